From an optimization exercise on the open Yosys and OpenROAD flow, aimed at small area; shortcuts taken in it are not production practice. At most, simulation tests tie the RTL to the original design; equivalence was not proved. Order is by start time. A run may have started before the one above it ended, and the first run may already hold edits. Some runs may be left out. An edit can pass the tests and still lose a function that they never use. No functional check of the RTL was part of runs 1, 2 and 8. In runs 8 to 11 the design's own scripts or RTL, not TritonCTS, make the clock network. No driver is modelled on the clock port, so clock power and skew are understated where the tree is cut down; a real chip needs a root buffer or a tree. Power figures rest on the tool's default switching activity, not on a simulated workload.

## flow/config.mk

```make
export PLATFORM = sky130hd
export DESIGN_NAME = top
export DESIGN_NICKNAME = top
export VERILOG_FILES = /design/flow/design.v
export SDC_FILE = /design/flow/constraint.sdc
export NUM_CORES = 4
export LEC_CHECK = 0
export CAP_MARGIN = 20
export CORE_MARGIN = 2
export CORE_UTILIZATION = 40
export SLEW_MARGIN = 20
```

## flow/constraint.sdc

```tcl
create_clock -name core_clock -period 12.0 [get_ports {clk}]
set_input_delay 2.4000 -clock core_clock [delete_from_list [all_inputs] [get_ports {clk}]]
set_output_delay 2.4000 -clock core_clock [all_outputs]
set_load 0.01 [all_outputs]
```

## flow/design.v

```verilog
module full_adder(input a, b, cin, output sum, carry);
    assign sum   = a ^ b ^ cin;
    assign carry = (a & b) | (a & cin) | (b & cin);
endmodule
module full_carry_only(input a, b, cin, output carry);
    assign carry = (a & b) | (a & cin) | (b & cin);
endmodule
module half_carry_only(input a, b, output carry);
    assign carry = a & b;
endmodule
module truncated_adder_8bit (
    input  wire signed [7:0] a,
    input  wire signed [7:0] b,
    input  wire c0,
    output reg  signed [7:0] sum_trunc
);
    reg c1, c2, c3, c4, c5, c6, c7, c8;   
    always @(*) begin
        c1 = (a[0] & b[0]) | (a[0] & c0) | (b[0] & c0);
        sum_trunc[0] = a[1] ^ b[1] ^ c1;
        c2 = (a[1] & b[1]) | (a[1] & c1) | (b[1] & c1);
        sum_trunc[1] = a[2] ^ b[2] ^ c2;
        c3 = (a[2] & b[2]) | (a[2] & c2) | (b[2] & c2);
        sum_trunc[2] = a[3] ^ b[3] ^ c3;
        c4 = (a[3] & b[3]) | (a[3] & c3) | (b[3] & c3);
        sum_trunc[3] = a[4] ^ b[4] ^ c4;
        c5 = (a[4] & b[4]) | (a[4] & c4) | (b[4] & c4);
        sum_trunc[4] = a[5] ^ b[5] ^ c5;
        c6 = (a[5] & b[5]) | (a[5] & c5) | (b[5] & c5);
        sum_trunc[5] = a[6] ^ b[6] ^ c6;
        c7 = (a[6] & b[6]) | (a[6] & c6) | (b[6] & c6);
        sum_trunc[6] = a[7] ^ b[7] ^ c7;
        c8 = (a[7] & b[7]) | (a[7] & c7) | (b[7] & c7);
        sum_trunc[7] = a[7] ^ b[7] ^ c8;
    end
endmodule
module truncated_multiplier_8bit (
    input signed [7:0] A, B,
    output [7:0] c
);
    wire [7:0] p0, p1, p2, p3, p4, p5, p6, p7;
    wire [15:0] p0_ext, p1_ext, p2_ext, p3_ext, p4_ext, p5_ext, p6_ext, p7_ext;
    wire [15:0] extra_add;
    assign p0 = A & {8{B[0]}};
    assign p1 = A & {8{B[1]}};
    assign p2 = A & {8{B[2]}};
    assign p3 = A & {8{B[3]}};
    assign p4 = A & {8{B[4]}};
    assign p5 = A & {8{B[5]}};
    assign p6 = A & {8{B[6]}};
    assign p7 = A & {8{B[7]}};
    assign p0_ext = {{8{p0[7]}}, p0};            
    assign p1_ext = {{7{p1[7]}}, p1, 1'b0};      
    assign p2_ext = {{6{p2[7]}}, p2, 2'b0};      
    assign p3_ext = {{5{p3[7]}}, p3, 3'b0};      
    assign p4_ext = {{4{p4[7]}}, p4, 4'b0};      
    assign p5_ext = {{3{p5[7]}}, p5, 5'b0};      
    assign p6_ext = {{2{p6[7]}}, p6, 6'b0};      
    assign p7_ext = B[7] ? {~p7[7], ~p7, 7'b0} : {p7, 7'b0};  
    assign extra_add = B[7] ? 16'b000000010000000 : 16'b0;  
    wire c1a;
    half_carry_only ha1a(p0_ext[1], p1_ext[1], c1a);
    wire s2a, c2a, c2b;
    full_adder fa2a(p0_ext[2], p1_ext[2], c1a, s2a, c2a);
    half_carry_only fa2b(s2a, p2_ext[2], c2b);
    wire s3a, s3b, c3a, c3b, c3c;
    full_adder fa3a(p0_ext[3], p1_ext[3], c2a, s3a, c3a);
    full_adder fa3b(s3a, p2_ext[3], c2b, s3b, c3b);
    half_carry_only fa3c(s3b, p3_ext[3], c3c);
    wire s4a, s4b, s4c, c4a, c4b, c4c, c4d;
    full_adder fa4a(p0_ext[4], p1_ext[4], c3a, s4a, c4a);
    full_adder fa4b(s4a, p2_ext[4], c3b, s4b, c4b);
    full_adder fa4c(s4b, p3_ext[4], c3c, s4c, c4c);
    half_carry_only fa4d(s4c, p4_ext[4], c4d);
    wire s5a, s5b, s5c, s5d, c5a, c5b, c5c, c5d, c5e;
    full_adder fa5a(p0_ext[5], p1_ext[5], c4a, s5a, c5a);
    full_adder fa5b(s5a, p2_ext[5], c4b, s5b, c5b);
    full_adder fa5c(s5b, p3_ext[5], c4c, s5c, c5c);
    full_adder fa5d(s5c, p4_ext[5], c4d, s5d, c5d);
    half_carry_only fa5e(s5d, p5_ext[5], c5e);
    wire s6a, s6b, s6c, s6d, s6e, c6a, c6b, c6c, c6d, c6e, c6f;
    full_adder fa6a(p0_ext[6], p1_ext[6], c5a, s6a, c6a);
    full_adder fa6b(s6a, p2_ext[6], c5b, s6b, c6b);
    full_adder fa6c(s6b, p3_ext[6], c5c, s6c, c6c);
    full_adder fa6d(s6c, p4_ext[6], c5d, s6d, c6d);
    full_adder fa6e(s6d, p5_ext[6], c5e, s6e, c6e);
    half_carry_only fa6f(s6e, p6_ext[6], c6f);
    wire s7a, s7b, s7c, s7d, s7e, s7f, c7a, c7b, c7c, c7d, c7e, c7f, c7g;
    full_adder fa7a(p0_ext[7], p1_ext[7], c6a, s7a, c7a);
    full_adder fa7b(s7a, p2_ext[7], c6b, s7b, c7b);
    full_adder fa7c(s7b, p3_ext[7], c6c, s7c, c7c);
    full_adder fa7d(s7c, p4_ext[7], c6d, s7d, c7d);
    full_adder fa7e(s7d, p5_ext[7], c6e, s7e, c7e);
    full_adder fa7f(s7e, p6_ext[7], c6f, s7f, c7f);
    full_carry_only fa7g(s7f, p7_ext[7], extra_add[7], c7g);
    wire s8a, s8b, s8c, s8d, s8e, s8f, c8a, c8b, c8c, c8d, c8e, c8f, c8g;
    full_adder fa8a(p0_ext[8], p1_ext[8], c7a, s8a, c8a);
    full_adder fa8b(s8a, p2_ext[8], c7b, s8b, c8b);
    full_adder fa8c(s8b, p3_ext[8], c7c, s8c, c8c);
    full_adder fa8d(s8c, p4_ext[8], c7d, s8d, c8d);
    full_adder fa8e(s8d, p5_ext[8], c7e, s8e, c8e);
    full_adder fa8f(s8e, p6_ext[8], c7f, s8f, c8f);
    full_adder fa8g(s8f, p7_ext[8], c7g, c[0], c8g);
    wire s9a, s9b, s9c, s9d, s9e, s9f, c9a, c9b, c9c, c9d, c9e, c9f, c9g;
    full_adder fa9a(p0_ext[9], p1_ext[9], c8a, s9a, c9a);
    full_adder fa9b(s9a, p2_ext[9], c8b, s9b, c9b);
    full_adder fa9c(s9b, p3_ext[9], c8c, s9c, c9c);
    full_adder fa9d(s9c, p4_ext[9], c8d, s9d, c9d);
    full_adder fa9e(s9d, p5_ext[9], c8e, s9e, c9e);
    full_adder fa9f(s9e, p6_ext[9], c8f, s9f, c9f);
    full_adder fa9g(s9f, p7_ext[9], c8g, c[1], c9g);
    wire s10a, s10b, s10c, s10d, s10e, s10f, c10a, c10b, c10c, c10d, c10e, c10f, c10g;
    full_adder fa10a(p0_ext[10], p1_ext[10], c9a, s10a, c10a);
    full_adder fa10b(s10a, p2_ext[10], c9b, s10b, c10b);
    full_adder fa10c(s10b, p3_ext[10], c9c, s10c, c10c);
    full_adder fa10d(s10c, p4_ext[10], c9d, s10d, c10d);
    full_adder fa10e(s10d, p5_ext[10], c9e, s10e, c10e);
    full_adder fa10f(s10e, p6_ext[10], c9f, s10f, c10f);
    full_adder fa10g(s10f, p7_ext[10], c9g, c[2], c10g);
    wire s11a, s11b, s11c, s11d, s11e, s11f, c11a, c11b, c11c, c11d, c11e, c11f, c11g;
    full_adder fa11a(p0_ext[11], p1_ext[11], c10a, s11a, c11a);
    full_adder fa11b(s11a, p2_ext[11], c10b, s11b, c11b);
    full_adder fa11c(s11b, p3_ext[11], c10c, s11c, c11c);
    full_adder fa11d(s11c, p4_ext[11], c10d, s11d, c11d);
    full_adder fa11e(s11d, p5_ext[11], c10e, s11e, c11e);
    full_adder fa11f(s11e, p6_ext[11], c10f, s11f, c11f);
    full_adder fa11g(s11f, p7_ext[11], c10g, c[3], c11g);
    wire s12a, s12b, s12c, s12d, s12e, s12f, c12a, c12b, c12c, c12d, c12e, c12f, c12g;
    full_adder fa12a(p0_ext[12], p1_ext[12], c11a, s12a, c12a);
    full_adder fa12b(s12a, p2_ext[12], c11b, s12b, c12b);
    full_adder fa12c(s12b, p3_ext[12], c11c, s12c, c12c);
    full_adder fa12d(s12c, p4_ext[12], c11d, s12d, c12d);
    full_adder fa12e(s12d, p5_ext[12], c11e, s12e, c12e);
    full_adder fa12f(s12e, p6_ext[12], c11f, s12f, c12f);
    full_adder fa12g(s12f, p7_ext[12], c11g, c[4], c12g);
    wire s13a, s13b, s13c, s13d, s13e, s13f, c13a, c13b, c13c, c13d, c13e, c13f, c13g;
    full_adder fa13a(p0_ext[13], p1_ext[13], c12a, s13a, c13a);
    full_adder fa13b(s13a, p2_ext[13], c12b, s13b, c13b);
    full_adder fa13c(s13b, p3_ext[13], c12c, s13c, c13c);
    full_adder fa13d(s13c, p4_ext[13], c12d, s13d, c13d);
    full_adder fa13e(s13d, p5_ext[13], c12e, s13e, c13e);
    full_adder fa13f(s13e, p6_ext[13], c12f, s13f, c13f);
    full_adder fa13g(s13f, p7_ext[13], c12g, c[5], c13g);
    wire s14a, s14b, s14c, s14d, s14e, s14f, c14a, c14b, c14c, c14d, c14e, c14f, c14g;
    full_adder fa14a(p0_ext[14], p1_ext[14], c13a, s14a, c14a);
    full_adder fa14b(s14a, p2_ext[14], c13b, s14b, c14b);
    full_adder fa14c(s14b, p3_ext[14], c13c, s14c, c14c);
    full_adder fa14d(s14c, p4_ext[14], c13d, s14d, c14d);
    full_adder fa14e(s14d, p5_ext[14], c13e, s14e, c14e);
    full_adder fa14f(s14e, p6_ext[14], c13f, s14f, c14f);
    full_adder fa14g(s14f, p7_ext[14], c13g, c[6], c14g);
    wire s15a, s15b, s15c, s15d, s15e, s15f, c15a, c15b, c15c, c15d, c15e, c15f, c15g;
    full_adder fa15a(p0_ext[15], p1_ext[15], c14a, s15a, c15a);
    full_adder fa15b(s15a, p2_ext[15], c14b, s15b, c15b);
    full_adder fa15c(s15b, p3_ext[15], c14c, s15c, c15c);
    full_adder fa15d(s15c, p4_ext[15], c14d, s15d, c15d);
    full_adder fa15e(s15d, p5_ext[15], c14e, s15e, c15e);
    full_adder fa15f(s15e, p6_ext[15], c14f, s15f, c15f);
    full_adder fa15g(s15f, p7_ext[15], c14g, c[7], c15g);
endmodule
module controller (
    input  wire clk,
    input  wire rst,
    output reg en_a1, en_a2, en_a3, en_a4,
    output reg en_b1, en_b2, en_b3, en_b4,
    output reg en_f1, en_f2, en_f3, en_f4,
    output reg en_add1_1, en_add1_2, en_add1_3, en_add1_4,
    output reg en_add2_1, en_add2_2, en_add2_3, en_add2_4,
    output reg save_c
);
    parameter S0=4'b0000, S1=4'b0001, S2=4'b0011, S3=4'b0010,
              S4=4'b0110, S5=4'b0111, S6=4'b1111, S7=4'b1110,
              S8=4'b1100, S9=4'b1101, S10=4'b0101, S11=4'b0100;
    reg  [3:0] state;
    always @(posedge clk or posedge rst) begin
        if (rst) begin
            state <= S0;
        end else begin
            case (state)
                S0:  state <= S1;
                S1:  state <= S2;
                S2:  state <= S3;
                S3:  state <= S4;
                S4:  state <= S5;
                S5:  state <= S6;
                S6:  state <= S7;
                S7:  state <= S8;
                S8:  state <= S9;
                S9:  state <= S10;
                S10: state <= S11;
                S11: state <= S0;
                default: state <= S0;
            endcase
        end
    end
    always @(*) begin
        en_a1=0; en_a2=0; en_a3=0; en_a4=0;
        en_b1=0; en_b2=0; en_b3=0; en_b4=0;
        en_f1=0; en_f2=0; en_f3=0; en_f4=0;
        en_add1_1=0; en_add1_2=0; en_add1_3=0; en_add1_4=0;
        en_add2_1=0; en_add2_2=0; en_add2_3=0; en_add2_4=0;
        save_c=0;
        case (state)
            S0:  begin en_a1=1; en_add2_4=1; en_f3=1; end
            S1:  begin en_a2=1; en_f4=1; end
            S2:  begin en_a3=1; end
            S3:  begin en_a4=1; end
            S4:  begin en_b1=1; end
            S5:  begin en_a1=1; save_c=1; en_b2=1; end
            S6:  begin en_a2=1; save_c=1; en_b3=1; end
            S7:  begin en_a3=1; save_c=1; en_b4=1; end
            S8:  begin en_a4=1; save_c=1; en_add1_1=1; end
            S9:  begin en_add1_2=1; en_add2_1=1; end
            S10: begin en_add1_3=1; en_add2_2=1; en_f1=1; end
            S11: begin en_add1_4=1; en_add2_3=1; en_f2=1; end
        endcase
    end
endmodule
module datapath (
    input  wire        clk,
    input  wire        rst,
    input  wire        en_a1, en_a2, en_a3, en_a4,
    input  wire        en_b1, en_b2, en_b3, en_b4,
    input  wire        en_f1, en_f2, en_f3, en_f4,
    input  wire        en_add1_1, en_add1_2, en_add1_3, en_add1_4,
    input  wire        en_add2_1, en_add2_2, en_add2_3, en_add2_4,
    input  wire        save_c,
    input  signed [7:0] din,
    output reg signed  [7:0] f1, f2, f3, f4
);
    reg cin;
    reg signed [7:0]  a1, a2, a3, a4, b1, b2, b3, b4, a_mult, b_mult, a_add1, b_add1, a_add2, b_add2;
    wire signed [7:0] c_mult, c_add1, c_add2;
    truncated_multiplier_8bit uut (.A(a_mult), .B(b_mult), .c(c_mult));
    truncated_adder_8bit add1 (a_add1, b_add1, 1'b0, c_add1);
    truncated_adder_8bit add2 (a_add2, b_add2, cin, c_add2);
    always @(posedge clk or posedge rst) begin
        if (rst) begin
            a1 <= 8'd0; a2 <= 8'd0; a3 <= 8'd0; a4 <= 8'd0;
            b1 <= 8'd0; b2 <= 8'd0; b3 <= 8'd0; b4 <= 8'd0;
            a_mult <= 8'd0; b_mult <= 8'd0;
            a_add1 <= 8'd0; b_add1 <= 8'd0; a_add2 <= 8'd0; b_add2 <= 8'd0;
            cin <= 1'b0;
            f1 <= 8'd0; f2 <= 8'd0; f3 <= 8'd0; f4 <= 8'd0;
        end else begin
            if (en_a1) begin
                if (save_c) a1 <= c_mult;
                else        a1 <= din;
            end
            if (en_a2) begin
                if (save_c) a2 <= c_mult;
                else        a2 <= din;
            end
            if (en_a3) begin
                if (save_c) a3 <= c_mult;
                else        a3 <= din;
            end
            if (en_a4) begin
                if (save_c) a4 <= c_mult;
                else        a4 <= din;
            end
            if (en_b1) begin
                a_mult <= a1;
                b_mult <= din;
                b1 <= din;
            end
            if (en_b2) begin
                a_mult <= a2;
                b_mult <= din;
                b2     <= din;
            end
            if (en_b3) begin
                a_mult <= a3;
                b_mult <= din;
                b3     <= din;
            end
            if (en_b4) begin
                a_mult <= a4;
                b_mult <= din;
                b4     <= din;
            end
            if (en_add1_1) begin
                a_add1 <= a1;  
                b_add1 <= din;  
            end
            if (en_add1_2) begin
                a_add1 <= a2;  
                b_add1 <= din;  
            end
            if (en_add1_3) begin
                a_add1 <= a3;  
                b_add1 <= din;  
            end
            if (en_add1_4) begin
                a_add1 <= a4;  
                b_add1 <= din;  
            end
            if (en_add2_1) begin
                a_add2 <= c_add1;  
                b_add2 <= {~b1[7], ~b1[7:1]};
                cin <= ~b1[0];
            end
            if (en_add2_2) begin
                a_add2 <= c_add1;  
                b_add2 <= {~b2[7], ~b2[7:1]};
                cin <= ~b2[0];
            end
            if (en_add2_3) begin
                a_add2 <= c_add1;  
                b_add2 <= {~b3[7], ~b3[7:1]};
                cin <= ~b3[0];
            end
            if (en_add2_4) begin
                a_add2 <= c_add1;  
                b_add2 <= {~b4[7], ~b4[7:1]};
                cin <= ~b4[0];
            end
            if (en_f1) f1 <= c_add2;  
            if (en_f2) f2 <= c_add2;  
            if (en_f3) f3 <= c_add2;  
            if (en_f4) f4 <= c_add2;  
        end
    end
endmodule
module top (
    input  wire        clk,
    input  wire        rst,
    input  wire signed [7:0] din,
    output wire signed [7:0] f1, f2, f3, f4
);
    wire en_a1, en_a2, en_a3, en_a4;
    wire en_b1, en_b2, en_b3, en_b4;
    wire en_f1, en_f2, en_f3, en_f4;
    wire en_add1_1, en_add1_2, en_add1_3, en_add1_4;
    wire en_add2_1, en_add2_2, en_add2_3, en_add2_4;
    wire save_c;
    controller ctrl_inst (
        .clk(clk),
        .rst(rst),
        .en_a1(en_a1), .en_a2(en_a2), .en_a3(en_a3), .en_a4(en_a4),
        .en_b1(en_b1), .en_b2(en_b2), .en_b3(en_b3), .en_b4(en_b4),
        .en_f1(en_f1), .en_f2(en_f2), .en_f3(en_f3), .en_f4(en_f4),
        .en_add1_1(en_add1_1), .en_add1_2(en_add1_2), .en_add1_3(en_add1_3), .en_add1_4(en_add1_4),
        .en_add2_1(en_add2_1), .en_add2_2(en_add2_2), .en_add2_3(en_add2_3), .en_add2_4(en_add2_4),
        .save_c(save_c)
    );
    datapath dp_inst (
        .clk(clk),
        .rst(rst),
        .en_a1(en_a1), .en_a2(en_a2), .en_a3(en_a3), .en_a4(en_a4),
        .en_b1(en_b1), .en_b2(en_b2), .en_b3(en_b3), .en_b4(en_b4),
        .en_f1(en_f1), .en_f2(en_f2), .en_f3(en_f3), .en_f4(en_f4),
        .en_add1_1(en_add1_1), .en_add1_2(en_add1_2), .en_add1_3(en_add1_3), .en_add1_4(en_add1_4),
        .en_add2_1(en_add2_1), .en_add2_2(en_add2_2), .en_add2_3(en_add2_3), .en_add2_4(en_add2_4),
        .save_c(save_c),
        .din(din),
        .f1(f1), .f2(f2), .f3(f3), .f4(f4)
    );
endmodule
```

## flow/run.sh

```bash
#!/bin/bash
# synth_recipe.tcl (not shown) runs the flow's synth.tcl, then flattens the netlist and writes it again
# the make line also repeats each setting of config.mk as NAME=value (left out here)
make -C /OpenROAD-flow-scripts/flow DESIGN_CONFIG=/design/flow/config.mk WORK_HOME=/design/flow/orfs CLKGATE_MAP_FILE= SYNTH_SCRIPT=/design/flow/synth_recipe.tcl finish
```

==> results_dict.tcl, run 1 <==
set metrics [dict create \
    row_count 54 \
    path_common_cell "fa_1" \
    wl_mm 18.64 \
    status "finished clean" \
    power.leakage_nw 4.562 \
    drc_errors 0 \
    cts_hold_buf 0 \
    post_cts_buffers 0 \
    synthDistinctLibCells 41 \
    synth_top_area_share_pct 42.32 \
    clk_latency_ps 430 \
    num_vias 5638 \
    place_inst 1089 \
    rsz0062_at_grt "false" \
    io_buffers 41 \
    drtIter0Drc 293 \
    synth-edff-count 0 \
    reg2reg_from "dp_inst.b_mult[1]" \
    dp_hpwl_mm 12.89 \
    worstSetupStartpointType "flip-flop" \
    gp_congestion 0.7597 \
    design.portCount 42 \
    synthTopCellsByArea "dfrtp_1 (42%), fa_1 (21%), mux2_2 (8.6%), nand2_1 (7.8%), o21ai_0 (3.4%)" \
    fin_ws_ps 1407 \
    worstMarginPinSlew_ps 1048 \
    synth_nets 900 \
    synth_area_leader_cell "dfrtp_1" \
    overflow 0 \
    grt_pass1_wl_mm 31.95 \
    wl_per_cell_um 16.63 \
    whs_ps 451.3 \
    ant_nets 0 \
    synth_warnings 3 \
    crit_family "adder cells" \
    finalSetupTns_ps 0 \
    setup.worst_path.end "dp_inst.a3[7]" \
    crit_type "flip-flop to flip-flop" \
    rr_worst_depth 27 \
    syn_inst 797 \
    critPathCaptureType "flip-flop" \
    fillers 2037 \
    cts_resized 0 \
    die_h_um 151.9 \
    drt_pre_antenna_iters 5 \
    finalCritPeriodShare_pct 88.27 \
    fmax_mhz 94.40 \
    critPathRequiredTime_ps 12300 \
    clk_path_buf_depth 2 \
    syn_area_per_cell_sq_um 10.98 \
    initial_core_util_pct 40.47 \
    yosysSeqAreaShare_pct 42.32 \
    p_per_area_nw_per_um2 232.1 \
    hold_path.class "flip-flop to flip-flop" \
    root_buffer "clkbuf_16" \
    grt_pass1_vias 5880 \
    core_area_sq_um 21620 \
    grt_max_degree 90 \
    r2r-end "dp_inst.a3[7]" \
    vias_per_cell 5.029 \
    die_w_um 151.9 \
    cts_tree "yes" \
    cp.buffers_inverters 1 \
    cp.depth 27 \
    fin_cells 1121 \
    setup_viol 0 \
    r2r_slack_ps 1410 \
    drive_gt1_share_pct 13.56 \
    numCtsBuffers 17 \
    die_area_sq_um 23080 \
    antenna_found_initial 0 \
    ys.flop_type "dfrtp_1" \
    critPathMaxFanout 8 \
    track_usage_pct 17.54 \
    final_max_slew_viol_count 0 \
    crit_start "dp_inst.b_mult[1]" \
    pre_cts_slack_ps 1398 \
    cap_violations 0 \
    antenna_cells 0 \
    utilization_pct 46.34 \
    vdd_drop_max_uv 114.8 \
    hold_violations 0 \
    htreeDepth 4 \
    min_period_ps 10590 \
    cpPeakStageDelay_ps 500 \
    slowest_stage "fa_1" \
    yosys_register_bits 148 \
    relSlewSlack_pct 29.98 \
    synthArstFlopShare_pct 100.0 \
    clkSinkCount 148 \
    clkTransAtPathRegs_ps 60 \
    fin_skew_ps 9.875 \
    layout.nets 931 \
    synthesis.area_sq_um 8751 \
    area_growth_pct 14.48 \
    arrival_ps 10900 \
]
[cell type report]
type / count / area (sq um) / area share [%]
inverters: 36 / 140.1 / 1.399
flip-flops and latches: 148 / 3705 / 36.98
well taps: 280 / 350.3 / 3.497
clock buffers: 17 / 425.4 / 4.246
repair buffers: 48 / 462.9 / 4.621
clock inverters: 15 / 161.4 / 1.611
multi-input cells: 577 / 4773 / 47.65
[cell families after synthesis]
logic type               synth area share (%)
XOR/XNOR                                1.258
flip-flops                              42.32
multiplexers                            11.37
AO/OA/AOI/OAI                           5.405
buffers and inverters                   3.231
AND/OR/NAND/NOR                         15.11
adder cells (fa/ha/maj)                 21.30
[worst min path at each step]
| stage | from | to | cells past startpoint |
|---|---|---|---|
| after floorplan | dp_inst.b4[0] | dp_inst.cin | 1 |
| after global placement | dp_inst.b4[0] | dp_inst.cin | 1 |
| final | dp_inst.b4[0] | dp_inst.cin | 1 |
| after detailed placement | dp_inst.b4[0] | dp_inst.cin | 1 |
| after global routing | dp_inst.b4[0] | dp_inst.cin | 1 |
| after CTS | dp_inst.b4[0] | dp_inst.cin | 1 |
[layer usage]
layer / track usage [%] / vias up / part of all wire (%)
met2: 28.36 / 106 / 49
li1: - / 2650 / -
met5: 0 / - / 0
met3: 3.451 / 23 / 3.0
met1: 24.18 / 2859 / 46
met4: 5.207 / 0 / 1.8
[report_power, final]
group | internal, mW | leakage, nW | switching (mW) | total (mW)
clock | 0.295 | 0.289 | 0.235 | 0.530
combinational | 0.529 | 2.54 | 0.547 | 1.08
sequential | 0.635 | 1.73 | 0.0836 | 0.719
total | 1.46 | 4.56 | 0.866 | 2.33
[worst reg2reg max path, stage by stage, from the launching register on]
cell	delay (ps)
dfrtp_1	460
and2_1	200
and3_1	200
fa_1	390
fa_1	470
fa_1	440
fa_1	470
fa_1	440
fa_1	470
fa_1	450
fa_1	480
fa_1	450
fa_1	390
fa_1	400
fa_1	500
inv_1	60
fa_1	440
fa_1	390
fa_1	400
fa_1	480
fa_1	440
fa_1	390
fa_1	380
xnor2_1	160
xnor3_1	290
xnor2_1	340
nor3_1	110
or3_1	390
[cell usage in the layout (no fill, tap or decap), types with 2 or more instances in the layout]
cell and count:
clkbuf_16 17, xor2_1 4, xnor2_1 6, o21ai_0 60, or3_1 3, and3_1 6
and2_1 35, nand2_1 183, dfrtp_1 147, mux2i_1 24, nand2b_1 16, fa_1 92
nand3_1 15, inv_8 4, inv_6 6, o22ai_1 3, nor3_1 6, or4_1 2
a221o_1 2, clkdlybuf4s50_1 41, inv_1 35, a21oi_1 8, mux2_2 67, nor2_1 22
buf_4 7, a221oi_1 5, o21ai_1 2, clkinv_2 2
[through the flow]
step / power (mW) / area (sq um)
2_1_floorplan: 1.479 / 8751
3_3_place_gp: 1.802 / 9432
3_5_place_dp: 1.827 / 9432
4_1_cts: 2.369 / 10020
5_1_grt: 2.561 / 10020
6_report: 2.326 / 10020
[cell usage after synthesis, drive strengths merged (4+ instances only)]
library cell and n:
clkbuf 25, buf 11, nand2b 16, mux2i 24
xor2 4, inv 36, and2 36, nand3 15
and3 6, fa 92, nand2 183, nor3 7
xnor2 6, a221oi 5, mux2 67, nor2 23
o21ai 62, a21oi 8, dfrtp 148
==> inputs of run 2 (changes only) <==
==> flow/design.v (replaced) <==
module full_adder(input a, b, cin, output sum, carry);
    assign sum   = a ^ b ^ cin;
    assign carry = (a & b) | (a & cin) | (b & cin);
endmodule
module truncated_adder_8bit (
    input  wire [8:0] t,
    input  wire [7:0] d,
    output wire [7:0] r
);
    wire [9:2] c;
    wire c1 = t[0] & d[0];
    assign c[2] = (t[1] & d[1]) | (t[1] & c1) | (d[1] & c1);
    full_adder fa2 (t[2], d[2], c[2], r[0], c[3]);
    full_adder fa3 (t[3], d[3], c[3], r[1], c[4]);
    full_adder fa4 (t[4], d[4], c[4], r[2], c[5]);
    full_adder fa5 (t[5], d[5], c[5], r[3], c[6]);
    full_adder fa6 (t[6], d[6], c[6], r[4], c[7]);
    full_adder fa7 (t[7], d[7], c[7], r[5], c[8]);
    full_adder fa8 (t[8], d[7], c[8], r[6], c[9]);
    assign r[7] = t[8] ^ d[7] ^ c[9];
endmodule
module truncated_multiplier_8bit (
    input  wire [7:0] a,
    input  wire [7:0] b,
    output wire [8:0] t
);
    wire h1 = (a[0] & b[1]) & (a[1] & b[0]);
    full_adder fa_s2 ((a[0] & b[2]), (a[1] & b[1]), (a[2] & b[0]), s2, c3);
    wire h4 = h1 & s2;
    full_adder fa_s5 ((a[0] & b[3]), (a[1] & b[2]), (a[2] & b[1]), s5, c6);
    full_adder fa_s7 ((a[3] & b[0]), c3, h4, s7, c8);
    wire h9 = s5 & s7;
    full_adder fa_s10 ((a[0] & b[4]), (a[1] & b[3]), (a[2] & b[2]), s10, c11);
    full_adder fa_s12 ((a[3] & b[1]), (a[4] & b[0]), c6, s12, c13);
    full_adder fa_s14 (c8, h9, s10, s14, c15);
    wire h16 = s12 & s14;
    full_adder fa_s17 ((a[0] & b[5]), (a[1] & b[4]), (a[2] & b[3]), s17, c18);
    full_adder fa_s19 ((a[3] & b[2]), (a[4] & b[1]), (a[5] & b[0]), s19, c20);
    full_adder fa_s21 (c11, c13, c15, s21, c22);
    full_adder fa_s23 (h16, s17, s19, s23, c24);
    wire h25 = s21 & s23;
    full_adder fa_s26 ((a[0] & b[6]), (a[1] & b[5]), (a[2] & b[4]), s26, c27);
    full_adder fa_s28 ((a[3] & b[3]), (a[4] & b[2]), (a[5] & b[1]), s28, c29);
    full_adder fa_s30 ((a[6] & b[0]), c18, c20, s30, c31);
    full_adder fa_s32 (c22, c24, h25, s32, c33);
    full_adder fa_s34 (s26, s28, s30, s34, c35);
    wire h36 = s32 & s34;
    full_adder fa_s37 ((a[1] & b[6]), (a[2] & b[5]), (a[3] & b[4]), s37, c38);
    full_adder fa_s39 ((a[4] & b[3]), (a[5] & b[2]), (a[6] & b[1]), s39, c40);
    full_adder fa_s41 (~(a[0] & b[7]), ~(a[7] & b[0]), c27, s41, c42);
    full_adder fa_s43 (c29, c31, c33, s43, c44);
    full_adder fa_s45 (c35, h36, s37, s45, c46);
    full_adder fa_s47 (s39, s41, s43, s47, c48);
    wire h49 = s45 & s47;
    full_adder fa_s50 ((a[2] & b[6]), (a[3] & b[5]), (a[4] & b[4]), s50, c51);
    full_adder fa_s52 ((a[5] & b[3]), (a[6] & b[2]), ~(a[1] & b[7]), s52, c53);
    full_adder fa_s54 (~(a[7] & b[1]), 1'b1, c38, s54, c55);
    full_adder fa_s56 (c40, c42, c44, s56, c57);
    full_adder fa_s58 (c46, c48, h49, s58, c59);
    full_adder fa_s60 (s50, s52, s54, s60, c61);
    full_adder fa_s62 (s56, s58, s60, s62, c63);
    full_adder fa_s64 ((a[3] & b[6]), (a[4] & b[5]), (a[5] & b[4]), s64, c65);
    full_adder fa_s66 ((a[6] & b[3]), ~(a[2] & b[7]), ~(a[7] & b[2]), s66, c67);
    full_adder fa_s68 (~b[1], ~b[0], c51, s68, c69);
    full_adder fa_s70 (c53, c55, c57, s70, c71);
    full_adder fa_s72 (c59, c61, c63, s72, c73);
    full_adder fa_s74 (s64, s66, s68, s74, c75);
    full_adder fa_s76 (s70, s72, s74, s76, c77);
    full_adder fa_s78 ((a[4] & b[6]), (a[5] & b[5]), (a[6] & b[4]), s78, c79);
    full_adder fa_s80 (~(a[3] & b[7]), ~(a[7] & b[3]), ~b[2], s80, c81);
    full_adder fa_s82 (c65, c67, c69, s82, c83);
    full_adder fa_s84 (c71, c73, c75, s84, c85);
    full_adder fa_s86 (c77, s78, s80, s86, c87);
    full_adder fa_s88 (s82, s84, s86, s88, c89);
    full_adder fa_s90 ((a[5] & b[6]), (a[6] & b[5]), ~(a[4] & b[7]), s90, c91);
    full_adder fa_s92 (~(a[7] & b[4]), ~b[3], c79, s92, c93);
    full_adder fa_s94 (c81, c83, c85, s94, c95);
    full_adder fa_s96 (c87, c89, s90, s96, c97);
    full_adder fa_s98 (s92, s94, s96, s98, c99);
    full_adder fa_s100 ((a[6] & b[6]), ~(a[5] & b[7]), ~(a[7] & b[5]), s100, c101);
    full_adder fa_s102 (~b[4], c91, c93, s102, c103);
    full_adder fa_s104 (c95, c97, c99, s104, c105);
    full_adder fa_s106 (s100, s102, s104, s106, c107);
    full_adder fa_s108 (~(a[6] & b[7]), ~(a[7] & b[6]), ~b[5], s108, c109);
    full_adder fa_s110 (c101, c103, c105, s110, c111);
    full_adder fa_s112 (c107, s108, s110, s112, c113);
    full_adder fa_s114 ((a[7] & b[7]), ~b[6], c109, s114, c115);
    full_adder fa_s116 (c111, c113, s114, s116, c117);
    full_adder fa_s118 (b[7], c115, c117, s118, c119);
    assign t[0] = s62;
    assign t[1] = s76;
    assign t[2] = s88;
    assign t[3] = s98;
    assign t[4] = s106;
    assign t[5] = s112;
    assign t[6] = s116;
    assign t[7] = s118;
    assign t[8] = 1'b1 ^ c119;
endmodule
module top (
    input  wire        clk,
    input  wire        rst,
    input  wire signed [7:0] din,
    output reg  signed [7:0] f1, f2, f3, f4
);
    reg [3:0] ph;
    reg [8:0] s0, s1, s2, s3;
    wire [8:0] tn;
    wire [7:0] rn;
    truncated_multiplier_8bit mul (.a(s3[7:0]), .b(din), .t(tn));
    truncated_adder_8bit      add (.t(s3), .d(din), .r(rn));
    always @(posedge clk or posedge rst) begin
        if (rst) begin
            ph <= 4'd12;
        end else begin
            case (ph)
                4'd11:   ph <= 4'd0;
                4'd13:   ph <= 4'd2;
                default: ph <= ph + 4'd1;
            endcase
        end
    end
    always @(posedge clk) begin
        case (ph[3:2])
            2'b01:   s0 <= tn;
            2'b10:   s0 <= {1'b0, rn};
            default: s0 <= {1'b0, din};
        endcase
        s1 <= s0;
        s2 <= s1;
        s3 <= s2;
    end
    always @(posedge clk or posedge rst) begin
        if (rst) begin
            f1 <= 8'd0; f2 <= 8'd0; f3 <= 8'd0; f4 <= 8'd0;
        end else begin
            if (ph == 4'd10) f1 <= s1[7:0];
            if (ph == 4'd11) f2 <= s1[7:0];
            if (ph == 4'd0)  f3 <= s1[7:0];
            if (ph == 4'd1)  f4 <= s1[7:0];
        end
    end
endmodule
--- a/flow/config.mk
+++ b/flow/config.mk
@@ -11 +11,3 @@
 export SLEW_MARGIN = 20
+export SYNTH_HIERARCHICAL = 1
+export SYNTH_MINIMUM_KEEP_SIZE = 0
==> results_dict.tcl, run 2 <==
set metrics [dict create \
    yosysMostFrequentCell "fa_1" \
    synth_area_leader_cell "fa_1" \
    yosysSeqAreaShare_pct 38.90 \
    hold_path.class "flip-flop to flip-flop" \
    numCtsBuffers 9 \
    worstMarginPinSlew_ps 578.0 \
    root_buffer "clkbuf_8" \
    ys.flop_type "dfxtp_1" \
    gp_congestion 0.8131 \
    yosys_register_bits 72 \
    io_buffers 41 \
    dp_hpwl_mm 6.078 \
    fin_ws_ps 71.58 \
    status "finished clean" \
    track_usage_pct 16.07 \
    arrival_ps 12140 \
    wl_mm 7.938 \
    rsz0062_at_grt "true" \
    clk_path_buf_depth 2 \
    synth_common_cells "fa_1 (63), and2_1 (46), dfxtp_1 (36)" \
    clk_latency_ps 350 \
    design.portCount 42 \
    antenna_found_initial 0 \
    row_count 37 \
    syn_area_per_cell_sq_um 13.30 \
    area_growth_pct 18.16 \
    critPathCaptureType "flip-flop" \
    num_vias 2390 \
    setup_viol 0 \
    worstHoldPathCells 0 \
    synthTopCellsByArea "fa_1 (30%), dfrtp_1 (20%), dfxtp_1 (17%), and2_1 (6.9%), mux2_2 (6.5%)" \
    cts_hold_buf 0 \
    ant_nets 0 \
    synth_top_area_share_pct 30.21 \
    die_w_um 106.2 \
    crit_type "input pin to flip-flop" \
    synth-edff-count 0 \
    min_period_ps 11930 \
    pre_cts_slack_ps -710.8 \
    overflow 0 \
    vias_per_cell 4.751 \
    synthArstFlopShare_pct 50.00 \
    drtIter0Drc 88 \
    grt_pass1_vias 2708 \
    wl_per_cell_um 15.78 \
    synth_nets 395 \
    core_area_sq_um 10230 \
    cap_violations 0 \
    die_h_um 106.2 \
    synthesis.area_sq_um 4175 \
    drt_pre_antenna_iters 4 \
    grt_pass1_wl_mm 13.70 \
    drc_errors 0 \
    finalCritPeriodShare_pct 99.40 \
    clkSinkCount 72 \
    clkTransAtPathRegs_ps 80 \
    htreeDepth 3 \
    fmax_mhz 83.83 \
    drive_gt1_share_pct 23.43 \
    critPathMaxFanout 2 \
    cts_tree "yes" \
    synth_warnings 119 \
    post_cts_buffers 0 \
    r2r_slack_ps 1710 \
    rr_worst_depth 28 \
    critPathRequiredTime_ps 12220 \
    syn_inst 314 \
    initial_core_util_pct 40.81 \
    final_common_cell "fa_1" \
    layout_common_cells "fa_1 (54), and2_1 (40), clkdlybuf4s50_1 (38)" \
    slowest_stage "fa_1" \
    final_max_slew_viol_count 0 \
    r2r-end "s0[7]" \
    whs_endpoint "s3[1]" \
    hold_violations 0 \
    synthDistinctLibCells 28 \
    cpPeakStageDelay_ps 540 \
    reg2reg_from "s3[2]" \
    fin_skew_ps 17.21 \
    grt_max_degree 37 \
    relSlewSlack_pct 61.46 \
    worstSetupStartpointType "input pin" \
    die_area_sq_um 11270 \
    antenna_cells 0 \
    path_common_cell "fa_1" \
    layout.nets 443 \
    worstHoldStart "s2[1]" \
]
run 2: cell count changes in the layout (fill, tap and decap cells not counted), sizes merged, moves of 11 or more:
cell    before  now
and2        36   52
dfrtp      148   34
dfxtp        0   36
fa          92   63
inv         45   16
mux2        67   32
mux2i       24    1
nand2      183   22
nand2b      16    0
nand3       15    1
nor2        23   12
o21ai       62    0
run 2: how the worst max path moves through the flow:
stage	startpoint	to	slack, ps	depth (start not counted)
after floorplan	din[2]	s0[7]	-100	29
after global placement	din[2]	s0[7]	-640	29
after detailed placement	din[2]	s0[7]	-710	29
after CTS	din[1]	s0[7]	-50	29
after global routing	din[1]	s0[7]	-210	29
final	din[1]	s0[7]	70	29
run 2: cells by family (layout without fill, tap and decap cells):
logic type                 after synthesis  in the layout  share of synthesized area, %
AOI/OAI and AO/OA                       19             19                         2.787
xor gates and xnor gates                 3              3                        0.6294
adders and majority gates               71             71                         32.60
buffers and inverters                   26             79                         3.297
DFF                                     72             72                         38.90
muxes                                   33             33                         9.590
other                                    1              1                       0.08981
and+or+nand+nor                         89             89                         12.11
run 2: metal layers:
layer / vias up / track usage (%) / part of all wire [%]
met5: - / 0 / 0
met4: 0 / 4.229 / 1.0
met3: 9 / 3.801 / 4.4
met2: 46 / 27.38 / 53
met1: 1248 / 20.60 / 41
li1: 1087 / - / -
run 2: critical path, delay by kind of cell:
| family | cells | cell delay [ps] |
|---|---|---|
| AO/OA/AOI/OAI | 2 | 240 |
| buffers and inverters | 1 | 90 |
| adder cells (fa/ha/maj) | 20 | 8370 |
| AND/OR/NAND/NOR | 6 | 1010 |
run 2: per-stage QoR:
stage / hold slack, ps / TNS (ps) / cells / cell area, sq um / util (%)
3_5_place_dp: 313.5 / -1691 / 487 / 4762 / 46.55
3_3_place_gp: 310.0 / -1455 / 487 / 4762 / 46.55
4_1_cts: 320.8 / -47.97 / 503 / 4933 / 48.22
6_report: 318.0 / 0 / 503 / 4933 / 48.22
2_1_floorplan: 309.6 / -103.1 / 314 / 4203 / -
5_1_grt: 330.2 / -213.4 / 503 / 4933 / 48.22
run 2: timing repair:
| item | 4_1_cts | 5_1_grt |
|---|---|---|
| cloned | 0 | 0 |
| pin swaps | 27 | 5 |
| setup endpoints to repair | 3 | 2 |
| gates resized for setup | 17 | 0 |
run 2: area by class of cell:
| cell class | instances | area (sq um) |
|---|---|---|
| Inverter | 13 | 48.80 |
| Clock buffer | 10 | 127.6 |
| Sequential cell | 72 | 1624 |
| Fill cell | 929 | 5298 |
| Clock inverter | 6 | 42.54 |
| Tap cell | 136 | 170.2 |
| Multi-Input combinational cell | 216 | 2451 |
| Timing Repair Buffer | 50 | 469.2 |
run 2: modules after synthesis (local to each module, per instance):
module,cell area (sq um),copies in the design,flip-flops and latches
full_adder,20.02,63,0
top,2389,1,72
truncated_adder_8bit,32.53,1,0
truncated_multiplier_8bit,493.0,1,0
Power of run 2 is not shown: default switching activity piles up to over one toggle a cycle in this logic, so the estimate is an artifact.
==> inputs of run 3 (changes only) <==
==> flow/design.v (replaced) <==
module full_adder(input a, b, cin, output sum, carry);
    assign sum   = a ^ b ^ cin;
    assign carry = (a & b) | (a & cin) | (b & cin);
endmodule
module truncated_adder_8bit (
    input  wire [8:0] t,
    input  wire [7:0] d,
    output wire [7:0] r
);
    wire [9:2] c;
    wire c1 = t[0] | d[0];
    assign c[2] = (t[1] & d[1]) | (t[1] & c1) | (d[1] & c1);
    full_adder fa2 (t[2], d[2], c[2], r[0], c[3]);
    full_adder fa3 (t[3], d[3], c[3], r[1], c[4]);
    full_adder fa4 (t[4], d[4], c[4], r[2], c[5]);
    full_adder fa5 (t[5], d[5], c[5], r[3], c[6]);
    full_adder fa6 (t[6], d[6], c[6], r[4], c[7]);
    full_adder fa7 (t[7], d[7], c[7], r[5], c[8]);
    full_adder fa8 (t[8], d[7], c[8], r[6], c[9]);
    assign r[7] = t[8] ^ d[7] ^ c[9];
endmodule
module truncated_multiplier_8bit (
    input  wire [7:0] a,
    input  wire [7:0] b,
    output wire [8:0] tn
);
    wire p1 = ~(a[0] & b[0]);
    wire p2 = ~(a[0] & b[1]);
    wire p3 = ~(a[0] & b[2]);
    wire p4 = ~(a[0] & b[3]);
    wire p5 = ~(a[0] & b[4]);
    wire p6 = ~(a[0] & b[5]);
    wire p7 = ~(a[0] & b[6]);
    wire p8 = ~(a[1] & b[0]);
    wire p9 = ~(a[1] & b[1]);
    wire p10 = ~(a[1] & b[2]);
    wire p11 = ~(a[1] & b[3]);
    wire p12 = ~(a[1] & b[4]);
    wire p13 = ~(a[1] & b[5]);
    wire p14 = ~(a[1] & b[6]);
    wire p15 = ~(a[2] & b[0]);
    wire p16 = ~(a[2] & b[1]);
    wire p17 = ~(a[2] & b[2]);
    wire p18 = ~(a[2] & b[3]);
    wire p19 = ~(a[2] & b[4]);
    wire p20 = ~(a[2] & b[5]);
    wire p21 = ~(a[2] & b[6]);
    wire p22 = ~(a[3] & b[0]);
    wire p23 = ~(a[3] & b[1]);
    wire p24 = ~(a[3] & b[2]);
    wire p25 = ~(a[3] & b[3]);
    wire p26 = ~(a[3] & b[4]);
    wire p27 = ~(a[3] & b[5]);
    wire p28 = ~(a[3] & b[6]);
    wire p29 = ~(a[4] & b[0]);
    wire p30 = ~(a[4] & b[1]);
    wire p31 = ~(a[4] & b[2]);
    wire p32 = ~(a[4] & b[3]);
    wire p33 = ~(a[4] & b[4]);
    wire p34 = ~(a[4] & b[5]);
    wire p35 = ~(a[4] & b[6]);
    wire p36 = ~(a[5] & b[0]);
    wire p37 = ~(a[5] & b[1]);
    wire p38 = ~(a[5] & b[2]);
    wire p39 = ~(a[5] & b[3]);
    wire p40 = ~(a[5] & b[4]);
    wire p41 = ~(a[5] & b[5]);
    wire p42 = ~(a[5] & b[6]);
    wire p43 = ~(a[6] & b[0]);
    wire p44 = ~(a[6] & b[1]);
    wire p45 = ~(a[6] & b[2]);
    wire p46 = ~(a[6] & b[3]);
    wire p47 = ~(a[6] & b[4]);
    wire p48 = ~(a[6] & b[5]);
    wire p49 = ~(a[6] & b[6]);
    wire p50 = a[0] & b[7];
    wire p51 = a[7] & b[0];
    wire p52 = a[1] & b[7];
    wire p53 = a[7] & b[1];
    wire p54 = a[2] & b[7];
    wire p55 = a[7] & b[2];
    wire p56 = a[3] & b[7];
    wire p57 = a[7] & b[3];
    wire p58 = a[4] & b[7];
    wire p59 = a[7] & b[4];
    wire p60 = a[5] & b[7];
    wire p61 = a[7] & b[5];
    wire p62 = a[6] & b[7];
    wire p63 = a[7] & b[6];
    wire p64 = ~(a[7] & b[7]);
    wire p65 = ~b[7];
    wire h66 = p2 | p8;
    full_adder fa_s67 (p15, p3, p9, s67, c68);
    wire h69 = h66 | s67;
    full_adder fa_s70 (p10, p16, p22, s70, c71);
    full_adder fa_s72 (p4, c68, s70, s72, c73);
    wire h74 = h69 | s72;
    full_adder fa_s75 (p11, p17, p23, s75, c76);
    full_adder fa_s77 (p29, p5, c71, s77, c78);
    full_adder fa_s79 (s75, s77, c73, s79, c80);
    wire h81 = h74 | s79;
    full_adder fa_s82 (p12, p18, p24, s82, c83);
    full_adder fa_s84 (p30, p36, p6, s84, c85);
    full_adder fa_s86 (c76, s82, s84, s86, c87);
    full_adder fa_s88 (c78, s86, c80, s88, c89);
    wire h90 = h81 | s88;
    full_adder fa_s91 (p13, p19, p25, s91, c92);
    full_adder fa_s93 (p31, p37, p43, s93, c94);
    full_adder fa_s95 (p7, c83, c85, s95, c96);
    full_adder fa_s97 (s91, s93, c87, s97, c98);
    full_adder fa_s99 (s95, s97, c89, s99, c100);
    wire h101 = h90 | s99;
    full_adder fa_s102 (p14, p20, p26, s102, c103);
    full_adder fa_s104 (p32, p38, p44, s104, c105);
    full_adder fa_s106 (p50, p51, c92, s106, c107);
    full_adder fa_s108 (c94, s102, s104, s108, c109);
    full_adder fa_s110 (s106, c96, s108, s110, c111);
    full_adder fa_s112 (c98, s110, c100, s112, c113);
    wire h114 = h101 | s112;
    full_adder fa_s115 (p21, p27, p33, s115, c116);
    full_adder fa_s117 (p39, p45, p52, s117, c118);
    full_adder fa_s119 (p53, c103, c105, s119, c120);
    full_adder fa_s121 (s115, s117, c107, s121, c122);
    full_adder fa_s123 (c109, s119, s121, s123, c124);
    full_adder fa_s125 (c111, s123, c113, s125, c126);
    wire s127 = ~(h114 ^ s125);
    wire c128 = h114 | s125;
    full_adder fa_s129 (b[0], b[1], p28, s129, c130);
    full_adder fa_s131 (p34, p40, p46, s131, c132);
    full_adder fa_s133 (p54, p55, s129, s133, c134);
    full_adder fa_s135 (c116, c118, s131, s135, c136);
    full_adder fa_s137 (s133, c120, s135, s137, c138);
    full_adder fa_s139 (c122, s137, c124, s139, c140);
    full_adder fa_s141 (s139, c126, c128, s141, c142);
    full_adder fa_s143 (b[2], p35, p41, s143, c144);
    full_adder fa_s145 (p47, p56, p57, s145, c146);
    full_adder fa_s147 (c130, c132, s143, s147, c148);
    full_adder fa_s149 (s145, c134, c136, s149, c150);
    full_adder fa_s151 (s147, s149, c138, s151, c152);
    full_adder fa_s153 (s151, c140, c142, s153, c154);
    full_adder fa_s155 (b[3], p42, p48, s155, c156);
    full_adder fa_s157 (p58, p59, c144, s157, c158);
    full_adder fa_s159 (c146, s155, s157, s159, c160);
    full_adder fa_s161 (c148, c150, s159, s161, c162);
    full_adder fa_s163 (c152, s161, c154, s163, c164);
    full_adder fa_s165 (b[4], p49, p60, s165, c166);
    full_adder fa_s167 (p61, c156, s165, s167, c168);
    full_adder fa_s169 (c158, s167, c160, s169, c170);
    full_adder fa_s171 (s169, c162, c164, s171, c172);
    full_adder fa_s173 (b[5], p62, p63, s173, c174);
    full_adder fa_s175 (c166, s173, c168, s175, c176);
    full_adder fa_s177 (s175, c170, c172, s177, c178);
    full_adder fa_s179 (b[6], p64, c174, s179, c180);
    full_adder fa_s181 (s179, c176, c178, s181, c182);
    full_adder fa_s183 (p65, c180, c182, s183, c184);
    assign tn[0] = s127;
    assign tn[1] = s141;
    assign tn[2] = s153;
    assign tn[3] = s163;
    assign tn[4] = s171;
    assign tn[5] = s177;
    assign tn[6] = s181;
    assign tn[7] = s183;
    assign tn[8] = ~((c184) ^ 1'b0);
endmodule
module top (
    input  wire        clk,
    input  wire        rst,
    input  wire signed [7:0] din,
    output reg  signed [7:0] f1, f2, f3, f4
);
    reg [1:0] g, j;
    reg [8:0] s0, s1, s2, s3;
    wire [8:0] tn;
    wire [7:0] rn;
    truncated_multiplier_8bit mul (.a(s3[7:0]), .b(din), .tn(tn));
    truncated_adder_8bit      add (.t(s3), .d(din), .r(rn));
    always @(posedge clk or posedge rst) begin
        if (rst) begin
            g <= 2'd2;
            j <= 2'd0;
        end else begin
            j <= j + 2'd1;
            if (j == 2'd3) g <= {~g[1] & g[0], ~(g[1] & g[0])};
        end
    end
    always @(posedge clk) begin
        if (!g[0])     s0 <= {1'b0, din};
        else if (!g[1]) s0 <= ~tn;
        else           s0 <= {1'b0, rn};
        s1 <= s0;
        s2 <= s1;
        s3 <= s2;
    end
    always @(posedge clk or posedge rst) begin
        if (rst) begin
            f1 <= 8'd0; f2 <= 8'd0; f3 <= 8'd0; f4 <= 8'd0;
        end else begin
            if (g == 2'd3 && j == 2'd2) f1 <= s1[7:0];
            if (g == 2'd3 && j == 2'd3) f2 <= s1[7:0];
            if (g == 2'd0 && j == 2'd0) f3 <= s1[7:0];
            if (g == 2'd0 && j == 2'd1) f4 <= s1[7:0];
        end
    end
endmodule
==> results_dict.tcl, run 3 <==
set metrics [dict create \
    root_buffer "clkbuf_8" \
    grt_max_degree 37 \
    multi_input_area_sq_um 2246 \
    synthArstFlopShare_pct 50.00 \
    worstMarginPinSlew_ps 850.0 \
    wl_mm 7.225 \
    synthDistinctLibCells 31 \
    final_common_cell "fa_1" \
    die_w_um 104.2 \
    wl_per_cell_um 15.05 \
    grt_pass1_vias 2575 \
    r2r_slack_ps 4690 \
    synth_common_cells "fa_1 (62), nand2_1 (55), dfxtp_1 (36)" \
    critPathCaptureType "flip-flop" \
    numCtsBuffers 9 \
    drc_errors 0 \
    antenna_found_initial 0 \
    relSlewSlack_pct 43.33 \
    cp_cell_sequence "clkdlybuf4s50_1, nand2_1, fa_1, fa_1, fa_1, fa_1, fa_1, fa_1, or4b_1, nor3_2, ha_1, inv_1, fa_1, fa_1, fa_1, fa_1, fa_1, fa_1, fa_1, or2_2, a31oi_1" \
    antenna_cells 0 \
    drtIter0Drc 69 \
    rr_worst_depth 20 \
    synth_nets 382 \
    drive_gt1_share_pct 17.87 \
    fmax_mhz 103.3 \
    overflow 0 \
    worstHoldPathCells 0 \
    cpPeakStageDelay_ps 810 \
    ys.flop_type "dfxtp_1" \
    die_h_um 104.2 \
    ant_nets 0 \
    synth_area_leader_cell "fa_1" \
    cts_tree "yes" \
    clkTransAtPathRegs_ps 70 \
    htreeDepth 3 \
    synth_top_area_share_pct 30.93 \
    cts_resized 0 \
    rsz0062_at_grt "false" \
    dp_hpwl_mm 5.291 \
    slowest_stage "clkdlybuf4s50_1" \
    design.portCount 42 \
    drt_pre_antenna_iters 4 \
    status "finished clean" \
    r2r-end "s0[7]" \
    critPathMaxFanout 11 \
    final_max_slew_viol_count 0 \
    synth_warnings 117 \
    cp.buffers_inverters 2 \
    crit_type "input pin to flip-flop" \
    clk_latency_ps 340 \
    place_inst 464 \
    hold_path.class "flip-flop to flip-flop" \
    fillers 862 \
    fin_cells 480 \
    core_area_sq_um 9774 \
    setup_viol 0 \
    area_growth_pct 16.78 \
    gp_congestion 0.7883 \
    cap_violations 0 \
    io_buffers 41 \
    hold_violations 0 \
    arrival_ps 9950 \
    finalSetupTns_ps 0 \
    finalCritPeriodShare_pct 80.68 \
    whs_endpoint "s3[3]" \
    path_common_cell "fa_1" \
    yosys_register_bits 72 \
    cts_hold_buf 0 \
    synth-edff-count 0 \
    synthTopCellsByArea "fa_1 (31%), dfrtp_1 (22%), dfxtp_1 (18%), mux2_2 (9.0%), nand2_1 (5.1%)" \
    num_vias 2307 \
    vias_per_cell 4.806 \
    layout.nets 419 \
    worstHoldStart "s2[3]" \
    die_area_sq_um 10850 \
    syn_area_per_cell_sq_um 13.16 \
    track_usage_pct 14.89 \
    reg2reg_from "s3[2]" \
    syn_inst 305 \
    critPathRequiredTime_ps 12260 \
    post_cts_buffers 0 \
    yosysSeqAreaShare_pct 40.44 \
    crit_family "adder cells" \
    min_period_ps 9682 \
    seqCellArea_sq_um 1623 \
    initial_core_util_pct 41.05 \
    layout_common_cells "fa_1 (62), nand2_1 (55), clkdlybuf4s50_1 (41)" \
    yosysMostFrequentCell "fa_1" \
    grt_pass1_wl_mm 12.80 \
    clk_path_buf_depth 2 \
    synthesis.area_sq_um 4013 \
    clkSinkCount 72 \
    row_count 36 \
    fin_skew_ps 8.263 \
    worstSetupStartpointType "input pin" \
]
==> run 3: cell count changes in the layout (fill, tap and decap cells not counted), sizes merged, moves of 7 or more <==
| cell | change |
|---|---|
| a22oi | -8 |
| nand2 | +33 |
| inv | -7 |
| or2 | +7 |
| buf | -11 |
| and2 | -38 |
| a21oi | -10 |
==> run 3: per-layer routing <==
metal  vias up  share of wire, %  global-route usage, %
li1       1040                 -                      -
met1      1216                45                  19.82
met2        47                51                  24.48
met3         4               4.4                  4.198
met4         0              0.36                  3.185
met5         -                 0                      0
==> run 3: worst register-to-register path, cell delays in order (launching register included) <==
cell     delay (ps)
dfxtp_1         570
nand2_1         140
fa_1            430
fa_1            460
fa_1            410
fa_1            390
fa_1            380
fa_1            420
or4b_1          480
nor3_2          170
ha_1            170
inv_1            50
fa_1            370
fa_1            380
fa_1            390
fa_1            390
fa_1            390
fa_1            390
fa_1            430
or2_2           270
a31oi_1         160
==> run 3: logic make-up after synthesis <==
logic type / Yosys count / synth area share (%)
fa+ha+maj: 67 / 32.49
simple gates: 95 / 12.13
mux: 32 / 8.980
xor+xnor: 2 / 0.4366
compound gates: 12 / 1.933
buf+inv: 25 / 3.586
flops: 72 / 40.44
==> run 3: worst max-delay path by stage <==
| stage | slack [ps] | cells past startpoint | end | from |
|---|---|---|---|---|
| after global routing | 1960 | 21 | s0[7] | din[2] |
| after floorplan | 2950 | 21 | s0[7] | din[2] |
| after detailed placement | 1940 | 21 | s0[7] | din[2] |
| final | 2320 | 21 | s0[7] | din[2] |
| after global placement | 2060 | 21 | s0[7] | din[2] |
| after CTS | 2270 | 21 | s0[7] | din[2] |
==> run 3: modules after synthesis (local to each module, per instance) <==
module                     times used  cell area (sq um)
truncated_multiplier_8bit           1              394.1
truncated_adder_8bit                1              33.78
full_adder                         62              20.02
top                                 1               2343
==> run 3: layout make-up <==
type,instances,share of cell area [%]
Multi-Input combinational cell,208,47.93
Sequential cell,72,34.63
Tap cell,133,3.551
Clock inverter,3,0.8545
Timing Repair Buffer,42,8.919
Inverter,9,0.7210
Clock buffer,13,3.391
==> run 3: through the flow <==
stage	hold slack (ps)	utilization (%)	instance area, sq um	setup WS (ps)
after detailed placement	312.1	45.90	4487	1939
after floorplan	309.6	-	4013	2948
after CTS	327.1	47.94	4686	2275
after global routing	328.9	47.94	4686	1962
after global placement	310.8	45.90	4487	2058
final	326.1	47.94	4686	2318
Power of run 3 is not shown: the default activity estimate is doubtful for this run.
==> inputs of run 4 (changes only) <==
==> flow/flow/run.sh (new file) <==
#!/bin/bash
# The standard layout, with buf_1 port buffers and a clock tree without
# dummy loads. Each tool's output goes to a log file in this folder.
set -euo pipefail
bash standard.sh \
  "BUFFER_PORTS_ARGS=-buffer_cell sky130_fd_sc_hd__buf_1" \
  "CTS_ARGS=-sink_clustering_enable -repair_clock_nets -dont_use_dummy_load" \
  finish > flow_standard.log 2>&1
==> flow/standard.sh (new file) <==
#!/bin/bash
# synth_recipe.tcl (not shown) runs the flow's synth.tcl, then flattens the netlist and writes it again
# the make line also repeats each setting of config.mk as NAME=value (left out here)
make -C /OpenROAD-flow-scripts/flow DESIGN_CONFIG=/design/flow/config.mk WORK_HOME=/design/flow/orfs CLKGATE_MAP_FILE= SYNTH_SCRIPT=/design/flow/synth_recipe.tcl "${@:-finish}"
removed: flow/run.sh
==> results_dict.tcl, run 4 <==
set metrics [dict create \
    overflow 0 \
    slowest_stage "or4b_1" \
    cpPeakStageDelay_ps 490 \
    critPathCaptureType "flip-flop" \
    finalSetupTns_ps 0 \
    clk_latency_ps 330 \
    cap_violations 0 \
    grt_max_degree 37 \
    numCtsBuffers 9 \
    yosysMostFrequentCell "fa_1" \
    area_growth_pct 8.887 \
    clk_path_buf_depth 2 \
    synth-edff-count 0 \
    antenna_cells 0 \
    drive_gt1_share_pct 17.25 \
    clkSinkCount 72 \
    seqCellArea_sq_um 1623 \
    design.portCount 42 \
    grt_pass1_vias 2603 \
    syn_area_per_cell_sq_um 13.16 \
    synthArstFlopShare_pct 50.00 \
    worstHoldPathCells 0 \
    rsz0062_at_grt "false" \
    cts_tree "yes" \
    ys.flop_type "dfxtp_1" \
    multi_input_area_sq_um 2246 \
    drc_errors 0 \
    cp_cell_sequence "buf_1, nand2_1, fa_1, fa_1, fa_1, fa_1, fa_1, fa_1, or4b_1, nor3_2, ha_1, inv_1, fa_1, fa_1, fa_1, fa_1, fa_1, fa_1, fa_1, or2_2, a31oi_1" \
    track_usage_pct 14.80 \
    status "finished clean" \
    htreeDepth 3 \
    crit_family "adder cells" \
    syn_inst 305 \
    gp_congestion 0.7965 \
    die_w_um 104.2 \
    fin_skew_ps 16.77 \
    synth_top_area_share_pct 30.93 \
    layout.nets 421 \
    worstSetupStartpointType "input pin" \
    io_buffers 41 \
    layout_common_cells "fa_1 (62), nand2_1 (55), buf_1 (41)" \
    worstMarginPinSlew_ps 822.1 \
    yosys_register_bits 72 \
    synthDistinctLibCells 31 \
    row_count 36 \
    synth_nets 382 \
    dp_hpwl_mm 5.465 \
    critPathRequiredTime_ps 12260 \
    synth_warnings 117 \
    fillers 923 \
    die_area_sq_um 10850 \
    cp.buffers_inverters 2 \
    cp.depth 21 \
    grt_pass1_wl_mm 12.69 \
    cts_hold_buf 0 \
    relSlewSlack_pct 45.20 \
    cts_resized 0 \
    wl_per_cell_um 15.13 \
    die_h_um 104.2 \
    hold_violations 0 \
    vias_per_cell 4.806 \
    arrival_ps 9620 \
    initial_core_util_pct 41.05 \
    rr_worst_depth 20 \
    hold_path.class "flip-flop to flip-flop" \
    finalCritPeriodShare_pct 78.04 \
    setup_viol 0 \
    clkTransAtPathRegs_ps 60 \
    final_common_cell "fa_1" \
    drt_pre_antenna_iters 4 \
    min_period_ps 9364 \
    root_buffer "clkbuf_8" \
    path_common_cell "fa_1" \
    synth_area_leader_cell "fa_1" \
    num_vias 2283 \
    drtIter0Drc 56 \
    critPathMaxFanout 11 \
    core_area_sq_um 9774 \
    ant_nets 0 \
    post_cts_buffers 0 \
    crit_type "input pin to flip-flop" \
    synth_common_cells "fa_1 (62), nand2_1 (55), dfxtp_1 (36)" \
    wl_mm 7.186 \
    synthesis.area_sq_um 4013 \
    antenna_found_initial 0 \
    yosysSeqAreaShare_pct 40.44 \
    final_max_slew_viol_count 0 \
    synthTopCellsByArea "fa_1 (31%), dfrtp_1 (22%), dfxtp_1 (18%), mux2_2 (9.0%), nand2_1 (5.1%)" \
    fmax_mhz 106.8 \
]
==> run 4: metrics by stage <==
step / util, % / worst slack (ps) / area [sq um] / std cells / hold slack (ps)
after floorplan: - / 2948 / 4013 / 305 / 309.6
after detailed placement: 43.43 / 2246 / 4245 / 466 / 312.1
after global placement: 43.43 / 2378 / 4245 / 466 / 311.4
final: 44.70 / 2636 / 4369 / 475 / 325.3
after CTS: 44.70 / 2607 / 4369 / 475 / 328.4
after global routing: 44.70 / 2339 / 4369 / 475 / 332.4
==> run 4: modules after synthesis, one instance, submodules excluded <==
module,times used,flops+latches,cells inside
truncated_multiplier_8bit,1,0,80
top,1,72,158
full_adder,62,0,1
truncated_adder_8bit,1,0,5
==> run 4: layer usage <==
metal / global-route usage [%] / wire length, um / up-vias
li1: - / - / 1039
met1: 18.37 / 3133 / 1194
met2: 25.94 / 3725 / 43
met3: 4.261 / 291 / 7
met4: 2.799 / 36 / 0
met5: 0 / 0 / -
==> run 4: logic make-up after synthesis <==
logic type / synth area share, %
AOI/OAI and AO/OA: 1.933
DFF: 40.44
buffers and inverters: 3.586
adders and majority gates: 32.49
xor gates and xnor gates: 0.4366
and+or+nand+nor: 12.13
muxes: 8.980
==> run 4: final cells by class <==
| cell class | instances | share of cell area, % |
|---|---|---|
| clock buffers | 9 | 2.835 |
| inverters | 9 | 0.7732 |
| multi-input cells | 208 | 51.40 |
| flip-flops and latches | 72 | 37.14 |
| well taps | 133 | 3.809 |
| repair buffers | 44 | 4.038 |
==> run 4: final timing paths <==
kind                       startpoint  endpoint  slack, ps
max                            din[2]     s0[7]       2640
min                             s2[3]     s3[3]        330
max reg2reg                     s3[2]     s0[7]       4590
min reg2reg                     s2[3]     s3[3]        330
max in group asynchronous         rst      g[1]       9540
min in group asynchronous         rst     f2[0]       2130
Power of run 4 is not shown: the default activity estimate is doubtful for this run.
==> inputs of run 5 (changes only) <==
--- a/flow/flow/run.sh
+++ b/flow/flow/run.sh
@@ -6,3 +6,3 @@
   "BUFFER_PORTS_ARGS=-buffer_cell sky130_fd_sc_hd__buf_1" \
-  "CTS_ARGS=-sink_clustering_enable -repair_clock_nets -dont_use_dummy_load" \
+  "CTS_ARGS=-sink_clustering_enable -repair_clock_nets -dont_use_dummy_load -sink_clustering_size 40 -sink_clustering_max_diameter 300 -buf_list {sky130_fd_sc_hd__clkbuf_4 sky130_fd_sc_hd__clkbuf_8} -root_buf sky130_fd_sc_hd__clkbuf_8" \
   finish > flow_standard.log 2>&1
==> results_dict.tcl, run 5 <==
set metrics [dict create \
    synthArstFlopShare_pct 50.00 \
    finalSetupTns_ps 0 \
    path_common_cell "fa_1" \
    grt_pass1_wl_mm 12.69 \
    hold_path.class "flip-flop to flip-flop" \
    drc_errors 0 \
    relSlewSlack_pct 45.20 \
    root_buffer "clkbuf_8" \
    min_period_ps 9364 \
    gp_congestion 0.7965 \
    fillers 923 \
    cpPeakStageDelay_ps 490 \
    grt_pass1_vias 2603 \
    vias_per_cell 4.806 \
    synthesis.area_sq_um 4013 \
    syn_inst 305 \
    setup_viol 0 \
    cts_resized 0 \
    wl_per_cell_um 15.13 \
    rsz0062_at_grt "false" \
    synth-edff-count 0 \
    clkSinkCount 72 \
    initial_core_util_pct 41.05 \
    yosys_register_bits 72 \
    synth_common_cells "fa_1 (62), nand2_1 (55), dfxtp_1 (36)" \
    clkTransAtPathRegs_ps 60 \
    worstMarginPinSlew_ps 822.1 \
    fin_skew_ps 16.77 \
    htreeDepth 3 \
    numCtsBuffers 9 \
    synth_top_area_share_pct 30.93 \
    yosysSeqAreaShare_pct 40.44 \
    overflow 0 \
    fin_ws_ps 2636 \
    slowest_stage "or4b_1" \
    drt_pre_antenna_iters 4 \
    critPathMaxFanout 11 \
    cts_hold_buf 0 \
    area_growth_pct 8.887 \
    drive_gt1_share_pct 17.25 \
    ys.flop_type "dfxtp_1" \
    crit_type "input pin to flip-flop" \
    synthTopCellsByArea "fa_1 (31%), dfrtp_1 (22%), dfxtp_1 (18%), mux2_2 (9.0%), nand2_1 (5.1%)" \
    cp_cell_sequence "buf_1, nand2_1, fa_1, fa_1, fa_1, fa_1, fa_1, fa_1, or4b_1, nor3_2, ha_1, inv_1, fa_1, fa_1, fa_1, fa_1, fa_1, fa_1, fa_1, or2_2, a31oi_1" \
    final_cell_area_sq_um 4369 \
    hold_violations 0 \
    post_cts_buffers 0 \
    crit_family "adder cells" \
    syn_area_per_cell_sq_um 13.16 \
    track_usage_pct 14.80 \
    status "finished clean" \
    ant_nets 0 \
    design.portCount 42 \
    clk_latency_ps 330 \
    placed_cell_area_sq_um 4245 \
    synth_area_leader_cell "fa_1" \
    row_count 36 \
    synth_nets 382 \
    die_h_um 104.2 \
    cap_violations 0 \
    die_w_um 104.2 \
    worstSetupStartpointType "input pin" \
    yosysMostFrequentCell "fa_1" \
    cp.buffers_inverters 2 \
    antenna_cells 0 \
    clk_path_buf_depth 2 \
    final_max_slew_viol_count 0 \
    drtIter0Drc 56 \
    core_area_sq_um 9774 \
    grt_max_degree 37 \
    num_vias 2283 \
    io_buffers 41 \
    synth_warnings 117 \
    wl_mm 7.186 \
    dp_hpwl_mm 5.465 \
    finalCritPeriodShare_pct 78.04 \
    critPathRequiredTime_ps 12260 \
    cts_tree "yes" \
    final_common_cell "fa_1" \
    layout.nets 421 \
    arrival_ps 9620 \
    fmax_mhz 106.8 \
    layout_common_cells "fa_1 (62), nand2_1 (55), buf_1 (41)" \
    antenna_found_initial 0 \
    critPathCaptureType "flip-flop" \
    synthDistinctLibCells 31 \
    pre_cts_slack_ps 2246 \
    die_area_sq_um 10850 \
]
==> run 5: cell counts in the layout (fill, tap and decap cells not counted) <==
No cell type changed its count.
==> run 5: modules after synthesis, one instance, submodules excluded <==
module / flops+latches / cell area [sq um] / times used / cells
full_adder: 0 / 20.02 / 62 / 1
top: 72 / 2343 / 1 / 158
truncated_multiplier_8bit: 0 / 394.1 / 1 / 80
truncated_adder_8bit: 0 / 33.78 / 1 / 5
==> run 5: metrics by stage <==
step                      std cells  util (%)  hold slack, ps
final                           475     44.70           325.3
after detailed placement        466     43.43           312.1
after floorplan                 305         -           309.6
after CTS                       475     44.70           328.4
after global placement          466     43.43           311.4
after global routing            475     44.70           332.4
==> run 5: worst paths after layout <==
kind / from / endpoint / slack, ps / depth (start not counted)
setup / recovery: din[2] / s0[7] / 2640 / 21
setup reg to reg: s3[2] / s0[7] / 4590 / 20
min in group asynchronous: rst / f2[0] / 2130 / 3
hold / removal: s2[3] / s3[3] / 330 / 0
hold reg to reg: s2[3] / s3[3] / 330 / 0
max in group asynchronous: rst / g[1] / 9540 / 3
==> run 5: kinds of logic after synthesis <==
kind of cell,count (synthesis),share of synthesized area [%]
and+or+nand+nor,95,12.13
muxes,32,8.980
xor gates and xnor gates,2,0.4366
AOI/OAI and AO/OA,12,1.933
DFF,72,40.44
adders and majority gates,67,32.49
buffers and inverters,25,3.586
==> run 5: per-layer routing <==
layer  global-route usage, %  routed length [um]  up-vias
met2                   25.94                3725       43
li1                        -                   -     1039
met4                   2.799                  36        0
met3                   4.261                 291        7
met1                   18.37                3133     1194
met5                       0                   0        -
==> run 5: area by class of cell <==
class / count / area [sq um] / share of cell area, %
Clock buffer: 9 / 123.9 / 2.835
Inverter: 9 / 33.78 / 0.7732
Multi-Input combinational cell: 208 / 2246 / 51.40
Sequential cell: 72 / 1623 / 37.14
Tap cell: 133 / 166.4 / 3.809
Timing Repair Buffer: 44 / 176.4 / 4.038
==> run 5: worst register-to-register path, stage by stage (launching register included) <==
cell and delay (ps):
dfxtp_1 580, nand2_1 150, fa_1 450, fa_1 470
fa_1 430, fa_1 390, fa_1 390, fa_1 430
or4b_1 490, nor3_2 190, ha_1 170, inv_1 50
fa_1 370, fa_1 380, fa_1 390, fa_1 390
fa_1 390, fa_1 400, fa_1 420, or2_2 280
a31oi_1 150
Power of run 5 is not shown: the default activity estimate is doubtful for this run.
==> inputs of run 6 (changes only) <==
--- a/flow/design.v
+++ b/flow/design.v
@@ -182,4 +182,4 @@
         end else begin
-            j <= j + 2'd1;
-            if (j == 2'd3) g <= {~g[1] & g[0], ~(g[1] & g[0])};
+            j <= {j[0], ~j[1]};
+            if (j == 2'd2) g <= {~g[1] & g[0], ~(g[1] & g[0])};
         end
@@ -187,5 +187,4 @@
     always @(posedge clk) begin
-        if (!g[0])     s0 <= {1'b0, din};
-        else if (!g[1]) s0 <= ~tn;
-        else           s0 <= {1'b0, rn};
+        s0[7:0] <= !g[0] ? din : (g[1] ? rn : ~tn[7:0]);
+        s0[8]   <= ~tn[8];
         s1 <= s0;
@@ -198,4 +197,4 @@
         end else begin
-            if (g == 2'd3 && j == 2'd2) f1 <= s1[7:0];
-            if (g == 2'd3 && j == 2'd3) f2 <= s1[7:0];
+            if (g == 2'd3 && j == 2'd3) f1 <= s1[7:0];
+            if (g == 2'd3 && j == 2'd2) f2 <= s1[7:0];
             if (g == 2'd0 && j == 2'd0) f3 <= s1[7:0];
==> flow/flow/run.sh (replaced) <==
#!/bin/bash
# The standard layout, with buf_1 port buffers, every combinational cell at
# its smallest drive after floorplan (repair sizes up what needs it), and a
# clock tree without dummy loads. Tool output goes to log files here.
set -euo pipefail
here=$(pwd)
bash standard.sh \
  "BUFFER_PORTS_ARGS=-buffer_cell sky130_fd_sc_hd__buf_1" \
  "POST_FLOORPLAN_TCL=$here/flow/downsize.tcl" \
  "CTS_ARGS=-sink_clustering_enable -repair_clock_nets -dont_use_dummy_load -buf_list {sky130_fd_sc_hd__clkbuf_16} -root_buf sky130_fd_sc_hd__clkbuf_16 -sink_clustering_size 80 -sink_clustering_max_diameter 500" \
  finish > flow_standard.log 2>&1
==> flow/flow/downsize.tcl (new file) <==
# Give every combinational cell the smallest drive strength of its kind.
# Later repair steps size up whatever timing, slew or load needs.
set db [ord::get_db]
set block [ord::get_db_block]
set n 0
foreach inst [$block getInsts] {
  set m [[$inst getMaster] getName]
  if { ![regexp {^(sky130_fd_sc_hd__([a-z0-9]+))_(\d+)$} $m -> base kind drv] } { continue }
  if { [regexp {^(df|edf|sdf|sedf|dl|clk|tap|fill|decap|conb|diode|probe|lpflow)} $kind] } { continue }
  foreach d {0 1 2} {
    set cand "${base}_$d"
    if { $cand eq $m } { break }
    set cm [$db findMaster $cand]
    if { $cm ne "NULL" && $cm ne "" } {
      replace_cell [get_cells [$inst getName]] $cand
      incr n
      break
    }
  }
}
puts "downsize: replaced $n cells"
==> results_dict.tcl, run 6 <==
set metrics [dict create \
    status "finished clean" \
    dp_hpwl_mm 5.334 \
    synthArstFlopShare_pct 50.00 \
    fillers 919 \
    yosys_register_bits 72 \
    reg2reg_from "s3[2]" \
    row_count 36 \
    gp_congestion 0.8023 \
    grt_max_degree 37 \
    critPathCaptureType "flip-flop" \
    finalSetupTns_ps 0 \
    grt_pass1_wl_mm 12.19 \
    arrival_ps 9690 \
    yosysSeqAreaShare_pct 41.02 \
    worstMarginPinSlew_ps 1013 \
    drc_errors 0 \
    cts_hold_buf 0 \
    synth_warnings 117 \
    critPathRequiredTime_ps 12240 \
    antenna_cells 0 \
    fin_skew_ps 15.25 \
    synthDistinctLibCells 27 \
    cts_resized 0 \
    worstHoldStart "s2[3]" \
    clkSinkCount 72 \
    grt_pass1_vias 2564 \
    worstSetupStartpointType "input pin" \
    finalCritPeriodShare_pct 78.75 \
    fmax_mhz 105.8 \
    rsz0062_at_grt "false" \
    initial_core_util_pct 40.85 \
    syn_area_per_cell_sq_um 13.23 \
    critPathMaxFanout 11 \
    crit_type "input pin to flip-flop" \
    layout_common_cells "fa_1 (62), nand2_1 (56), buf_1 (41)" \
    numCtsBuffers 9 \
    synthTopCellsByArea "fa_1 (31%), dfrtp_1 (22%), dfxtp_1 (18%), mux2_2 (9.4%), nand2_1 (5.3%)" \
    cp_cell_sequence "buf_1, nand2_1, fa_1, fa_1, fa_1, fa_1, fa_1, fa_1, or4b_1, nor3_1, ha_1, inv_1, fa_1, fa_1, fa_1, fa_1, fa_1, fa_1, fa_1, or2_0, a31oi_1" \
    vias_per_cell 4.817 \
    synth_top_area_share_pct 31.37 \
    layout.nets 411 \
    clk_latency_ps 320 \
    slowest_stage "fa_1" \
    track_usage_pct 15.03 \
    multi_input_area_sq_um 2171 \
    num_vias 2259 \
    path_common_cell "fa_1" \
    relSlewSlack_pct 32.29 \
    core_area_sq_um 9684 \
    wl_per_cell_um 15.06 \
    final_max_slew_viol_count 0 \
    crit_start "din[2]" \
    synth_area_leader_cell "fa_1" \
    drt_pre_antenna_iters 4 \
    ys.flop_type "dfxtp_1" \
    die_area_sq_um 10700 \
    root_buffer "clkbuf_16" \
    min_period_ps 9450 \
    cpPeakStageDelay_ps 480 \
    die_h_um 103.5 \
    synthesis.area_sq_um 3956 \
    hold_path.class "flip-flop to flip-flop" \
    die_w_um 103.5 \
    hold_violations 0 \
    synth-edff-count 0 \
    antenna_found_initial 0 \
    clkTransAtPathRegs_ps 60 \
    syn_inst 299 \
    yosysMostFrequentCell "fa_1" \
    htreeDepth 3 \
    wl_mm 7.061 \
    clk_path_buf_depth 2 \
    cap_violations 0 \
    post_cts_buffers 0 \
    final_common_cell "fa_1" \
    synth_common_cells "fa_1 (62), nand2_1 (56), dfxtp_1 (36)" \
    drive_gt1_share_pct 4.167 \
    overflow 0 \
    setup_viol 0 \
    drtIter0Drc 99 \
    seqCellArea_sq_um 1623 \
    cts_tree "yes" \
    ant_nets 0 \
    synth_nets 372 \
    crit_family "adder cells" \
    design.portCount 42 \
    io_buffers 41 \
    cp.buffers_inverters 2 \
    area_growth_pct 10.82 \
]
-- run 6: changes by cell type in the layout (fill, tap and decap cells not counted), sizes merged, moves of 2 or more --
cell and change:
ha -4, nor3b -3, nand2b -2, nand3 -2
-- run 6: cell families (layout without fill, tap and decap cells) --
logic type / count (synthesis) / count (layout) / synth area share (%)
AND/OR/NAND/NOR: 95 / 95 / 12.49
buffers and inverters: 23 / 60 / 3.194
adder cells (fa/ha/maj): 63 / 63 / 31.69
AO/OA/AOI/OAI: 11 / 11 / 1.771
XOR/XNOR: 2 / 2 / 0.4428
flip-flops: 72 / 72 / 41.02
multiplexers: 33 / 33 / 9.393
-- run 6: per-layer routing --
layer | track usage [%] | share of wire, % | vias up
met2 | 25.06 | 51 | 43
li1 | - | - | 1025
met4 | 2.530 | 0.65 | 0
met3 | 4.234 | 4.3 | 6
met1 | 20.03 | 44 | 1185
met5 | 0 | 0 | -
-- run 6: cell type report --
class	count	share of cell area, %
multi-input cells	204	49.51
flip-flops and latches	72	37.01
repair buffers	43	3.853
well taps	133	3.796
inverters	8	0.6849
clock buffers	9	5.137
-- run 6: worst reg2reg max path, delay by kind of cell, from the launching register on --
family	cells	cell delay, ps
flip-flops	1	590
AO/OA/AOI/OAI	1	160
buffers and inverters	1	50
AND/OR/NAND/NOR	4	1050
adder cells (fa/ha/maj)	14	5490
-- run 6: path summary, 6_finish.rpt --
path,endpoint,slack [ps],depth (start not counted)
max in group asynchronous,g[1],9510,3
worst max-delay path,s0[7],2550,21
worst max register to register,s0[7],4580,20
min in group asynchronous,f1[4],2150,3
worst min register to register,s3[3],320,0
worst min-delay path,s3[3],320,0
-- run 6: Yosys stat by module (local to each module, per instance) --
module | cell area [sq um] | cells inside | flip-flops and latches | copies in the design
truncated_multiplier_8bit | 394.1 | 80 | 0 | 1
truncated_adder_8bit | 33.78 | 5 | 0 | 1
top | 2287 | 152 | 72 | 1
full_adder | 20.02 | 1 | 0 | 62
-- run 6: per-stage QoR --
step | hold WS [ps] | utilization [%] | area, sq um | instances | setup slack, ps
after global placement | 310.6 | 42.95 | 4159 | 460 | 2423
after detailed placement | 312.1 | 42.95 | 4159 | 460 | 2171
final | 315.9 | 45.27 | 4384 | 469 | 2550
after global routing | 324.2 | 45.27 | 4384 | 469 | 2194
after floorplan | 309.6 | - | 3956 | 299 | 2948
after CTS | 314.1 | 45.27 | 4384 | 469 | 2499
Power of run 6 is not shown: the default activity estimate is doubtful for this run.
==> inputs of run 7 (changes only) <==
--- a/flow/flow/run.sh
+++ b/flow/flow/run.sh
@@ -9,3 +9,3 @@
   "POST_FLOORPLAN_TCL=$here/flow/downsize.tcl" \
-  "CTS_ARGS=-sink_clustering_enable -repair_clock_nets -dont_use_dummy_load -buf_list {sky130_fd_sc_hd__clkbuf_16} -root_buf sky130_fd_sc_hd__clkbuf_16 -sink_clustering_size 80 -sink_clustering_max_diameter 500" \
+  "CTS_ARGS=-sink_clustering_enable -repair_clock_nets -dont_use_dummy_load -buf_list {sky130_fd_sc_hd__clkbuf_4} -root_buf sky130_fd_sc_hd__clkbuf_4 -tree_buf sky130_fd_sc_hd__clkbuf_4" \
   finish > flow_standard.log 2>&1
==> results_dict.tcl, run 7 <==
set metrics [dict create \
    antenna_found_initial 0 \
    hold_path.class "flip-flop to flip-flop" \
    yosysSeqAreaShare_pct 41.02 \
    core_area_sq_um 9684 \
    grt_pass1_wl_mm 12.23 \
    clk_path_buf_depth 2 \
    hold_violations 0 \
    routed-wl-met3_um 263 \
    finalSetupTns_ps 0 \
    status "finished clean" \
    ys.flop_type "dfxtp_1" \
    wl_mm 7.034 \
    dp_hpwl_mm 5.334 \
    final_max_slew_viol_count 0 \
    top_layer "met4" \
    fmax_mhz 106.5 \
    die_area_sq_um 10700 \
    clkSinkCount 72 \
    synth_common_cells "fa_1 (62), nand2_1 (56), dfxtp_1 (36)" \
    seqCellArea_sq_um 1623 \
    drive_gt1_share_pct 4.167 \
    drc_errors 0 \
    slowest_stage "buf_1" \
    clkTransAtPathRegs_ps 120 \
    vias_per_cell 4.810 \
    num_vias 2256 \
    numCtsBuffers 9 \
    overflow 0 \
    yosysMostFrequentCell "fa_1" \
    min_period_ps 9387 \
    yosys_register_bits 72 \
    die_w_um 103.5 \
    path_common_cell "fa_1" \
    fin_skew_ps 38.75 \
    htreeDepth 3 \
    utilization_pct 43.64 \
    cts_tree "yes" \
    wl_per_cell_um 15.00 \
    cpPeakStageDelay_ps 480 \
    grt_max_degree 37 \
    layout_common_cells "fa_1 (62), nand2_1 (56), buf_1 (41)" \
    synthArstFlopShare_pct 50.00 \
    layout.nets 411 \
    rsz0062_at_grt "false" \
    track_usage_pct 15.10 \
    drtIter0Drc 127 \
    post_cts_buffers 0 \
    cts_hold_buf 0 \
    critPathMaxFanout 11 \
    cts_resized 0 \
    fillers 938 \
    multi_input_area_sq_um 2171 \
    die_h_um 103.5 \
    worstMarginPinSlew_ps 996.4 \
    synth-edff-count 0 \
    synth_top_area_share_pct 31.37 \
    design.portCount 42 \
    synthTopCellsByArea "fa_1 (31%), dfrtp_1 (22%), dfxtp_1 (18%), mux2_2 (9.4%), nand2_1 (5.3%)" \
    syn_inst 299 \
    row_count 36 \
    met1_length_mm 3.112 \
    synth_warnings 117 \
    synth_nets 372 \
    synthesis.area_sq_um 3956 \
    gp_congestion 0.8023 \
    syn_area_per_cell_sq_um 13.23 \
    critPathCaptureType "flip-flop" \
    clk_latency_ps 390 \
    drt_pre_antenna_iters 4 \
    critPathRequiredTime_ps 12300 \
    relSlewSlack_pct 33.40 \
    final_common_cell "fa_1" \
    arrival_ps 9690 \
    initial_core_util_pct 40.85 \
    synth_area_leader_cell "fa_1" \
    worstSetupStartpointType "input pin" \
    crit_type "input pin to flip-flop" \
    synthDistinctLibCells 27 \
    grt_pass1_vias 2550 \
    ant_nets 0 \
    area_growth_pct 6.831 \
    finalCritPeriodShare_pct 78.23 \
    cap_violations 0 \
    root_buffer "clkbuf_4" \
    dr_wl_met2_mm 3.594 \
    io_buffers 41 \
    cp_cell_sequence "buf_1, nand2_1, fa_1, fa_1, fa_1, fa_1, fa_1, fa_1, or4b_1, nor3_1, ha_1, inv_1, fa_1, fa_1, fa_1, fa_1, fa_1, fa_1, fa_1, or2_0, a31oi_1" \
    antenna_cells 0 \
    setup_viol 0 \
]
==> run 7: cell counts after synthesis <==
Identical to the previous run, type by type.
==> run 7: metrics by stage <==
step	instance area, sq um	worst slack, ps	instances	hold WS (ps)
after global routing	4227	2291	469	316.0
final	4227	2613	469	309.4
after detailed placement	4159	2171	460	312.1
after CTS	4227	2591	469	312.8
after global placement	4159	2423	460	310.6
after floorplan	3956	2948	299	309.6
==> run 7: final cells by class <==
class | count | area share [%]
inverters | 8 | 0.7105
flip-flops and latches | 72 | 38.40
repair buffers | 43 | 3.996
clock buffers | 9 | 1.599
well taps | 133 | 3.937
multi-input cells | 204 | 51.36
==> run 7: worst paths after layout <==
check,start,end,slack (ps),cells after the start
hold / removal,s2[3],s3[3],310,0
min in group asynchronous,rst,f1[0],2070,3
setup reg to reg,s3[2],s0[7],4550,20
max in group asynchronous,rst,f1[7],9560,3
setup / recovery,din[2],s0[7],2610,21
hold reg to reg,s2[3],s3[3],310,0
==> run 7: Yosys stat by module, one instance, submodules excluded <==
module                     times used  flip-flops and latches
full_adder                         62                       0
top                                 1                      72
truncated_adder_8bit                1                       0
truncated_multiplier_8bit           1                       0
==> run 7: cells by family (layout without fill, tap and decap cells) <==
| kind of cell | Yosys count | count (layout) | share of synthesized area [%] |
|---|---|---|---|
| adders and majority gates | 63 | 63 | 31.69 |
| xor gates and xnor gates | 2 | 2 | 0.4428 |
| and+or+nand+nor | 95 | 95 | 12.49 |
| AOI/OAI and AO/OA | 11 | 11 | 1.771 |
| buffers and inverters | 23 | 60 | 3.194 |
| muxes | 33 | 33 | 9.393 |
| DFF | 72 | 72 | 41.02 |
==> run 7: critical path: cells and delay by family <==
kind | cells | cell delay (ps)
simple gates | 4 | 1080
fa+ha+maj | 14 | 5520
compound gates | 1 | 160
buf+inv | 2 | 530
==> run 7: per-layer routing <==
metal / vias to the layer above / track usage (%)
li1: 1024 / -
met1: 1183 / 20.34
met2: 43 / 24.96
met3: 6 / 4.234
met4: 0 / 2.530
met5: - / 0
Power of run 7 is not shown: the default activity estimate is doubtful for this run.
==> inputs of run 8 (changes only) <==
--- a/flow/design.v
+++ b/flow/design.v
@@ -186,5 +186,9 @@
     end
+    wire       selA  = ~g[0];
+    wire       selR  = g[0] & g[1];
+    wire       nselT = ~g[0] | g[1];
+    wire [7:0] s0_d;
+    ring_mux rm [7:0] (.sa(selA), .sr(selR), .nst(nselT), .d(din), .r(rn), .tn(tn[7:0]), .y(s0_d));
     always @(posedge clk) begin
-        s0[7:0] <= !g[0] ? din : (g[1] ? rn : ~tn[7:0]);
-        s0[8]   <= ~tn[8];
+        s0 <= {~tn[8], s0_d};
         s1 <= s0;
@@ -193,2 +197,11 @@
     end
+    wire e1 = (g == 2'd3) & (j == 2'd3);
+    wire e2 = (g == 2'd3) & (j == 2'd2);
+    wire e3 = (g == 2'd0) & (j == 2'd0);
+    wire e4 = (g == 2'd0) & (j == 2'd1);
+    wire [7:0] f1_d, f2_d, f3_d, f4_d;
+    hold_mux h1 [7:0] (.en(e1), .enn(~e1), .d(s1[7:0]), .q(f1), .y(f1_d));
+    hold_mux h2 [7:0] (.en(e2), .enn(~e2), .d(s1[7:0]), .q(f2), .y(f2_d));
+    hold_mux h3 [7:0] (.en(e3), .enn(~e3), .d(s1[7:0]), .q(f3), .y(f3_d));
+    hold_mux h4 [7:0] (.en(e4), .enn(~e4), .d(s1[7:0]), .q(f4), .y(f4_d));
     always @(posedge clk or posedge rst) begin
@@ -197,6 +210,3 @@
         end else begin
-            if (g == 2'd3 && j == 2'd3) f1 <= s1[7:0];
-            if (g == 2'd3 && j == 2'd2) f2 <= s1[7:0];
-            if (g == 2'd0 && j == 2'd0) f3 <= s1[7:0];
-            if (g == 2'd0 && j == 2'd1) f4 <= s1[7:0];
+            f1 <= f1_d; f2 <= f2_d; f3 <= f3_d; f4 <= f4_d;
         end
@@ -204 +214,7 @@
 endmodule
+module ring_mux (input wire sa, sr, nst, d, r, tn, output wire y);
+    assign y = (sa & d) | (sr & r) | ~(nst | tn);
+endmodule
+module hold_mux (input wire en, enn, d, q, output wire y);
+    assign y = (en & d) | (enn & q);
+endmodule
==> flow/flow/run.sh (replaced) <==
#!/bin/bash
# The standard layout, with buf_1 port buffers, every combinational cell at
# its smallest drive after floorplan (repair sizes up what needs it), and a
# flat clock tree of 2 x 2 buffers clkbuf_8. Tool output goes to log files here.
set -euo pipefail
here=$(pwd)
export CLK_GX=2 CLK_GY=2 CLK_BUF=sky130_fd_sc_hd__clkbuf_8
bash standard.sh \
  "BUFFER_PORTS_ARGS=-buffer_cell sky130_fd_sc_hd__buf_1" \
  "POST_FLOORPLAN_TCL=$here/flow/downsize.tcl" \
  "CTS_ARGS=-sink_clustering_enable -repair_clock_nets -dont_use_dummy_load" \
  "POST_CTS_TCL=$here/flow/clocktree.tcl" \
  finish > flow_standard.log 2>&1
==> flow/flow/clocktree.tcl (new file) <==
# After CTS: replace the clock tree CTS built by a flat one. The sinks are
# split into a CLK_GX x CLK_GY grid of groups (by x, then by y within each
# column); each group gets one buffer of type CLK_BUF at its centroid, driven
# from the clock port.
set gx [expr { [info exists ::env(CLK_GX)] ? $::env(CLK_GX) : 1 }]
set gy [expr { [info exists ::env(CLK_GY)] ? $::env(CLK_GY) : 1 }]
set bufcell [expr { [info exists ::env(CLK_BUF)] ? $::env(CLK_BUF) : "sky130_fd_sc_hd__clkbuf_16" }]
set db [ord::get_db]
set block [ord::get_db_block]
set clk [$block findNet clk]

# the clock tree: every buffer reached from the clock port through clock buffers
set tree {}
set front [list $clk]
set sinks {}
while { [llength $front] } {
  set net [lindex $front 0]
  set front [lrange $front 1 end]
  foreach it [$net getITerms] {
    if { ![$it isInputSignal] } { continue }
    set inst [$it getInst]
    set m [[$inst getMaster] getName]
    if { [string match "sky130_fd_sc_hd__clkbuf_*" $m] || [string match "sky130_fd_sc_hd__clkinv*" $m] } {
      lappend tree $inst
      lappend front [[$inst findITerm X] getNet]
    } else {
      lappend sinks $it
    }
  }
}
puts "clocktree: [llength $tree] tree cells, [llength $sinks] sinks"
foreach inst $tree {
  set onet [[$inst findITerm X] getNet]
  foreach it [$onet getITerms] { $it disconnect }
  odb::dbInst_destroy $inst
  odb::dbNet_destroy $onet
}
foreach it $sinks { $it disconnect }

# split the sinks by x
set keyed {}
foreach it $sinks {
  set b [[$it getInst] getBBox]
  lappend keyed [list [expr { ([$b xMin] + [$b xMax]) / 2 }] [expr { ([$b yMin] + [$b yMax]) / 2 }] $it]
}
set keyed [lsort -integer -index 0 $keyed]
set n [llength $keyed]
set master [$db findMaster $bufcell]
set g 0
for { set cx 0 } { $cx < $gx } { incr cx } {
  set col [lrange $keyed [expr { $cx * $n / $gx }] [expr { ($cx + 1) * $n / $gx - 1 }]]
  set col [lsort -integer -index 1 $col]
  set m [llength $col]
  for { set cy 0 } { $cy < $gy } { incr cy } {
    set part [lrange $col [expr { $cy * $m / $gy }] [expr { ($cy + 1) * $m / $gy - 1 }]]
    set net [odb::dbNet_create $block "clknet_flat_$g"]
    $net setSigType CLOCK
    set buf [odb::dbInst_create $block $master "clkbuf_flat_$g"]
    [$buf findITerm A] connect $clk
    [$buf findITerm X] connect $net
    set sx 0; set sy 0
    foreach k $part {
      lassign $k x y it
      $it connect $net
      incr sx $x; incr sy $y
    }
    set cnt [llength $part]
    $buf setLocation [expr { $sx / $cnt }] [expr { $sy / $cnt }]
    $buf setPlacementStatus PLACED
    puts "clocktree: $bufcell clkbuf_flat_$g drives $cnt sinks"
    incr g
  }
}
detailed_placement
check_placement -verbose
estimate_parasitics -placement
report_clock_skew
==> results_dict.tcl, run 8 <==
set metrics [dict create \
    status "finished clean" \
    die_w_um 101.4 \
    grt_pass1_vias 2384 \
    whs_ps 335.2 \
    worstHoldStart "s2[4]" \
    synth_warnings 117 \
    fin_skew_ps 4.877 \
    layout_common_cells "fa_1 (62), nand2_1 (49), buf_1 (41)" \
    clkSinkCount 72 \
    vias_per_cell 5.046 \
    fillers 867 \
    yosysSeqAreaShare_pct 42.75 \
    core_area_sq_um 9240 \
    crit_start "din[2]" \
    synthAdderAreaFrac_pct 33.03 \
    io_buffers 41 \
    finalCritPeriodShare_pct 79.50 \
    drt_pre_antenna_iters 6 \
    design.portCount 42 \
    yosys_register_bits 72 \
    gp_congestion 0.8116 \
    antenna_found_initial 0 \
    wl_mm 7.175 \
    drc_errors 0 \
    rsz0062_at_grt "false" \
    critPathRequiredTime_ps 12050 \
    final_max_slew_viol_count 0 \
    drive_gt1_share_pct 2.469 \
    min_period_ps 9540 \
    critPathMaxFanout 11 \
    die_area_sq_um 10290 \
    grt_pass1_wl_mm 11.96 \
    r2r_slack_ps 4610 \
    syn_inst 286 \
    worstSetupStartpointType "input pin" \
    crit_type "input pin to flip-flop" \
    top_layer "met4" \
    hold_path.class "flip-flop to flip-flop" \
    track_usage_pct 14.99 \
    synthTopCellsByArea "fa_1 (33%), dfrtp_1 (23%), dfxtp_1 (19%), a22o_1 (7.4%), nand2_1 (4.8%)" \
    worstMarginPinSlew_ps 719.8 \
    synth_area_leader_cell "fa_1" \
    ys.flop_type "dfxtp_1" \
    arrival_ps 9590 \
    r2r-end "s0[7]" \
    whs_endpoint "s3[4]" \
    met1_length_mm 3.262 \
    reg2reg_from "s3[2]" \
    pre_cts_slack_ps 2232 \
    num_vias 2286 \
    ant_nets 0 \
    row_count 35 \
    synth-xor-area-share_pct 0.4614 \
    synth_compound_gate_area_share_pct 10.02 \
    wl_per_cell_um 15.84 \
    synthDistinctLibCells 29 \
    routed-wl-met3_um 156 \
    dr_wl_met2_mm 3.674 \
    finalSetupTns_ps 0 \
    clk_latency_ps 160 \
    yosysMostFrequentCell "fa_1" \
    setup_viol 0 \
    overflow 0 \
    rr_worst_depth 20 \
    layout.nets 399 \
    worstHoldPathCells 0 \
    area_growth_pct 8.174 \
    muxShareOfSynthArea_pct 0.2637 \
    synthArstFlopShare_pct 50.00 \
    synth_nets 359 \
    synth_top_area_share_pct 32.70 \
    hold_violations 0 \
    critPathCaptureType "flip-flop" \
    final_common_cell "fa_1" \
    synth_top_family_by_area "adder cells" \
    cap_violations 0 \
    synth_common_cells "fa_1 (62), nand2_1 (49), dfxtp_1 (36)" \
    antenna_cells 0 \
    fin_ws_ps 2460 \
    yosys.area_share.simple_pct 10.51 \
    synthesis.area_sq_um 3796 \
    relSlewSlack_pct 52.02 \
    clkTransAtPathRegs_ps 100 \
    drtIter0Drc 79 \
    dp_hpwl_mm 5.583 \
    syn_area_per_cell_sq_um 13.27 \
    initial_core_util_pct 41.08 \
    grt_max_degree 37 \
    fmax_mhz 104.8 \
    die_h_um 101.4 \
    synth-edff-count 0 \
]
-- run 8: stage by stage --
step | instance area [sq um] | cells | utilization [%]
after floorplan | 3796 | 286 | -
after global placement | 4051 | 449 | 43.85
after detailed placement | 4051 | 449 | 43.85
after global routing | 4106 | 453 | 44.44
final | 4106 | 453 | 44.44
-- run 8: logic make-up (layout without fill, tap and decap cells) --
group,after synthesis,in the layout
AO/OA/AOI/OAI,43,43
buffers and inverters,22,60
flip-flops,72,72
adder cells (fa/ha/maj),63,63
XOR/XNOR,2,2
multiplexers,1,1
AND/OR/NAND/NOR,83,83
-- run 8: final cells by class --
cell class | instances | area (sq um) | share of cell area, %
flip-flops and latches | 72 | 1623 | 39.52
well taps | 129 | 161.4 | 3.931
inverters | 12 | 45.04 | 1.097
plain buffers | 4 | 55.05 | 1.341
multi-input cells | 192 | 2046 | 49.82
repair buffers | 44 | 176.4 | 4.296
-- run 8: worst max path at each step --
stage                       end  slack (ps)  depth (start not counted)
after floorplan           s0[7]        3010                         21
after global placement    s0[7]        2370                         21
after detailed placement  s0[7]        2230                         21
after global routing      s0[7]        2130                         21
final                     s0[7]        2460                         21
-- run 8: worst max-delay path: stages --
cell	delay, ps
buf_1	460
nand2_1	170
fa_1	450
fa_1	480
fa_1	440
fa_1	390
fa_1	390
fa_1	420
or4b_1	460
nor3_1	220
ha_1	180
inv_1	50
fa_1	370
fa_1	390
fa_1	380
fa_1	380
fa_1	390
fa_1	380
fa_1	480
nor2_1	40
a221o_1	270
-- run 8: Yosys stat by module, one instance, submodules excluded --
module | flip-flops and latches | area (sq um) | cells inside | copies in the design
top | 72 | 1737 | 91 | 1
truncated_multiplier_8bit | 0 | 394.1 | 80 | 1
truncated_adder_8bit | 0 | 33.78 | 5 | 1
full_adder | 0 | 20.02 | 1 | 62
ring_mux | 0 | 13.76 | 2 | 8
hold_mux | 0 | 8.758 | 1 | 32
-- run 8: metal layers --
layer | up-vias | global-route usage (%)
met2 | 29 | 24.86
li1 | 1024 | -
met1 | 1226 | 20.88
met4 | 0 | 4.054
met5 | - | 0
met3 | 7 | 2.139
Power of run 8 is not shown: the default activity estimate is doubtful for this run.
==> inputs of run 9 (changes only) <==
--- a/flow/design.v
+++ b/flow/design.v
@@ -24,3 +24,4 @@
     input  wire [7:0] b,
-    output wire [8:0] tn
+    output wire [7:0] tn,
+    output wire       t8
 );
@@ -125,4 +126,5 @@
     full_adder fa_s125 (c111, s123, c113, s125, c126);
-    wire s127 = ~(h114 ^ s125);
-    wire c128 = h114 | s125;
+    wire s127, c128;
+    xnor_bit xn_s127 (h114, s125, s127);
+    or_bit or_c128 (h114, s125, c128);
     full_adder fa_s129 (b[0], b[1], p28, s129, c130);
@@ -163,3 +165,9 @@
     assign tn[7] = s183;
-    assign tn[8] = ~((c184) ^ 1'b0);
+    assign t8 = (c184) ^ 1'b0;
+endmodule
+module xnor_bit (input wire a, b, output wire y);
+    assign y = ~(a ^ b);
+endmodule
+module or_bit (input wire a, b, output wire y);
+    assign y = a | b;
 endmodule
@@ -173,5 +181,6 @@
     reg [8:0] s0, s1, s2, s3;
-    wire [8:0] tn;
+    wire [7:0] tn;
+    wire       t8;
     wire [7:0] rn;
-    truncated_multiplier_8bit mul (.a(s3[7:0]), .b(din), .tn(tn));
+    truncated_multiplier_8bit mul (.a(s3[7:0]), .b(din), .tn(tn), .t8(t8));
     truncated_adder_8bit      add (.t(s3), .d(din), .r(rn));
@@ -190,5 +199,5 @@
     wire [7:0] s0_d;
-    ring_mux rm [7:0] (.sa(selA), .sr(selR), .nst(nselT), .d(din), .r(rn), .tn(tn[7:0]), .y(s0_d));
+    ring_mux rm [7:0] (.sa(selA), .sr(selR), .nst(nselT), .d(din), .r(rn), .tn(tn), .y(s0_d));
     always @(posedge clk) begin
-        s0 <= {~tn[8], s0_d};
+        s0 <= {t8, s0_d};
         s1 <= s0;
==> results_dict.tcl, run 9 <==
set metrics [dict create \
    final_common_cell "fa_1" \
    critPathMaxFanout 11 \
    pre_cts_slack_ps 2391 \
    ant_nets 0 \
    clkTransAtPathRegs_ps 100 \
    synth_top_area_share_pct 32.73 \
    finalSetupTns_ps 0 \
    cpPeakStageDelay_ps 490 \
    clk_latency_ps 160 \
    track_usage_pct 14.98 \
    synth_common_cells "fa_1 (62), nand2_1 (49), dfxtp_1 (36)" \
    synth_warnings 117 \
    drt_pre_antenna_iters 4 \
    yosysMostFrequentCell "fa_1" \
    hold_violations 0 \
    grt_max_degree 37 \
    utilization_pct 44.17 \
    wl_mm 7.090 \
    drtIter0Drc 119 \
    fmax_mhz 106.7 \
    drive_gt1_share_pct 2.194 \
    yosys_register_bits 72 \
    worstSetupStartpointType "input pin" \
    gp_congestion 0.8026 \
    synthesis.area_sq_um 3792 \
    crit_type "input pin to flip-flop" \
    top_layer "met4" \
    hold_path.class "flip-flop to flip-flop" \
    syn_inst 283 \
    setup_viol 0 \
    vias_per_cell 5.009 \
    synth_area_leader_cell "fa_1" \
    relSlewSlack_pct 53.65 \
    dr_wl_met2_mm 3.675 \
    final_max_slew_viol_count 0 \
    antenna_found_initial 0 \
    io_buffers 41 \
    design.portCount 42 \
    cap_violations 0 \
    yosysSeqAreaShare_pct 42.79 \
    overflow 0 \
    r2r_slack_ps 4810 \
    row_count 35 \
    core_area_sq_um 9240 \
    syn_area_per_cell_sq_um 13.40 \
    synthArstFlopShare_pct 50.00 \
    crit_family "adder cells" \
    die_w_um 101.4 \
    slowest_stage "fa_1" \
    synth-edff-count 0 \
    grt_pass1_vias 2390 \
    critPathCaptureType "flip-flop" \
    die_h_um 101.4 \
    cp_cell_sequence "buf_1, nand2_1, fa_1, fa_1, fa_1, fa_1, fa_1, fa_1, nor4b_1, nand4_1, or2_0, fa_1, fa_1, fa_1, fa_1, fa_1, fa_1, fa_1, nor2_1, a221o_1" \
    fin_skew_ps 8.738 \
    wl_per_cell_um 15.83 \
    ys.flop_type "dfxtp_1" \
    finalCritPeriodShare_pct 78.07 \
    met1_length_mm 3.141 \
    layout.nets 393 \
    synthTopCellsByArea "fa_1 (33%), dfrtp_1 (23%), dfxtp_1 (19%), a22o_1 (7.4%), nand2_1 (4.8%)" \
    initial_core_util_pct 41.04 \
    min_period_ps 9368 \
    dp_hpwl_mm 5.453 \
    drc_errors 0 \
    num_vias 2244 \
    layout_common_cells "fa_1 (62), nand2_1 (49), buf_1 (41)" \
    die_area_sq_um 10280 \
    status "finished clean" \
    clkSinkCount 72 \
    synthDistinctLibCells 28 \
    area_growth_pct 7.621 \
    critPathRequiredTime_ps 12050 \
    routed-wl-met3_um 221 \
    grt_pass1_wl_mm 12.01 \
    synth_nets 355 \
    antenna_cells 0 \
    worstMarginPinSlew_ps 695.3 \
    path_common_cell "fa_1" \
    arrival_ps 9420 \
    cp.buffers_inverters 1 \
    fin_ws_ps 2632 \
    rsz0062_at_grt "false" \
]
run 9: cell count changes after synthesis, sizes merged:
cell | previous run | this run
buf | 8 | 11
or2 | 0 | 1
nand4 | 0 | 1
xnor2 | 2 | 3
or4b | 2 | 0
ha | 1 | 0
inv | 12 | 7
nor4b | 0 | 2
nor3 | 2 | 1
clkbuf | 2 | 0
run 9: final cells by class:
| class | count | area (sq um) |
|---|---|---|
| inverter | 7 | 26.28 |
| timing repair buffer | 43 | 168.9 |
| sequential | 72 | 1623 |
| tap | 129 | 161.4 |
| buffer | 4 | 55.05 |
| multi-input combinational | 193 | 2047 |
| fill | 847 | 5159 |
run 9: kinds of logic (layout without fill, tap and decap cells):
group,Yosys count,count (layout),synth area share [%]
AND/OR/NAND/NOR,84,84,10.82
buffers and inverters,18,54,2.672
adder cells (fa/ha/maj),62,62,32.73
multiplexers,1,1,0.2639
XOR/XNOR,3,3,0.6930
AO/OA/AOI/OAI,43,43,10.03
flip-flops,72,72,42.79
run 9: Yosys stat by module, one instance, submodules excluded:
module                     copies in the design  cells  flops+latches
or_bit                                        1      1              0
full_adder                                   62      1              0
truncated_multiplier_8bit                     1     76              0
hold_mux                                     32      1              0
xnor_bit                                      1      1              0
ring_mux                                      8      2              0
top                                           1     90             72
truncated_adder_8bit                          1      5              0
run 9: final timing paths:
kind	startpoint	cells after the start	end
worst max-delay path	din[2]	20	s0[7]
worst min-delay path	s0[4]	0	s1[4]
worst max register to register	s3[1]	19	s0[7]
worst min register to register	s0[4]	0	s1[4]
max in group asynchronous	rst	3	g[1]
min in group asynchronous	rst	3	f4[6]
run 9: metrics by stage:
step	instances	hold slack [ps]	area (sq um)
2_1_floorplan	283	309.6	3792
3_3_place_gp	444	312.0	4026
3_5_place_dp	444	312.1	4026
5_1_grt	448	341.9	4081
6_report	448	328.0	4081
run 9: per-layer routing:
layer / up-vias / GRT usage (%)
li1: 1019 / -
met1: 1185 / 20.50
met2: 34 / 25.37
met3: 6 / 3.313
met4: 0 / 2.079
met5: - / 0
Power of run 9 is not shown: the default activity estimate is doubtful for this run.
==> inputs of run 10 (changes only) <==
--- a/flow/flow/downsize.tcl
+++ b/flow/flow/downsize.tcl
@@ -1,3 +1,4 @@
-# Give every combinational cell the smallest drive strength of its kind.
-# Later repair steps size up whatever timing, slew or load needs.
+# Give every combinational cell the smallest drive strength of its kind,
+# except drivers of more than 6 pins, which keep the drive synthesis gave
+# them. Later repair steps size up whatever timing, slew or load needs.
 set db [ord::get_db]
@@ -9,2 +10,9 @@
   if { [regexp {^(df|edf|sdf|sedf|dl|clk|tap|fill|decap|conb|diode|probe|lpflow)} $kind] } { continue }
+  set fo 0
+  foreach it [$inst getITerms] {
+    if { [$it isOutputSignal] && [$it getNet] ne "NULL" } {
+      incr fo [expr { [llength [[$it getNet] getITerms]] - 1 }]
+    }
+  }
+  if { $fo > 6 } { continue }
   foreach d {0 1 2} {
==> results_dict.tcl, run 10 <==
set metrics [dict create \
    cp_cell_sequence "buf_1, nand2_1, fa_1, fa_1, fa_1, fa_1, fa_1, fa_1, fa_1, or2_0, fa_1, fa_1, fa_1, fa_1, fa_1, fa_1, fa_1, nor2_1, a221o_1" \
    synth_nets 355 \
    overflow 0 \
    met1_length_mm 3.141 \
    area_growth_pct 7.786 \
    multi_input_area_sq_um 2053 \
    synthesis.area_sq_um 3792 \
    num_vias 2300 \
    ant_nets 0 \
    synthAdderAreaFrac_pct 32.73 \
    die_w_um 101.4 \
    grt_max_degree 37 \
    hold_violations 0 \
    fin_ws_ps 2674 \
    layout_common_cells "fa_1 (62), nand2_1 (49), buf_1 (41)" \
    synthArstFlopShare_pct 50.00 \
    dr_wl_met2_mm 3.779 \
    seqCellArea_sq_um 1623 \
    pre_cts_slack_ps 2452 \
    clkSinkCount 72 \
    drt_pre_antenna_iters 4 \
    synthDistinctLibCells 28 \
    cap_violations 0 \
    synth_top_area_share_pct 32.73 \
    finalSetupTns_ps 0 \
    path_common_cell "fa_1" \
    setup_viol 0 \
    fmax_mhz 107.2 \
    ys.flop_type "dfxtp_1" \
    yosysMostFrequentCell "fa_1" \
    final_max_slew_viol_count 0 \
    gp_congestion 0.8087 \
    die_h_um 101.4 \
    rsz0062_at_grt "false" \
    grt_pass1_wl_mm 12.38 \
    worstSetupStartpointType "input pin" \
    core_area_sq_um 9240 \
    top_layer "met4" \
    antenna_found_initial 0 \
    clkTransAtPathRegs_ps 100 \
    drtIter0Drc 126 \
    synth_top_family_by_area "adder cells" \
    io_buffers 41 \
    crit_type "input pin to flip-flop" \
    critPathMaxFanout 11 \
    routed-wl-met3_um 264 \
    synthTopCellsByArea "fa_1 (33%), dfrtp_1 (23%), dfxtp_1 (19%), a22o_1 (7.4%), nand2_1 (4.8%)" \
    row_count 35 \
    worstMarginPinSlew_ps 691.4 \
    yosysSeqAreaShare_pct 42.79 \
    syn_inst 283 \
    wl_per_cell_um 16.15 \
    vias_per_cell 5.134 \
    min_period_ps 9326 \
    cpPeakStageDelay_ps 480 \
    die_area_sq_um 10280 \
    drive_gt1_share_pct 2.821 \
    slowest_stage "fa_1" \
    finalCritPeriodShare_pct 77.72 \
    initial_core_util_pct 41.04 \
    synth_compound_gate_area_share_pct 10.03 \
    final_common_cell "fa_1" \
    synth_warnings 117 \
    grt_pass1_vias 2447 \
    syn_area_per_cell_sq_um 13.40 \
    critPathRequiredTime_ps 12060 \
    muxShareOfSynthArea_pct 0.2639 \
    synth_common_cells "fa_1 (62), nand2_1 (49), dfxtp_1 (36)" \
    hold_path.class "flip-flop to flip-flop" \
    design.portCount 42 \
    antenna_cells 0 \
    drc_errors 0 \
    relSlewSlack_pct 53.91 \
    synth-edff-count 0 \
    track_usage_pct 15.60 \
    arrival_ps 9380 \
    clk_latency_ps 160 \
    layout.nets 393 \
    dp_hpwl_mm 5.575 \
    yosys.area_share.simple_pct 10.82 \
    wl_mm 7.237 \
    fin_skew_ps 9.108 \
    synth-xor-area-share_pct 0.6928 \
    critPathCaptureType "flip-flop" \
    synth_area_leader_cell "fa_1" \
    yosys_register_bits 72 \
    status "finished clean" \
    fillers 868 \
]
run 10: layout make-up:
cell class,instances,share of cell area (%)
tap,129,3.949
buffer,4,1.347
multi-input combinational,193,50.23
sequential,72,39.70
inverter,7,0.6428
timing repair buffer,43,4.132
run 10: cell families after synthesis:
logic type / Yosys count
DFF: 72
AOI/OAI and AO/OA: 43
buffers and inverters: 18
xor gates and xnor gates: 3
muxes: 1
adders and majority gates: 62
and+or+nand+nor: 84
run 10: final timing paths:
| kind | slack (ps) | startpoint | end | cells after the start |
|---|---|---|---|---|
| max | 2670 | din[2] | s0[7] | 19 |
| min | 330 | s2[6] | s3[6] | 0 |
| max reg2reg | 4870 | s3[1] | s0[7] | 18 |
| min reg2reg | 330 | s2[6] | s3[6] | 0 |
| max in group asynchronous | 9360 | rst | g[1] | 3 |
| min in group asynchronous | 2290 | rst | f4[0] | 3 |
run 10: Yosys stat by module (local to each module, per instance):
| module | flops+latches | copies in the design | area [sq um] |
|---|---|---|---|
| full_adder | 0 | 62 | 20.02 |
| hold_mux | 0 | 32 | 8.758 |
| or_bit | 0 | 1 | 6.256 |
| ring_mux | 0 | 8 | 13.76 |
| top | 72 | 1 | 1733 |
| truncated_adder_8bit | 0 | 1 | 33.78 |
| truncated_multiplier_8bit | 0 | 1 | 379.1 |
| xnor_bit | 0 | 1 | 8.758 |
run 10: critical path, delay by kind of cell:
family | cells | cell delay (ps)
buf+inv | 1 | 470
simple gates | 3 | 460
compound gates | 1 | 260
fa+ha+maj | 14 | 5780
run 10: per-layer routing:
metal / vias to the layer above / GRT usage [%]
li1: 1018 / -
met1: 1237 / 21.82
met2: 40 / 25.88
met3: 5 / 2.553
met4: 0 / 3.534
met5: - / 0
run 10: through the flow:
stage / instances / hold WS (ps) / util [%] / area (sq um)
global placement: 444 / 311.1 / 43.64 / 4033
global route: 448 / 342.3 / 44.24 / 4088
finish: 448 / 334.7 / 44.24 / 4088
floorplan: 283 / 309.6 / - / 3792
detailed placement: 444 / 313.2 / 43.64 / 4033
Power of run 10 is not shown: the default activity estimate is doubtful for this run.
==> inputs of run 11 (changes only) <==
--- a/flow/flow/run.sh
+++ b/flow/flow/run.sh
@@ -3,6 +3,6 @@
 # its smallest drive after floorplan (repair sizes up what needs it), and a
-# flat clock tree of 2 x 2 buffers clkbuf_8. Tool output goes to log files here.
+# flat clock tree of 2 x 1 buffers clkbuf_16. Tool output goes to log files here.
 set -euo pipefail
 here=$(pwd)
-export CLK_GX=2 CLK_GY=2 CLK_BUF=sky130_fd_sc_hd__clkbuf_8
+export CLK_GX=2 CLK_GY=1 CLK_BUF=sky130_fd_sc_hd__clkbuf_16
 bash standard.sh \
==> flow/flow/downsize.tcl (replaced) <==
# Give every combinational cell the smallest drive strength of its kind.
# Later repair steps size up whatever timing, slew or load needs.
set db [ord::get_db]
set block [ord::get_db_block]
set n 0
foreach inst [$block getInsts] {
  set m [[$inst getMaster] getName]
  if { ![regexp {^(sky130_fd_sc_hd__([a-z0-9]+))_(\d+)$} $m -> base kind drv] } { continue }
  if { [regexp {^(df|edf|sdf|sedf|dl|clk|tap|fill|decap|conb|diode|probe|lpflow)} $kind] } { continue }
  foreach d {0 1 2} {
    set cand "${base}_$d"
    if { $cand eq $m } { break }
    set cm [$db findMaster $cand]
    if { $cm ne "NULL" && $cm ne "" } {
      replace_cell [get_cells [$inst getName]] $cand
      incr n
      break
    }
  }
}
puts "downsize: replaced $n cells"
--- a/flow/config.mk
+++ b/flow/config.mk
@@ -9,3 +9,4 @@
 export CORE_MARGIN = 2
-export CORE_UTILIZATION = 40
+export CORE_UTILIZATION = 65
+export PLACE_DENSITY = 0.75
 export SLEW_MARGIN = 20
==> results_dict.tcl, run 11 <==
set metrics [dict create \
    clkSinkCount 72 \
    drt_pre_antenna_iters 7 \
    ys.flop_type "dfxtp_1" \
    drive_gt1_share_pct 1.577 \
    layout_common_cells "fa_1 (62), nand2_1 (49), buf_1 (41)" \
    wl_mm 7.056 \
    arrival_ps 9360 \
    yosys_register_bits 72 \
    synthArstFlopShare_pct 50.00 \
    clkTransAtPathRegs_ps 120 \
    gp_congestion 0.7913 \
    grt_max_degree 37 \
    row_count 27 \
    finalCritPeriodShare_pct 77.34 \
    grt_pass1_wl_mm 11.84 \
    synth_common_cells "fa_1 (62), nand2_1 (49), dfxtp_1 (36)" \
    clk_latency_ps 180 \
    synthDistinctLibCells 28 \
    status "finished clean" \
    final_common_cell "fa_1" \
    path_common_cell "fa_1" \
    fmax_mhz 107.8 \
    rsz0062_at_grt "false" \
    synth_nets 355 \
    reg2reg_from "s3[2]" \
    synth_area_leader_cell "fa_1" \
    layout.nets 391 \
    synthTopCellsByArea "fa_1 (33%), dfrtp_1 (23%), dfxtp_1 (19%), a22o_1 (7.4%), nand2_1 (4.8%)" \
    cpPeakStageDelay_ps 480 \
    finalSetupTns_ps 0 \
    num_vias 2299 \
    ant_nets 0 \
    initial_core_util_pct 68.04 \
    cap_violations 0 \
    hold_violations 0 \
    yosysMostFrequentCell "fa_1" \
    antenna_found_initial 0 \
    fin_ws_ps 2719 \
    grt_pass1_vias 2391 \
    track_usage_pct 24.30 \
    synth-edff-count 0 \
    synth_top_area_share_pct 32.73 \
    worstHoldPathCells 0 \
    worstSetupStartpointType "input pin" \
    rr_worst_depth 18 \
    worstHoldStart "s0[3]" \
    die_h_um 80.39 \
    hold_path.class "flip-flop to flip-flop" \
    critPathCaptureType "flip-flop" \
    r2r_slack_ps 4830 \
    synthesis.area_sq_um 3792 \
    drc_errors 0 \
    r2r-end "s0[7]" \
    pre_cts_slack_ps 2479 \
    slowest_stage "fa_1" \
    fin_skew_ps 5.878 \
    die_area_sq_um 6462 \
    die_w_um 80.39 \
    setup_viol 0 \
    relSlewSlack_pct 51.76 \
    drtIter0Drc 144 \
    fillers 427 \
    yosysSeqAreaShare_pct 42.79 \
    wl_per_cell_um 18.14 \
    cp_cell_sequence "buf_1, nand2_1, fa_1, fa_1, fa_1, fa_1, fa_1, fa_1, fa_1, or2_0, fa_1, fa_1, fa_1, fa_1, fa_1, fa_1, fa_1, nor2_1, a221o_1" \
    io_buffers 41 \
    final_max_slew_viol_count 0 \
    synth_warnings 117 \
    overflow 0 \
    syn_area_per_cell_sq_um 13.40 \
    vias_per_cell 5.910 \
    antenna_cells 0 \
    critPathRequiredTime_ps 12080 \
    critPathMaxFanout 11 \
    worstMarginPinSlew_ps 723.6 \
    design.portCount 42 \
    crit_type "input pin to flip-flop" \
    dp_hpwl_mm 5.330 \
    core_area_sq_um 5574 \
    area_growth_pct 5.609 \
    min_period_ps 9281 \
    syn_inst 283 \
    whs_endpoint "s1[3]" \
]
[run 11: final cells by class]
type / instances / area [sq um] / share of cell area [%]
timing repair buffer: 43 / 168.9 / 4.217
inverter: 7 / 26.28 / 0.6560
sequential: 72 / 1623 / 40.52
multi-input combinational: 193 / 2047 / 51.11
tap: 72 / 90.09 / 2.249
buffer: 2 / 50.05 / 1.250
[run 11: how the worst max path moves through the flow]
stage	start	to	slack [ps]	cells past startpoint
after floorplan	din[1]	s0[7]	3030	20
after detailed placement	din[2]	s0[7]	2480	19
after global routing	din[2]	s0[7]	2460	20
after global placement	din[2]	s0[7]	2600	20
final	din[2]	s0[7]	2720	19
[run 11: routing by layer]
layer,wire [um],global-route usage (%),up-vias
met3,337,3.371,5
met4,36,2.542,0
met5,0,0,-
met2,3625,41.00,63
li1,-,-,1012
met1,3058,35.47,1219
[run 11: metrics by stage]
step	hold slack, ps	cell area [sq um]	instances	utilization (%)
final	337.5	4005	389	71.85
after global routing	345.5	4005	389	71.85
after detailed placement	313.2	3955	387	70.95
after global placement	310.9	3955	387	70.95
after floorplan	309.6	3792	283	-
[run 11: per-module statistics from Yosys, one instance, submodules excluded]
module	copies in the design	flops+latches	cell area, sq um	cells inside
truncated_adder_8bit	1	0	33.78	5
or_bit	1	0	6.256	1
hold_mux	32	0	8.758	1
top	1	72	1733	90
ring_mux	8	0	13.76	2
truncated_multiplier_8bit	1	0	379.1	76
xnor_bit	1	0	8.758	1
full_adder	62	0	20.02	1
[run 11: cells by family (layout without fill, tap and decap cells)]
family	count (synthesis)	count (layout)	share of synthesized area [%]
xor+xnor	3	3	0.6930
simple gates	84	84	10.82
flops	72	72	42.79
compound gates	43	43	10.03
fa+ha+maj	62	62	32.73
mux	1	1	0.2639
buf+inv	18	52	2.672
[run 11: worst max-delay path, delay by kind of cell]
kind	cells	cell delay, ps
AND/OR/NAND/NOR	3	460
adder cells (fa/ha/maj)	14	5780
buffers and inverters	1	450
AO/OA/AOI/OAI	1	260
Power of run 11 is not shown: the default activity estimate is doubtful for this run.

==> static timing again, ports no longer ideal <==
No port has a modelled driver above. Below, the same layouts with a new extraction and two added sets of constraints. Step 1: set_driving_cell puts a clkbuf_16 on clk and a buf_2 on each other input, an assumption about the parent block. Step 2 times the ports against the registers' clock, not the clock port: input delays grow and output delays shrink by t, the midpoint of the rising clock arrivals with the driver on. a / b / c = no drivers / after step 1 / after step 2; a / b = the first two.
run | shift t [ns] | setup WS [ns] | worst setup path at the end | worst register clock-pin slew, ns
run 1 | 0.468 | 1.407 / 1.407 / 1.407 | register to register | 0.07 / 0.07
run 2 | 0.366 | 0.072 / 0.067 / -0.299 | input to register | 0.09 / 0.09
run 3 | 0.360 | 2.318 / 2.318 / 1.958 | input to register | 0.07 / 0.07
run 4 | 0.350 | 2.636 / 2.633 / 2.284 | input to register | 0.07 / 0.07
run 5 | 0.350 | 2.636 / 2.633 / 2.284 | input to register | 0.07 / 0.07
run 6 | 0.341 | 2.550 / 2.553 / 2.213 | input to register | 0.06 / 0.06
run 7 | 0.393 | 2.613 / 2.611 / 2.218 | input to register | 0.12 / 0.12
run 8 | 0.209 | 2.460 / 2.488 / 2.279 | input to register | 0.10 / 0.10
run 9 | 0.210 | 2.632 / 2.665 / 2.455 | input to register | 0.10 / 0.10
run 10 | 0.209 | 2.674 / 2.702 / 2.493 | input to register | 0.10 / 0.10
run 11 | 0.222 | 2.719 / 2.744 / 2.522 | input to register | 0.12 / 0.12
With both steps, setup timing fails in run 2, where it was met with ideal ports. The setup slack of run 7, which loses most, moves by -0.002 ns with the drivers and by -0.395 ns with both steps.
